Context: an optimization exercise on an open-source flow, tuned for small area. The choices shown serve that exercise and are no tape-out recipe. RTL that was checked went through simulation tests only; none was proved equivalent to the original. Runs are listed by start time; runs that overlapped did not see each other's results, and the first one shown may already differ from the original design. Not every run is shown, and edits may drop behaviour that the tests do not exercise. For runs 2 to 4, only the layout was checked, not whether the RTL still works. In runs 5 and 7 to 14 the design's own scripts or RTL, not TritonCTS, make the clock network. The clock input has no modelled driver; a real chip could not lean on it and would need a root buffer or a full tree. Power and IR drop assume default switching activity.

`flow/config.mk`:
```
export PLATFORM = sky130hd
export DESIGN_NAME = Morse_IP
export DESIGN_NICKNAME = Morse_IP
export VERILOG_FILES = /design/flow/design.v
export SDC_FILE = /design/flow/constraint.sdc
export NUM_CORES = 4
export LEC_CHECK = 0
export CAP_MARGIN = 20
export CORE_MARGIN = 2
export CORE_UTILIZATION = 40
export SLEW_MARGIN = 20
```
`flow/constraint.sdc`:
```
create_clock -name core_clock -period 10.0 [get_ports {clk}]
set_input_delay 2.0000 -clock core_clock [delete_from_list [all_inputs] [get_ports {clk}]]
set_output_delay 2.0000 -clock core_clock [all_outputs]
set_load 0.01 [all_outputs]
```
`flow/design.v`:
```
module Morse_IP
#( 
    parameter DOT_TIME = 25_000,  
    parameter WAIT_TIME = 50_000 
) (
    input clk,                 
    input reset_n, 
    input write,              
    input read,                 
    input [1:0] address,        
    input [31:0] writedata,     
    output reg [7:0] readdata,    
	 input [7:0] inital,
	 input MODE,
    output reg [7:0] ascii_out,
    output reg dot_t,           
    output reg wait_t           
);
    localparam DW = $clog2(DOT_TIME + 1);
    localparam TW = $clog2(WAIT_TIME + 2);
    reg [4:0] morse_code;        
    reg [2:0] length;
	 reg [1:0] signal;       
    reg [TW-1:0] timer, wait_cnt; 
    reg [DW-1:0] dot_cnt;
    wire clear = !signal[1] || (write && address == 2'd0 && !writedata[1]);
    localparam IDLE = 2'b00, DETECT = 2'b01, RECORD = 2'b10;
    reg [1:0] state, next_state;
    always @(posedge clk or negedge reset_n) begin
        if (!reset_n) begin
            readdata <= 8'b0;
            signal <= 2'b0;
        end else begin
            if (read) begin
                case (address)
                    2'd0: readdata <= {7'b0, MODE};
                    2'd1: readdata <= {3'b0, morse_code};
                    2'd2: readdata <= {5'b0, length};
                    2'd3: readdata <= ascii_out;
                    default: readdata <= 8'b0;
                endcase
            end
            if (write) begin
                case (address)
                    2'd0: signal <= writedata[1:0] ;
                    default: ;
                endcase
            end
        end
    end
    always @(posedge clk or negedge reset_n) begin
        if (!reset_n) begin
            dot_t <= 1'b0;
            wait_t <= 1'b0;
            dot_cnt <= {DW{1'b0}};
            wait_cnt <= {TW{1'b0}};
        end else begin
            if (dot_cnt == DOT_TIME) begin
                dot_t <= ~dot_t;
                dot_cnt <= {DW{1'b0}};
            end else begin
                dot_cnt <= dot_cnt + 1'b1;
            end
            if (wait_cnt == WAIT_TIME) begin
                wait_t <= ~wait_t;
                wait_cnt <= {TW{1'b0}};
            end else begin
                wait_cnt <= wait_cnt + 1'b1;
            end
        end
    end
    always @(posedge clk) begin
        if (!clear && MODE) begin
            case (state)
                IDLE: next_state <= signal[0] ? IDLE : DETECT;
                DETECT: if (signal[0]) next_state <= RECORD;
                RECORD: if (timer > WAIT_TIME) next_state <= IDLE;
                default: ;
            endcase
        end
    end
    always @(posedge clk or negedge reset_n) begin
        if (!reset_n) begin
            state <= IDLE;
            morse_code <= 5'b0;
            length <= 3'b0;
            timer <= {TW{1'b0}};
        end else if (clear) begin
            state <= IDLE;
            morse_code <= 5'b0;
            length <= 3'b0;
            timer <= {TW{1'b0}};
        end else 
		  if(!MODE) begin
		  		morse_code <= inital[4:0] ;
				length <= inital[7:5];
         end else begin
                case (state)
                    IDLE: begin
                        timer <= {TW{1'b0}};
                        if (!signal[0]) begin 
									 length <= length + 1'b1;
                            state <= DETECT;
                        end else
									 state <= IDLE;
                    end
                    DETECT: begin
                        if (!signal[0]) begin
                            if (timer != {TW{1'b1}})
                                timer <= timer + 1'b1;
                            state <= next_state;
                        end else begin
                            if (timer < DOT_TIME) begin
                                morse_code <= {morse_code[3:0], 1'b0};   
                            end else begin
                                morse_code <= {morse_code[3:0], 1'b1};   
                            end
                            state <= RECORD;
                        end
                    end
                    RECORD: begin
                        if (timer > WAIT_TIME) begin
                            state <= IDLE;
                        end else  begin
                            timer <= timer + 1'b1;
                            state <= next_state;
                        end
                    end
                    default: state <= next_state;
                endcase
            end 
    end
	always @(*) begin
		case (length)
			3'd1: begin
				case (morse_code[0])
					1'b0: ascii_out = 8'h45;     
					1'b1: ascii_out = 8'h54;     
				endcase
			end
			3'd2: begin
				case (morse_code[1:0])
					2'b00: ascii_out = 8'h49;    
					2'b01: ascii_out = 8'h41;    
					2'b10: ascii_out = 8'h4E;    
					2'b11: ascii_out = 8'h4D;    
				endcase
			end
			3'd3: begin
				case (morse_code[2:0])
					3'b000: ascii_out = 8'h53;   
					3'b001: ascii_out = 8'h55;   
					3'b010: ascii_out = 8'h52;   
					3'b011: ascii_out = 8'h57;   
					3'b100: ascii_out = 8'h44;   
					3'b101: ascii_out = 8'h4B;   
					3'b110: ascii_out = 8'h47;   
					3'b111: ascii_out = 8'h4F;   
				endcase
			end
			3'd4: begin
				case (morse_code[3:0])
					4'b0000: ascii_out = 8'h48;   
					4'b0001: ascii_out = 8'h56;   
					4'b0010: ascii_out = 8'h46;   
				   4'b0011: ascii_out = 8'h32;   
					4'b0100: ascii_out = 8'h4C;   
					4'b0101: ascii_out = 8'h5E;   
					4'b0110: ascii_out = 8'h50;   
					4'b0111: ascii_out = 8'h4A;   
					4'b1000: ascii_out = 8'h42;   
					4'b1001: ascii_out = 8'h58;   
					4'b1010: ascii_out = 8'h43;   
					4'b1011: ascii_out = 8'h59;   
					4'b1100: ascii_out = 8'h5A;   
					4'b1101: ascii_out = 8'h51;   
					4'b1110: ascii_out = 8'h2B;   
					4'b1111: ascii_out = 8'h2D;   
				endcase
			end
			3'd5: begin
			case (morse_code[4:0])
					5'b00000: ascii_out = 8'h35;   
					5'b00001: ascii_out = 8'h34;   
					5'b00010: ascii_out = 8'h2A;   
					5'b00011: ascii_out = 8'h33;   
					5'b01010: ascii_out = 8'h2E;   
					5'b01011: ascii_out = 8'h22;   
					5'b01110: ascii_out = 8'h3F;   
					5'b01111: ascii_out = 8'h31;   
					5'b10000: ascii_out = 8'h36;   
					5'b10001: ascii_out = 8'h7E;   
					5'b11000: ascii_out = 8'h37;   
					5'b11001: ascii_out = 8'h27;   
					5'b11100: ascii_out = 8'h38;   
					5'b11101: ascii_out = 8'h2F;   
					5'b11110: ascii_out = 8'h39;   
					5'b11111: ascii_out = 8'h3A;   
					default: ascii_out = 8'h5F;    
				endcase
			end
			default: ascii_out = 8'h5F; 
		endcase
	end
endmodule
```
`flow/run.sh`:
```
#!/bin/bash
# synth_recipe.tcl (not shown) runs the flow's synth.tcl, then flattens the netlist and writes it again
# the make line also repeats each setting of config.mk as NAME=value (left out here)
make -C /OpenROAD-flow-scripts/flow DESIGN_CONFIG=/design/flow/config.mk WORK_HOME=/design/flow/orfs CLKGATE_MAP_FILE= SYNTH_SCRIPT=/design/flow/synth_recipe.tcl finish
```
==> impl_metrics.yaml, run 1 <==
setup_path:
  cp_max_fo: 19
  arrival_ps: 3240
  crit_path_max_incr_delay_ps: 720
  cp_num_buf_inv: 2
  crit_required_ps: 8000
  crit_chain: "inv_1 -> ha_1 -> nor2_1 -> a2111oi_0 -> a211oi_1 -> or3b_2 -> clkdlybuf4s50_1"
  crit_family: "flip-flops"
  worst-setup-path-type: "reg -> out"
  slowest_stage: "dfrtp_1"
  worst-r2r-cell-count: 7
  crit_cells: 7
  critPathCaptureType: "output pin"
  startpoint_type: "flop"
global_routing:
  grt_pass1_wl_microns: 17700
  grt_usage_pct: 17.5
  overflow: 0
  antenna_found_initial: 0
  grt_pass1_vias: 3641
  grt_max_degree: 69
timing:
  final-setup-viol-count: 0
  period_minus_slack_ps: 5240
  fin_ws_ps: 4760
  fin_crit_sh_pct: 52.4
  hold_viol: 0
  worst_pin_slew_ps: 858
  totalNegativeSetupSlack_ps: 0
  maxSlewHeadroom_pct: 42.8
  fmax_mhz: 191
  maxSlewViolCount: 0
  fin_worst_skew_ps: 6.82
  grt_setup_unrepaired: "no"
yosys:
  synth.area.top_cells: "dfrtp_1 (37%), ha_1 (6.0%), nor2_1 (3.7%)"
  synth_cells: 520
  avgSynthCellArea_sq_um: 8.77
  synth-edff-count: 2
  synth_flop_cell: "dfrtp_1"
  yosysMostFrequentCell: "dfrtp_1"
  yosysTopAreaCell: "dfrtp_1"
  synth.top_cell.area_share_pct: 37.3
  synth_common_cells: "dfrtp_1 (68), nor2_1 (45), nand2_1 (41)"
  synth-async-reset-ratio_pct: 97.1
  yosysUniqueCellTypes: 68
  yosys_warnings: 1
  netlist_area_sq_um: 4560
  ys_seq_area_share_pct: 38.6
  ys_seq_elements: 70
clock_network:
  cts.path.max_buffers: 2
  cts.htree.levels: 3
  root_buffer: "clkbuf_16"
  cts-resized-gates: 0
  post-cts-setup-buffer-count: 0
  numCtsBuffers: 9
  cts_hold_buf: 0
  tritoncts: "yes"
  cts_sinks: 70
  path_clk_slew_ps: 60
  clock_latency_ps: 340
hold_path:
  min_path_type: "reg -> reg"
  min_path_cells: 1
power:
  p_leak_nw: 2.18
  switchingPower_mw: 0.270
  cellPowerDensity_nw_per_um2: 164
  seqPwrFrac_pct: 38.3
  pwr-share-comb_pct: 23.6
  swShare_pct: 31.6
  internal_power_mw: 0.585
  ir_drop_mv: 0.0881
  pwr-share-clk_pct: 38.0
route:
  wl_per_cell_microns: 15.4
  wl_microns: 10400
  ant_nets: 0
  num_vias: 3871
  drt-pass1-iter-count: 4
  viasPerCell: 5.71
  drcViolationCount: 0
  drtIter0Drc: 381
placed_design:
  place_ws_ps: 5120
  dp_hpwl_microns: 7380
  postPlaceCellArea_sq_um: 4920
  gp_congestion: 0.865
  port_buffers: 32
floorplanning:
  io_pins: 65
  die_area_sq_um: 12300
  die_h_microns: 111
  start_util_pct: 41.5
  core_sq_um: 11000
  die_w_microns: 111
  row_count: 38
final_layout:
  areaGrowthSynthToFinish_pct: 14.6
  utilization_pct: 47.6
  stdcell_area_sq_um: 5220
  layout-drive-gt1-share_pct: 5.95
  n_antenna_cell: 0
  nets: 602
status:
  status: "complete, no violations"
run:
  maxCapViolCount: 0
==> through the flow <==
stage / hold WS (ps) / std cells / power (mW)
finish: 467 / 678 / 0.855
floorplan: 455 / 521 / 0.458
detailed placement: 456 / 662 / 0.535
global placement: 455 / 662 / 0.532
global route: 484 / 678 / 0.900
CTS: 470 / 678 / 0.863
==> per-layer routing <==
metal	global-route usage, %	part of all wire, %
met5	0	0
met4	7.50	2.1
met3	3.44	3.8
met2	27.8	48
met1	23.2	47
==> sequential cells by signal (all words and copies together) (netlist names) <==
name and count:
dot_t 1, signal 2, state 2, readdata 7, timer 16, wait_t 1
next_state 2, morse_code 5, dot_cnt 15, wait_cnt 16, length 3
==> placed cells by master, fill, tap and decap left out, drive strengths merged, types with 12 or more instances in the layout <==
| cell type | n |
|---|---|
| dfrtp | 68 |
| clkdlybuf4s50 | 31 |
| nand2 | 41 |
| nor2 | 46 |
| nand4 | 14 |
| and3 | 16 |
| xnor2 | 18 |
| inv | 26 |
| o21ai | 25 |
| a31oi | 12 |
| nor2b | 14 |
| ha | 22 |
| a21oi | 19 |
| nor3 | 13 |
| nand3 | 27 |
==> cell type report <==
class                   instances  area (sq um)
inverters                      25          93.8
fillers                      1053          5760
clock buffers                  10           229
repair buffers                 34           330
clock inverters                 6          71.3
multi-input cells             393          2560
flip-flops and latches         70          1760
well taps                     140           175
==> worst reg2reg max path, cell delays in order (launching register included) <==
cell and delay, ps:
dfrtp_1 720, inv_1 210, ha_1 390, nor2_1 60, a2111oi_0 380, a211oi_1 120, or3b_2 520, o221a_2 270
==> kinds of logic after synthesis <==
kind of cell / after synthesis / share of synthesized area (%)
other: 1 / 0.0823
adder cells (fa/ha/maj): 22 / 6.04
buffers and inverters: 58 / 5.22
flip-flops: 70 / 38.6
multiplexers: 9 / 2.03
AO/OA/AOI/OAI: 116 / 17.3
AND/OR/NAND/NOR: 215 / 25.1
XOR/XNOR: 29 / 5.57
==> path summary, 6_finish.rpt <==
kind	start	end	slack (ps)
min in group asynchronous	reset_n	dot_cnt[12]$_DFF_PN0_	1850
min reg2reg	wait_t$_DFFE_PN0N_	wait_t$_DFFE_PN0N_	470
max reg2reg	morse_code[1]$_DFFE_PN0P_	readdata[0]$_DFFE_PN0P_	7220
max in group asynchronous	reset_n	morse_code[3]$_DFFE_PN0P_	7580
min	wait_t$_DFFE_PN0N_	wait_t$_DFFE_PN0N_	470
max	morse_code[1]$_DFFE_PN0P_	ascii_out[0]	4760
==> power by group through the flow <==
stage / Combinational [mW] / Clock [mW] / Sequential, mW
2_1_floorplan: 0.143 / 0 / 0.315
3_3_place_gp: 0.200 / 0 / 0.332
3_5_place_dp: 0.203 / 0 / 0.333
4_1_cts: 0.203 / 0.332 / 0.328
5_1_grt: 0.224 / 0.345 / 0.331
6_report: 0.202 / 0.325 / 0.328
==> run 2: changes to the inputs <==
==> flow/design.v (replaced) <==
module Morse_IP
#(
    parameter DOT_TIME = 25_000,
    parameter WAIT_TIME = 50_000
) (
    input clk,
    input reset_n,
    input write,
    input read,
    input [1:0] address,
    input [31:0] writedata,
    output [7:0] readdata,        
    input [7:0] inital,
    input MODE,
    output reg [7:0] ascii_out,
    output reg dot_t,
    output reg wait_t
);
    reg [4:0] morse_code;
    reg [2:0] length;
    reg [1:0] signal;
    reg [6:0] rdata;              
    assign readdata = {1'b0, rdata};
    wire wr0 = write && address == 2'd0;
    wire clear = !signal[1] || (wr0 && !writedata[1]);
    always @(posedge clk or negedge reset_n) begin
        if (!reset_n) begin
            rdata <= 7'b0;
            signal <= 2'b0;
        end else begin
            if (read) begin
                case (address)
                    2'd0: rdata <= {6'b0, MODE};
                    2'd1: rdata <= {2'b0, morse_code};
                    2'd2: rdata <= {4'b0, length};
                    default: rdata <= ascii_out[6:0];
                endcase
            end
            if (wr0)
                signal <= writedata[1:0];
        end
    end
    reg [14:0] dot_cnt;
    wire dot_cnt_end = (dot_cnt & 15'd32631) == 15'd5232;
    wire [14:0] dot_cnt_next = {dot_cnt[13:0], ~(dot_cnt[14] ^ dot_cnt[6])} ^ ({15{dot_cnt_end}} & 15'd16);
    always @(posedge clk or negedge reset_n) begin
        if (!reset_n) begin
            dot_cnt <= 15'd10464;
            dot_t <= 1'b0;
        end else begin
            dot_cnt <= dot_cnt_next;
            dot_t <= dot_t ^ dot_cnt_end;
        end
    end
    reg [15:0] wait_cnt;
    wire wait_cnt_end = (wait_cnt & 16'd65533) == 16'd19353;
    wire [15:0] wait_cnt_next = {wait_cnt[14:0], ~(wait_cnt[15] ^ wait_cnt[8])} ^ ({16{wait_cnt_end}} & 16'd512);
    always @(posedge clk or negedge reset_n) begin
        if (!reset_n) begin
            wait_cnt <= 16'd38194;
            wait_t <= 1'b0;
        end else begin
            wait_cnt <= wait_cnt_next;
            wait_t <= wait_t ^ wait_cnt_end;
        end
    end
    localparam IDLE = 2'b00, DET_S = 2'b01, DET_L = 2'b11, RECORD = 2'b10;
    reg [1:0] state;
    reg [15:0] timer;
    localparam [15:0] T_DOT = DOT_TIME - 1, T_DONE = WAIT_TIME + 1;
    wire t_dot  = &(timer | ~T_DOT);      
    wire t_done = &(timer | ~T_DONE);   
    wire detect = state[0];
    wire t_clr = clear || (MODE && state == IDLE);
    wire t_inc = !clear && MODE && !t_done && (state == RECORD || (detect && !signal[0]));
    always @(posedge clk or negedge reset_n) begin
        if (!reset_n)
            timer <= 16'd0;
        else if (t_clr)
            timer <= 16'd0;
        else if (t_inc)
            timer <= timer + 1'b1;
    end
    always @(posedge clk or negedge reset_n) begin
        if (!reset_n) begin
            state <= IDLE;
            morse_code <= 5'b0;
            length <= 3'b0;
        end else if (clear) begin
            state <= IDLE;
            morse_code <= 5'b0;
            length <= 3'b0;
        end else if (!MODE) begin
            morse_code <= inital[4:0];
            length <= inital[7:5];
        end else begin
            case (state)
                IDLE:
                    if (!signal[0]) begin
                        length <= length + 1'b1;
                        state <= DET_S;
                    end
                DET_S:
                    if (signal[0]) begin
                        morse_code <= {morse_code[3:0], 1'b0};   
                        state <= RECORD;
                    end else if (t_dot)
                        state <= DET_L;
                DET_L:
                    if (signal[0]) begin
                        morse_code <= {morse_code[3:0], 1'b1};   
                        state <= RECORD;
                    end
                default:   
                    if (t_done)
                        state <= IDLE;
            endcase
        end
    end
	always @(*) begin
		case (length)
			3'd1: begin
				case (morse_code[0])
					1'b0: ascii_out = 8'h45;     
					1'b1: ascii_out = 8'h54;     
				endcase
			end
			3'd2: begin
				case (morse_code[1:0])
					2'b00: ascii_out = 8'h49;    
					2'b01: ascii_out = 8'h41;    
					2'b10: ascii_out = 8'h4E;    
					2'b11: ascii_out = 8'h4D;    
				endcase
			end
			3'd3: begin
				case (morse_code[2:0])
					3'b000: ascii_out = 8'h53;   
					3'b001: ascii_out = 8'h55;   
					3'b010: ascii_out = 8'h52;   
					3'b011: ascii_out = 8'h57;   
					3'b100: ascii_out = 8'h44;   
					3'b101: ascii_out = 8'h4B;   
					3'b110: ascii_out = 8'h47;   
					3'b111: ascii_out = 8'h4F;   
				endcase
			end
			3'd4: begin
				case (morse_code[3:0])
					4'b0000: ascii_out = 8'h48;   
					4'b0001: ascii_out = 8'h56;   
					4'b0010: ascii_out = 8'h46;   
				   4'b0011: ascii_out = 8'h32;   
					4'b0100: ascii_out = 8'h4C;   
					4'b0101: ascii_out = 8'h5E;   
					4'b0110: ascii_out = 8'h50;   
					4'b0111: ascii_out = 8'h4A;   
					4'b1000: ascii_out = 8'h42;   
					4'b1001: ascii_out = 8'h58;   
					4'b1010: ascii_out = 8'h43;   
					4'b1011: ascii_out = 8'h59;   
					4'b1100: ascii_out = 8'h5A;   
					4'b1101: ascii_out = 8'h51;   
					4'b1110: ascii_out = 8'h2B;   
					4'b1111: ascii_out = 8'h2D;   
				endcase
			end
			3'd5: begin
			case (morse_code[4:0])
					5'b00000: ascii_out = 8'h35;   
					5'b00001: ascii_out = 8'h34;   
					5'b00010: ascii_out = 8'h2A;   
					5'b00011: ascii_out = 8'h33;   
					5'b01010: ascii_out = 8'h2E;   
					5'b01011: ascii_out = 8'h22;   
					5'b01110: ascii_out = 8'h3F;   
					5'b01111: ascii_out = 8'h31;   
					5'b10000: ascii_out = 8'h36;   
					5'b10001: ascii_out = 8'h7E;   
					5'b11000: ascii_out = 8'h37;   
					5'b11001: ascii_out = 8'h27;   
					5'b11100: ascii_out = 8'h38;   
					5'b11101: ascii_out = 8'h2F;   
					5'b11110: ascii_out = 8'h39;   
					5'b11111: ascii_out = 8'h3A;   
					default: ascii_out = 8'h5F;    
				endcase
			end
			default: ascii_out = 8'h5F; 
		endcase
	end
endmodule
--- a/flow/config.mk
+++ b/flow/config.mk
@@ -8,4 +8,7 @@
 export CAP_MARGIN = 20
 export CORE_MARGIN = 2
 export CORE_UTILIZATION = 40
+export CTS_BUF_LIST = sky130_fd_sc_hd__clkbuf_8
+export CTS_CLUSTER_DIAMETER = 500
+export CTS_CLUSTER_SIZE = 100
 export SLEW_MARGIN = 20
==> run 2 against run 1 <==
Still clean; flip-flop and latch count shrank 2; synthesized cell count shrank 28%; sequential power shrank 3%; clock-buffer cell count grew 1; utilization shrank 0.39 points; largest cell class unchanged; clock skew is essentially flat; total power shrank 13%; critical endpoint is now ascii_out[3]; critical path type unchanged; critical path depth is the same.
==> impl_metrics.yaml, run 2 <==
route:
  drtIter0Drc: 174
  wl_microns: 8120
  ant_nets: 0
  num_vias: 2890
  drcViolationCount: 0
  drt-pass1-iter-count: 4
  wl_per_cell_microns: 15.7
  viasPerCell: 5.59
setup_path:
  crit_path_max_incr_delay_ps: 730
  crit_chain: "inv_1 -> ha_1 -> or3_1 -> a21oi_1 -> a311oi_1 -> or4_1 -> clkdlybuf4s50_1"
  crit_required_ps: 8000
  slowest_stage: "dfrtp_1"
  cp_max_fo: 17
  critPathCaptureType: "output pin"
  worst-setup-path-type: "reg -> out"
  worst-r2r-cell-count: 5
  startpoint_type: "flop"
  arrival_ps: 3070
yosys:
  yosysUniqueCellTypes: 61
  synth_flop_cell: "dfrtp_1"
  netlist_area_sq_um: 3720
  synth-async-reset-ratio_pct: 100
  ys_seq_elements: 68
  synth.top_cell.area_share_pct: 37.7
  yosysMostFrequentCell: "dfrtp_1"
  synth-edff-count: 0
  synth.area.top_cells: "dfrtp_1 (38%), dfstp_2 (8.5%), ha_1 (5.7%)"
  ys_seq_area_share_pct: 46.2
  yosysTopAreaCell: "dfrtp_1"
  synth_common_cells: "dfrtp_1 (56), nor2_1 (28), nand2_1 (22)"
  avgSynthCellArea_sq_um: 9.86
  yosys_warnings: 1
  synth_cells: 377
floorplanning:
  core_sq_um: 9110
  row_count: 35
  start_util_pct: 40.8
  die_h_microns: 100
  io_pins: 65
  die_area_sq_um: 10100
  die_w_microns: 100
status:
  status: "complete, no violations"
timing:
  fin_worst_skew_ps: 6.98
  hold_viol: 0
  period_minus_slack_ps: 5070
  fin_crit_sh_pct: 50.7
  fmax_mhz: 197
  grt_setup_unrepaired: "no"
  final-setup-viol-count: 0
  maxSlewViolCount: 0
  worst_pin_slew_ps: 911
  maxSlewHeadroom_pct: 39.3
  totalNegativeSetupSlack_ps: 0
  fin_ws_ps: 4930
power:
  p_leak_nw: 1.72
  cellPowerDensity_nw_per_um2: 174
  ir_drop_mv: 0.0844
clock_network:
  post-cts-setup-buffer-count: 0
  cts_sinks: 68
  cts.path.max_buffers: 2
  tritoncts: "yes"
  root_buffer: "clkbuf_8"
  cts-resized-gates: 0
  clock_latency_ps: 340
  path_clk_slew_ps: 70
  cts_hold_buf: 0
  cts.htree.levels: 3
  numCtsBuffers: 9
final_layout:
  final-seq-area_sq_um: 1720
  layout-drive-gt1-share_pct: 11.8
  nets: 465
  largestRegisters: "timer: 16 flops, wait_cnt: 16 flops, dot_cnt: 15 flops"
  fillerInstances: 865
  multi_input_area_sq_um: 1830
  n_antenna_cell: 0
  final_cell_mix: "dfrtp_1 (56), clkdlybuf4s50_1 (31), nor2_1 (28)"
  areaGrowthSynthToFinish_pct: 15.6
  layout_commonest_cell: "dfrtp_1"
global_routing:
  overflow: 0
  grt_pass1_vias: 2808
  grt_pass1_wl_microns: 13800
  grt_usage_pct: 17.3
  antenna_found_initial: 0
  grt_max_degree: 69
placed_design:
  dp_hpwl_microns: 5730
  place_ws_ps: 5250
  port_buffers: 32
  gp_congestion: 0.894
run:
  maxCapViolCount: 0
hold_path:
  min_path_type: "reg -> reg"
  min_path_cells: 0
[run 2: layout make-up]
| type | instances | share of cell area [%] |
|---|---|---|
| Inverter | 21 | 1.83 |
| Timing Repair Buffer | 33 | 7.51 |
| Clock buffer | 11 | 3.52 |
| Clock inverter | 5 | 1.37 |
| Multi-Input combinational cell | 268 | 42.6 |
| Tap cell | 111 | 3.23 |
| Sequential cell | 68 | 40.0 |
[run 2: worst paths after layout]
check                                               start                endpoint  slack, ps
worst min-delay path                wait_cnt[4]$_DFF_PN1_   wait_cnt[5]$_DFF_PN1_        360
worst min register to register      wait_cnt[4]$_DFF_PN1_   wait_cnt[5]$_DFF_PN1_        360
min in group asynchronous                         reset_n  wait_cnt[13]$_DFF_PN0_       1840
worst max-delay path            morse_code[0]$_DFFE_PN0P_            ascii_out[3]       4930
worst max register to register  morse_code[2]$_DFFE_PN0P_    rdata[4]$_DFFE_PN0P_       7590
max in group asynchronous                         reset_n    state[1]$_DFFE_PN0P_       7610
[run 2: kinds of logic (layout without fill, tap and decap cells)]
kind of cell             Yosys count  count (layout)  synth area share [%]
flip-flops                        68              68                  46.2
AND/OR/NAND/NOR                  135             135                  20.2
other                              1               2                 0.101
XOR/XNOR                          14              14                  3.30
buffers and inverters             42              70                  4.71
AO/OA/AOI/OAI                     89              89                  16.6
adder cells (fa/ha/maj)           17              17                  5.72
multiplexers                      11              11                  3.20
[run 2: through the flow]
step | utilization (%) | area (sq um) | power, mW | hold WS (ps) | instances
after floorplan | - | 3720 | 0.440 | 347 | 378
after global placement | 44.9 | 4090 | 0.514 | 353 | 501
after detailed placement | 44.9 | 4090 | 0.515 | 355 | 501
after CTS | 47.2 | 4300 | 0.754 | 360 | 517
after global routing | 47.2 | 4300 | 0.791 | 362 | 517
final | 47.2 | 4300 | 0.746 | 362 | 517
[run 2: critical path: cells and delay by family (launching register included)]
kind / cells / cell delay [ps]
adder cells (fa/ha/maj): 1 / 310
AO/OA/AOI/OAI: 2 / 240
AND/OR/NAND/NOR: 2 / 740
flip-flops: 1 / 730
buffers and inverters: 2 / 700
[run 2: where the power goes]
group	internal (mW)	leakage, nW	switching (mW)
Sequential	0.287	0.840	0.0307
Clock	0.129	0.102	0.107
Combinational	0.0910	0.775	0.100
[run 2: metal layers]
layer,wire [microns],GRT usage (%),vias to the layer above
li1,-,-,1411
met1,3900,24.2,1401
met2,3780,26.3,65
met3,311,4.74,13
met4,133,5.27,0
met5,0,0,-
==> run 3: changes to the inputs <==
--- a/flow/config.mk
+++ b/flow/config.mk
@@ -8,7 +8,4 @@
 export CAP_MARGIN = 20
 export CORE_MARGIN = 2
 export CORE_UTILIZATION = 40
-export CTS_BUF_LIST = sky130_fd_sc_hd__clkbuf_8
-export CTS_CLUSTER_DIAMETER = 500
-export CTS_CLUSTER_SIZE = 100
 export SLEW_MARGIN = 20
==> run 3 against run 2 <==
Non-clock buffer count unchanged; synthesized cell count unchanged; flip-flop and latch count unchanged; sequential power hardly changed; global-route usage did not move; routed wire length unchanged; fmax stayed put.
==> impl_metrics.yaml, run 3 <==
setup_path:
  cp-startpoint: "morse_code[0]$_DFFE_PN0P_"
  critPathCaptureType: "output pin"
  crit_family: "simple AND/OR/NAND/NOR gates"
  arrival_ps: 3070
  worst-setup-path-type: "reg -> out"
  ff2ff_setup_slack_ps: 7590
  crit_required_ps: 8000
  crit_path_max_incr_delay_ps: 730
  reg2reg_from: "morse_code[2]$_DFFE_PN0P_"
  crit_end: "ascii_out[3]"
  reg2reg_to: "rdata[4]$_DFFE_PN0P_"
  slowest_stage: "dfrtp_1"
  cp_max_fo: 17
  worst-r2r-cell-count: 5
  cp_num_buf_inv: 2
  crit_cells: 7
  startpoint_type: "flop"
  crit_chain: "inv_1 -> ha_1 -> or3_1 -> a21oi_1 -> a311oi_1 -> or4_1 -> clkdlybuf4s50_1"
global_routing:
  grt_pass1_wl_microns: 13800
  antenna_found_initial: 0
  overflow: 0
  grt_usage_pct: 17.3
  grt_pass1_vias: 2808
  grt_max_degree: 69
timing:
  period_minus_slack_ps: 5070
  fin_worst_skew_ps: 6.98
  totalNegativeSetupSlack_ps: 0
  maxSlewHeadroom_pct: 39.3
  maxSlewViolCount: 0
  hold_viol: 0
  final-setup-viol-count: 0
  fin_crit_sh_pct: 50.7
  fmax_mhz: 197
  grt_setup_unrepaired: "no"
  worst_pin_slew_ps: 911
floorplanning:
  die_area_sq_um: 10100
  row_count: 35
  start_util_pct: 40.8
  core_sq_um: 9110
  io_pins: 65
  die_w_microns: 100
  die_h_microns: 100
yosys:
  yosysMostFrequentCell: "dfrtp_1"
  synth.top_cell.area_share_pct: 37.7
  synth_common_cells: "dfrtp_1 (56), nor2_1 (28), nand2_1 (22)"
  ys_seq_area_share_pct: 46.2
  avgSynthCellArea_sq_um: 9.86
  yosys_warnings: 1
  synth_flop_cell: "dfrtp_1"
  synth_cells: 377
  yosysUniqueCellTypes: 61
  ys_seq_elements: 68
  synth-edff-count: 0
  yosysTopAreaCell: "dfrtp_1"
  synth-async-reset-ratio_pct: 100
  netlist_area_sq_um: 3720
  synth.area.top_cells: "dfrtp_1 (38%), dfstp_2 (8.5%), ha_1 (5.7%)"
clock_network:
  post-cts-setup-buffer-count: 0
  cts.htree.levels: 3
  cts_sinks: 68
  numCtsBuffers: 9
  tritoncts: "yes"
  cts-resized-gates: 0
  path_clk_slew_ps: 70
  cts_hold_buf: 0
  clock_latency_ps: 340
  root_buffer: "clkbuf_8"
  cts.path.max_buffers: 2
status:
  status: "complete, no violations"
power:
  swShare_pct: 31.9
  pwr-share-comb_pct: 25.6
  cellPowerDensity_nw_per_um2: 174
  p_leak_nw: 1.72
  seqPwrFrac_pct: 42.6
  pwr-share-clk_pct: 31.7
  ir_drop_mv: 0.0844
  switchingPower_mw: 0.238
  internal_power_mw: 0.508
final_layout:
  n_antenna_cell: 0
  layout_commonest_cell: "dfrtp_1"
  layout-drive-gt1-share_pct: 11.8
  nets: 465
  stdcell_area_sq_um: 4300
  largestRegisters: "timer: 16 flops, wait_cnt: 16 flops, dot_cnt: 15 flops"
  final_cell_mix: "dfrtp_1 (56), clkdlybuf4s50_1 (31), nor2_1 (28)"
  areaGrowthSynthToFinish_pct: 15.6
placed_design:
  postPlaceCellArea_sq_um: 4090
  dp_hpwl_microns: 5730
  gp_congestion: 0.894
  port_buffers: 32
route:
  viasPerCell: 5.59
  ant_nets: 0
  wl_per_cell_microns: 15.7
  num_vias: 2890
  drcViolationCount: 0
  drt-pass1-iter-count: 4
  drtIter0Drc: 174
  wl_microns: 8120
run:
  maxCapViolCount: 0
hold_path:
  min_path_type: "reg -> reg"
[run 3: cell counts after synthesis]
No cell type changed its count.
[run 3: power by group through the flow]
stage	Combinational, mW	Clock [mW]	Sequential, mW
2_1_floorplan	0.134	0	0.306
3_3_place_gp	0.191	0	0.323
3_5_place_dp	0.192	0	0.323
4_1_cts	0.193	0.243	0.318
5_1_grt	0.215	0.254	0.322
6_report	0.191	0.237	0.318
[run 3: logic make-up after synthesis]
kind of cell | Yosys count | share of synthesized area [%]
and+or+nand+nor | 135 | 20.2
AOI/OAI and AO/OA | 89 | 16.6
DFF | 68 | 46.2
buffers and inverters | 42 | 4.71
adders and majority gates | 17 | 5.72
xor gates and xnor gates | 14 | 3.30
muxes | 11 | 3.20
other | 1 | 0.101
[run 3: through the flow]
stage	hold slack [ps]	total power, mW	utilization (%)	worst slack (ps)	std cells
after floorplan	347	0.440	-	5960	378
after global placement	353	0.514	44.9	5260	501
after detailed placement	355	0.515	44.9	5250	501
after CTS	360	0.754	47.2	4930	517
after global routing	362	0.791	47.2	4770	517
final	362	0.746	47.2	4930	517
[run 3: worst min path at each step]
| stage | from | end | cells after the start | slack [ps] |
|---|---|---|---|---|
| after floorplan | wait_cnt[7]$_DFF_PN0_ | wait_cnt[8]$_DFF_PN1_ | 0 | 350 |
| after global routing | wait_cnt[4]$_DFF_PN1_ | wait_cnt[5]$_DFF_PN1_ | 0 | 360 |
| final | wait_cnt[4]$_DFF_PN1_ | wait_cnt[5]$_DFF_PN1_ | 0 | 360 |
| after global placement | dot_cnt[10]$_DFF_PN0_ | dot_cnt[11]$_DFF_PN1_ | 0 | 350 |
| after detailed placement | wait_cnt[11]$_DFF_PN0_ | wait_cnt[12]$_DFF_PN1_ | 0 | 360 |
| after CTS | wait_cnt[4]$_DFF_PN1_ | wait_cnt[5]$_DFF_PN1_ | 0 | 360 |
[run 3: layout make-up]
type	instances	area (sq um)
Timing Repair Buffer	33	323
Fill cell	865	4810
Tap cell	111	139
Inverter	21	78.8
Sequential cell	68	1720
Clock inverter	5	58.8
Clock buffer	11	151
Multi-Input combinational cell	268	1830
[run 3: per-layer routing]
layer | global-route usage [%] | vias up | routed length [microns]
li1 | - | 1411 | -
met1 | 24.2 | 1401 | 3900
met2 | 26.3 | 65 | 3780
met3 | 4.74 | 13 | 311
met4 | 5.27 | 0 | 133
met5 | 0 | - | 0
==> run 4: changes to the inputs <==
==> flow/flow/run.sh (new file) <==
#!/bin/bash
# Standard layout, with smaller port buffers and a flatter clock tree.
export BUFFER_PORTS_ARGS="-buffer_cell sky130_fd_sc_hd__buf_1"
export CTS_ARGS="-sink_clustering_enable -sink_clustering_size 40 -sink_clustering_max_diameter 300 -buf_list sky130_fd_sc_hd__clkbuf_8 -root_buf sky130_fd_sc_hd__clkbuf_8 -repair_clock_nets"
bash standard.sh > standard.log 2>&1
==> flow/standard.sh (new file) <==
#!/bin/bash
# synth_recipe.tcl (not shown) runs the flow's synth.tcl, then flattens the netlist and writes it again
# the make line also repeats each setting of config.mk as NAME=value (left out here)
make -C /OpenROAD-flow-scripts/flow DESIGN_CONFIG=/design/flow/config.mk WORK_HOME=/design/flow/orfs CLKGATE_MAP_FILE= SYNTH_SCRIPT=/design/flow/synth_recipe.tcl "${@:-finish}"
removed: flow/run.sh
==> run 4 against run 3 <==
Register-to-register slack barely moved; largest power group unchanged; clock-buffer cell count did not move; still clean; via count fell by 0.83%; highest routed layer unchanged; area after synthesis did not move.
==> impl_metrics.yaml, run 4 <==
clock_network:
  cts_hold_buf: 0
  clock_latency_ps: 340
  cts.path.max_buffers: 2
  cts.htree.levels: 3
  tritoncts: "yes"
  post-cts-setup-buffer-count: 0
  root_buffer: "clkbuf_8"
  cts-resized-gates: 0
  path_clk_slew_ps: 70
  cts_sinks: 68
  numCtsBuffers: 9
power:
  seqPwrFrac_pct: 45.8
  pwr-share-comb_pct: 24.6
  switchingPower_mw: 0.236
  internal_power_mw: 0.457
  p_leak_nw: 1.62
  cellPowerDensity_nw_per_um2: 170
  swShare_pct: 34.0
  pwr-share-clk_pct: 29.5
  ir_drop_mv: 0.0621
yosys:
  yosysMostFrequentCell: "dfrtp_1"
  synth_xor_xnor_area_share_pct: 3.30
  synth-edff-count: 0
  yosysTopAreaCell: "dfrtp_1"
  synth_common_cells: "dfrtp_1 (56), nor2_1 (28), nand2_1 (22)"
  synth-simple-area-share_pct: 20.2
  ys_seq_elements: 68
  synth_top_family_by_area: "simple AND/OR/NAND/NOR gates"
  synthMuxAreaShare_pct: 3.20
  ys_seq_area_share_pct: 46.2
  netlist_area_sq_um: 3720
  yosys_warnings: 1
  synth_compound_area_share_pct: 16.6
  synth_flop_cell: "dfrtp_1"
  synth_fa_ha_area_share_pct: 5.72
  synth.top_cell.area_share_pct: 37.7
  synth.area.top_cells: "dfrtp_1 (38%), dfstp_2 (8.5%), ha_1 (5.7%)"
  synth_cells: 377
  yosysUniqueCellTypes: 61
  avgSynthCellArea_sq_um: 9.86
  synth-async-reset-ratio_pct: 100
setup_path:
  arrival_ps: 2750
  worst-r2r-cell-count: 7
  critPathCaptureType: "output pin"
  crit_required_ps: 8000
  reg2reg_from: "morse_code[0]$_DFFE_PN0P_"
  cp_max_fo: 17
  worst-setup-path-type: "reg -> out"
  crit_end: "ascii_out[3]"
  startpoint_type: "flop"
  ff2ff_setup_slack_ps: 7600
  cp-startpoint: "morse_code[0]$_DFFE_PN0P_"
  reg2reg_to: "rdata[3]$_DFFE_PN0P_"
final_layout:
  final_cell_mix: "dfrtp_1 (56), buf_1 (31), nor2_1 (28)"
  multi_input_area_sq_um: 1830
  fillerInstances: 890
  layout-drive-gt1-share_pct: 11.6
  stdcell_count: 516
  final-seq-area_sq_um: 1720
  nets: 465
  areaGrowthSynthToFinish_pct: 9.46
  n_antenna_cell: 0
  largestRegisters: "timer: 16 flops, wait_cnt: 16 flops, dot_cnt: 15 flops"
  layout_commonest_cell: "dfrtp_1"
route:
  num_vias: 2866
  wl_microns: 8230
  drtIter0Drc: 130
  drcViolationCount: 0
  wl_per_cell_microns: 15.9
  drt-pass1-iter-count: 4
  viasPerCell: 5.55
  ant_nets: 0
timing:
  fin_ws_ps: 5250
  maxSlewHeadroom_pct: 40.7
  fin_worst_skew_ps: 11.1
  period_minus_slack_ps: 4750
  fmax_mhz: 211
  maxSlewViolCount: 0
  fin_crit_sh_pct: 47.5
  worst_pin_slew_ps: 889
  hold_viol: 0
  totalNegativeSetupSlack_ps: 0
  final-setup-viol-count: 0
  grt_setup_unrepaired: "no"
hold_path:
  min_path_type: "reg -> reg"
global_routing:
  grt_pass1_vias: 2806
  grt_max_degree: 69
  grt_usage_pct: 17.4
  grt_pass1_wl_microns: 13800
  overflow: 0
  antenna_found_initial: 0
floorplanning:
  die_w_microns: 100
  core_sq_um: 9110
  start_util_pct: 40.8
  io_pins: 65
  die_h_microns: 100
  row_count: 35
  die_area_sq_um: 10100
placed_design:
  dp_hpwl_microns: 5770
  port_buffers: 32
  gp_congestion: 0.855
  place_ws_ps: 5520
  post-place-cells: 501
run:
  maxCapViolCount: 0
status:
  status: "complete, no violations"
[run 4: cell counts after synthesis]
Identical to the previous run, type by type.
[run 4: metal layers]
metal	share of wire [%]	up-vias	GRT usage, %
li1	-	1410	-
met1	48	1383	24.1
met2	46	60	27.2
met3	4.3	13	4.11
met4	1.6	0	5.16
met5	0	-	0
[run 4: critical path: stages (launching register included)]
cell and delay (ps):
dfrtp_1 720, inv_1 200, ha_1 330, or3_1 340, a21oi_1 160, a311oi_1 90, or4_1 430, buf_1 140
[run 4: worst min-delay path by stage]
stage,slack (ps),from,cells after the start,to
global route,360,wait_cnt[4]$_DFF_PN1_,0,wait_cnt[5]$_DFF_PN1_
finish,360,wait_cnt[4]$_DFF_PN1_,0,wait_cnt[5]$_DFF_PN1_
floorplan,350,wait_cnt[7]$_DFF_PN0_,0,wait_cnt[8]$_DFF_PN1_
detailed placement,360,dot_cnt[10]$_DFF_PN0_,0,dot_cnt[11]$_DFF_PN1_
global placement,350,dot_cnt[10]$_DFF_PN0_,0,dot_cnt[11]$_DFF_PN1_
CTS,360,wait_cnt[4]$_DFF_PN1_,0,wait_cnt[5]$_DFF_PN1_
[run 4: cell families after synthesis]
kind of cell | count (synthesis)
adder cells (fa/ha/maj) | 17
flip-flops | 68
other | 1
AND/OR/NAND/NOR | 135
buffers and inverters | 42
multiplexers | 11
XOR/XNOR | 14
AO/OA/AOI/OAI | 89
[run 4: layout make-up]
type                       count  share of cell area (%)
sequential                    68                    42.2
clock buffer                  11                    3.72
tap                          111                    3.41
multi-input combinational    268                    45.0
clock inverter                 4                   0.615
timing repair buffer          33                    3.17
inverter                      21                    1.94
[run 4: per-stage QoR]
step                      utilization [%]  cell area (sq um)  hold slack [ps]  power, mW
after floorplan                         -               3720              347      0.440
after global placement               42.7               3890              352      0.488
after detailed placement             42.7               3890              356      0.493
after CTS                            44.7               4070              361      0.700
after global routing                 44.7               4070              355      0.738
final                                44.7               4070              362      0.693
[run 4: power groups by stage]
stage / clock network, mW / registers [mW] / logic [mW]
3_3_place_gp: 0 / 0.322 / 0.166
5_1_grt: 0.223 / 0.321 / 0.194
2_1_floorplan: 0 / 0.306 / 0.134
6_report: 0.205 / 0.317 / 0.171
4_1_cts: 0.211 / 0.318 / 0.171
3_5_place_dp: 0 / 0.323 / 0.170
==> run 5: changes to the inputs <==
--- a/flow/design.v
+++ b/flow/design.v
@@ -67,19 +67,17 @@
     localparam IDLE = 2'b00, DET_S = 2'b01, DET_L = 2'b11, RECORD = 2'b10;
     reg [1:0] state;
     reg [15:0] timer;
-    localparam [15:0] T_DOT = DOT_TIME - 1, T_DONE = WAIT_TIME + 1;
-    wire t_dot  = &(timer | ~T_DOT);      
-    wire t_done = &(timer | ~T_DONE);   
+    localparam [15:0] T_DOT = 16'd48679, T_DONE = 16'd4641;
+    wire t_dot  = (timer & 16'd65526) == (T_DOT & 16'd65526);
+    wire t_done = (timer & 16'd65535) == (T_DONE & 16'd65535);
     wire detect = state[0];
     wire t_clr = clear || (MODE && state == IDLE);
     wire t_inc = !clear && MODE && !t_done && (state == RECORD || (detect && !signal[0]));
-    always @(posedge clk or negedge reset_n) begin
-        if (!reset_n)
-            timer <= 16'd0;
-        else if (t_clr)
+    always @(posedge clk) begin
+        if (t_clr)
             timer <= 16'd0;
         else if (t_inc)
-            timer <= timer + 1'b1;
+            timer <= {timer[14:0], ~(timer[15] ^ timer[2])};
     end
     always @(posedge clk or negedge reset_n) begin
         if (!reset_n) begin
==> flow/flow/run.sh (replaced) <==
#!/bin/bash
# The standard layout (standard.sh), with two changes:
#  - the port buffers are sky130_fd_sc_hd__buf_1 instead of the resizer's default;
#  - clock_tree_synthesis is replaced (through the PRE_CTS_TCL hook) by a small
#    two-level tree built in flow/manual_cts.tcl: a root buffer driven by the clock
#    port feeds one buffer per group of nearby flip-flops.
set -euo pipefail
export BUFFER_PORTS_ARGS="-buffer_cell sky130_fd_sc_hd__buf_1"
export PRE_CTS_TCL="$PWD/flow/manual_cts.tcl"
export MANUAL_CTS_GROUPS=3
export MANUAL_CTS_LEAF=sky130_fd_sc_hd__clkbuf_16
export MANUAL_CTS_ROOT=sky130_fd_sc_hd__clkbuf_4
bash standard.sh > standard.log 2>&1
==> flow/flow/manual_cts.tcl (new file) <==
# Replaces clock_tree_synthesis with a small two-level clock tree: the clock
# flip-flops are split into MANUAL_CTS_GROUPS groups by position (k-means);
# each group gets a MANUAL_CTS_LEAF buffer at its centre, and one
# MANUAL_CTS_ROOT buffer, driven by the clock port, drives the group buffers.
proc mcts_add_buf { block master name in_net out_net x y } {
  set buf [odb::dbInst_create $block $master $name]
  foreach mt [$master getMTerms] {
    if { [$mt getSigType] ne "SIGNAL" } { continue }
    if { [$mt getIoType] eq "INPUT" } { [$buf findITerm [$mt getName]] connect $in_net }
    if { [$mt getIoType] eq "OUTPUT" } { [$buf findITerm [$mt getName]] connect $out_net }
  }
  $buf setLocation [expr {int($x)}] [expr {int($y)}]
  $buf setPlacementStatus PLACED
  return $buf
}

proc clock_tree_synthesis { args } {
  set k $::env(MANUAL_CTS_GROUPS)
  set db [ord::get_db]
  set block [ord::get_db_block]
  set leaf [$db findMaster $::env(MANUAL_CTS_LEAF)]
  set root [$db findMaster $::env(MANUAL_CTS_ROOT)]
  set clk_net [$block findNet clk]
  set sinks {}
  foreach it [$clk_net getITerms] {
    set bb [[$it getInst] getBBox]
    lappend sinks [list $it [expr {([$bb xMin] + [$bb xMax]) / 2.0}] [expr {([$bb yMin] + [$bb yMax]) / 2.0}]]
  }
  set n [llength $sinks]
  # k-means, seeded with sinks spread through the list sorted by x
  set sorted [lsort -real -index 1 $sinks]
  set cx {}; set cy {}
  for { set g 0 } { $g < $k } { incr g } {
    set s [lindex $sorted [expr {int(($g + 0.5) * $n / $k)}]]
    lappend cx [lindex $s 1]; lappend cy [lindex $s 2]
  }
  for { set iter 0 } { $iter < 50 } { incr iter } {
    set assign {}
    foreach s $sinks {
      set best 0; set bd 1e30
      for { set g 0 } { $g < $k } { incr g } {
        set d [expr {abs([lindex $s 1] - [lindex $cx $g]) + abs([lindex $s 2] - [lindex $cy $g])}]
        if { $d < $bd } { set bd $d; set best $g }
      }
      lappend assign $best
    }
    set nx {}; set ny {}
    for { set g 0 } { $g < $k } { incr g } {
      set sx 0; set sy 0; set c 0
      foreach s $sinks a $assign {
        if { $a == $g } { set sx [expr {$sx + [lindex $s 1]}]; set sy [expr {$sy + [lindex $s 2]}]; incr c }
      }
      if { $c > 0 } { lappend nx [expr {$sx / $c}]; lappend ny [expr {$sy / $c}] } else { lappend nx [lindex $cx $g]; lappend ny [lindex $cy $g] }
    }
    set cx $nx; set cy $ny
  }
  set root_net [odb::dbNet_create $block clknet_root]
  $root_net setSigType CLOCK
  set rx 0; set ry 0
  for { set g 0 } { $g < $k } { incr g } {
    set net [odb::dbNet_create $block clknet_leaf_$g]
    $net setSigType CLOCK
    set c 0
    foreach s $sinks a $assign {
      if { $a == $g } { set it [lindex $s 0]; $it disconnect; $it connect $net; incr c }
    }
    mcts_add_buf $block $leaf clkbuf_leaf_$g $root_net $net [lindex $cx $g] [lindex $cy $g]
    set rx [expr {$rx + [lindex $cx $g]}]; set ry [expr {$ry + [lindex $cy $g]}]
    puts "manual CTS: group $g has $c sinks"
  }
  mcts_add_buf $block $root clkbuf_root $clk_net $root_net [expr {$rx / $k}] [expr {$ry / $k}]
  set_propagated_clock [all_clocks]
}
==> run 5 against run 4 <==
Fmax increased by 0.84%; worst setup slack improved by 40 ps; critical path depth decreased by 1; global-route usage decreased by 3.1 points.
==> impl_metrics.yaml, run 5 <==
status:
  status: "complete, no violations"
yosys:
  yosysMostFrequentCell: "dfrtp_1"
  synth_cells: 331
  ys_seq_elements: 68
  synth.area.top_cells: "dfrtp_1 (28%), dfxtp_1 (9.1%), dfstp_2 (8.9%)"
  synth-async-reset-ratio_pct: 76.5
  ys_seq_area_share_pct: 46.4
  synth_common_cells: "dfrtp_1 (40), nor2_1 (31), mux2i_1 (24)"
  synth_flop_cell: "dfrtp_1"
  yosysUniqueCellTypes: 65
  yosys_warnings: 1
  netlist_area_sq_um: 3520
  avgSynthCellArea_sq_um: 10.6
  synth.top_cell.area_share_pct: 28.4
  synth-edff-count: 0
  yosysTopAreaCell: "dfrtp_1"
global_routing:
  antenna_found_initial: 0
  grt_pass1_vias: 2429
  grt_pass1_wl_microns: 11800
  grt_usage_pct: 14.3
  grt_max_degree: 53
  overflow: 0
route:
  wl_per_cell_microns: 14.9
  drt-pass1-iter-count: 4
  drcViolationCount: 0
  viasPerCell: 5.43
  drtIter0Drc: 121
  ant_nets: 0
  num_vias: 2488
  wl_microns: 6850
clock_network:
  cts_hold_buf: 0
  clock_latency_ps: 370
  path_clk_slew_ps: 80
  cts-resized-gates: 0
  post-cts-setup-buffer-count: 0
final_layout:
  areaGrowthSynthToFinish_pct: 6.29
  n_antenna_cell: 0
  stdcell_count: 458
  utilization_pct: 43.4
  final_cell_mix: "dfrtp_1 (40), nor2_1 (31), buf_1 (31)"
  stdcell_area_sq_um: 3740
  largestRegisters: "timer: 16 flops, wait_cnt: 16 flops, dot_cnt: 15 flops"
  layout_commonest_cell: "dfrtp_1"
  layout-drive-gt1-share_pct: 12.9
  nets: 414
timing:
  maxSlewHeadroom_pct: 40.2
  fin_ws_ps: 5290
  grt_setup_unrepaired: "no"
  hold-worst-slack_ps: 367
  maxSlewViolCount: 0
  fmax_mhz: 212
  fin_crit_sh_pct: 47.1
  period_minus_slack_ps: 4710
  hold_viol: 0
  final-setup-viol-count: 0
  worst_pin_slew_ps: 897
  totalNegativeSetupSlack_ps: 0
  fin_worst_skew_ps: 21.3
setup_path:
  crit_required_ps: 8000
  cp_max_fo: 17
  crit_path_max_incr_delay_ps: 700
  slowest_stage: "dfrtp_1"
  cp-startpoint: "morse_code[1]$_DFFE_PN0P_"
  ff2ff_setup_slack_ps: 7490
  crit_cells: 6
  reg2reg_from: "morse_code[1]$_DFFE_PN0P_"
  crit_chain: "ha_1 -> nor3b_1 -> a31oi_1 -> a2111oi_0 -> o31ai_1 -> buf_1"
  arrival_ps: 2710
  crit_end: "ascii_out[6]"
  startpoint_type: "flop"
  reg2reg_to: "rdata[6]$_DFFE_PN0P_"
  worst-r2r-cell-count: 6
  worst-setup-path-type: "reg -> out"
  cp_num_buf_inv: 1
  crit_family: "compound AO/OA/AOI/OAI gates"
  critPathCaptureType: "output pin"
floorplanning:
  die_area_sq_um: 9580
  start_util_pct: 40.8
  die_h_microns: 97.9
  io_pins: 65
  core_sq_um: 8640
  row_count: 34
  die_w_microns: 97.9
power:
  cellPowerDensity_nw_per_um2: 167
  seqPwrFrac_pct: 49.9
  switchingPower_mw: 0.207
  swShare_pct: 33.1
  p_leak_nw: 1.54
  ir_drop_mv: 0.0793
  internal_power_mw: 0.419
  finalPower_mw: 0.626
  pwr-share-clk_pct: 21.3
  pwr-share-comb_pct: 28.8
hold_path:
  min_path_type: "reg -> reg"
placed_design:
  postPlaceCellArea_sq_um: 3660
  dp_hpwl_microns: 5050
  gp_congestion: 0.874
  post-place-cells: 454
  place_ws_ps: 5720
  port_buffers: 32
run:
  maxCapViolCount: 0
==> run 5: cell families after synthesis <==
| group | Yosys count | share of synthesized area (%) |
|---|---|---|
| buffers and inverters | 33 | 5.33 |
| adders and majority gates | 15 | 5.33 |
| other | 1 | 0.106 |
| DFF | 68 | 46.4 |
| muxes | 28 | 8.10 |
| xor gates and xnor gates | 7 | 1.74 |
| and+or+nand+nor | 112 | 17.8 |
| AOI/OAI and AO/OA | 67 | 15.2 |
==> run 5: worst reg2reg max path: cells and delay by family (launching register included) <==
family,cells,cell delay [ps]
AOI/OAI and AO/OA,4,1130
DFF,1,700
adders and majority gates,1,370
and+or+nand+nor,1,210
==> run 5: final cells by class <==
class                      instances  area [sq um]
fill                             855          4890
timing repair buffer              34           136
inverter                          13          51.3
buffer                             4          82.6
multi-input combinational        231          1700
tap                              108           135
sequential                        68          1640
==> run 5: worst min path at each step <==
stage	depth (start not counted)	end	from
4_1_cts	0	wait_cnt[5]$_DFF_PN1_	wait_cnt[4]$_DFF_PN1_
5_1_grt	0	dot_cnt[6]$_DFF_PN1_	dot_cnt[5]$_DFF_PN1_
3_3_place_gp	0	wait_cnt[4]$_DFF_PN1_	wait_cnt[3]$_DFF_PN0_
6_report	0	wait_cnt[5]$_DFF_PN1_	wait_cnt[4]$_DFF_PN1_
2_1_floorplan	0	wait_cnt[8]$_DFF_PN1_	wait_cnt[7]$_DFF_PN0_
3_5_place_dp	0	wait_cnt[10]$_DFF_PN1_	wait_cnt[9]$_DFF_PN0_
==> run 5: power groups by stage <==
| stage | combinational (mW) | clock, mW | sequential, mW |
|---|---|---|---|
| final | 0.180 | 0.133 | 0.313 |
| after global routing | 0.201 | 0.151 | 0.317 |
| after CTS | 0.182 | 0.141 | 0.313 |
| after detailed placement | 0.181 | 0 | 0.318 |
| after global placement | 0.180 | 0 | 0.319 |
| after floorplan | 0.149 | 0 | 0.304 |
==> run 5: layer usage <==
| layer | GRT usage, % | vias up | wire length (microns) |
|---|---|---|---|
| met5 | 0 | - | 0 |
| met4 | 2.14 | 0 | 80 |
| met3 | 2.00 | 7 | 441 |
| met2 | 23.2 | 64 | 3250 |
| met1 | 20.9 | 1189 | 3070 |
| li1 | - | 1228 | - |
==> run 6: changes to the inputs <==
==> flow/run.sh (new file) <==
#!/bin/bash
# synth_recipe.tcl (not shown) runs the flow's synth.tcl, then flattens the netlist and writes it again
# the make line also repeats each setting of config.mk as NAME=value (left out here)
make -C /OpenROAD-flow-scripts/flow DESIGN_CONFIG=/design/flow/config.mk WORK_HOME=/design/flow/orfs CLKGATE_MAP_FILE= SYNTH_SCRIPT=/design/flow/synth_recipe.tcl finish
removed: flow/flow/run.sh
removed: flow/flow/manual_cts.tcl
removed: flow/standard.sh
==> run 6 against run 5 <==
Combinational power up 14%; routed wire length up 6.3%; still clean; utilization up 3.9 points; sequential power about the same; clock power up 89%; first-iteration DRC count down 24%; cell area up 8.9%; critical path type unchanged; via count up 2.3%; worst hold slack worse by 2.2 ps.
==> impl_metrics.yaml, run 6 <==
global_routing:
  met2_usage_pct: 24.7
  grt_busiest_layer: "met2"
  overflow: 0
  antenna_found_initial: 0
  use_met1_pct: 22.4
  grt_max_degree: 53
  grt_pass1_vias: 2458
  grt_util_met3_pct: 4.44
  grt_pass1_wl_microns: 12500
  grt_usage_pct: 16.1
placed_design:
  dp_hpwl_microns: 5120
  gp_congestion: 0.837
  port_buffers: 32
  post-place-cells: 454
yosys:
  yosysMostFrequentCell: "dfrtp_1"
  ys_seq_area_share_pct: 46.4
  yosysUniqueCellTypes: 65
  yosys_warnings: 1
  synth-simple-area-share_pct: 17.8
  netlist_area_sq_um: 3520
  synth_top_family_by_area: "simple AND/OR/NAND/NOR gates"
  synth-async-reset-ratio_pct: 76.5
  avgSynthCellArea_sq_um: 10.6
  synth.area.top_cells: "dfrtp_1 (28%), dfxtp_1 (9.1%), dfstp_2 (8.9%)"
  ys_seq_elements: 68
  synth_fa_ha_area_share_pct: 5.33
  synth_flop_cell: "dfrtp_1"
  synth_cells: 331
  synth.top_cell.area_share_pct: 28.4
  synth_common_cells: "dfrtp_1 (40), nor2_1 (31), mux2i_1 (24)"
  synth_xor_xnor_area_share_pct: 1.74
  synth_compound_area_share_pct: 15.2
  synth-edff-count: 0
  yosysTopAreaCell: "dfrtp_1"
  synthMuxAreaShare_pct: 8.10
final_layout:
  layout-drive-gt1-share_pct: 15.7
  n_antenna_cell: 0
  final_cell_mix: "dfrtp_1 (40), nor2_1 (31), clkdlybuf4s50_1 (31)"
  largestRegisters: "timer: 16 flops, wait_cnt: 16 flops, dot_cnt: 15 flops"
  fillerInstances: 844
  utilization_pct: 47.2
  stdcell_count: 470
  areaGrowthSynthToFinish_pct: 15.8
  nets: 419
  layout_commonest_cell: "dfrtp_1"
  final-seq-area_sq_um: 1640
  multi_input_area_sq_um: 1700
clock_network:
  cts.htree.levels: 3
  root_buffer: "clkbuf_8"
  cts_hold_buf: 0
  cts.path.max_buffers: 2
  clock_latency_ps: 340
  cts_sinks: 68
  tritoncts: "yes"
  post-cts-setup-buffer-count: 0
  numCtsBuffers: 9
  cts-resized-gates: 0
  path_clk_slew_ps: 80
setup_path:
  startpoint_type: "flop"
  crit_required_ps: 8000
  worst-setup-path-type: "reg -> out"
  cp_max_fo: 17
  ff2ff_setup_slack_ps: 7550
  critPathCaptureType: "output pin"
  arrival_ps: 3000
  worst-r2r-cell-count: 6
floorplanning:
  die_w_microns: 97.9
  die_h_microns: 97.9
  die_area_sq_um: 9580
  core_sq_um: 8640
  start_util_pct: 40.8
  io_pins: 65
  row_count: 34
run:
  maxCapViolCount: 0
timing:
  fmax_mhz: 200
  totalNegativeSetupSlack_ps: 0
  hold-worst-slack_ps: 365
  grt_setup_unrepaired: "no"
  maxSlewHeadroom_pct: 39.5
  final-setup-viol-count: 0
  fin_crit_sh_pct: 50.0
  worst_pin_slew_ps: 908
  maxSlewViolCount: 0
  fin_worst_skew_ps: 14.9
  period_minus_slack_ps: 5000
  hold_viol: 0
power:
  swShare_pct: 31.7
  internal_power_mw: 0.527
  pwr-share-comb_pct: 26.7
  cellPowerDensity_nw_per_um2: 189
  ir_drop_mv: 0.0989
  p_leak_nw: 1.69
  switchingPower_mw: 0.244
  seqPwrFrac_pct: 40.7
  pwr-share-clk_pct: 32.5
route:
  wl_microns: 7280
  drt-pass1-iter-count: 4
  drtIter0Drc: 92
  viasPerCell: 5.41
  drcViolationCount: 0
  wl_per_cell_microns: 15.5
  ant_nets: 0
  num_vias: 2544
status:
  status: "complete, no violations"
hold_path:
  min_path_type: "reg -> reg"
  min_path_cells: 0
[run 6: power by group through the flow]
stage | clock network [mW] | logic, mW | registers (mW)
5_1_grt | 0.272 | 0.228 | 0.317
6_report | 0.251 | 0.206 | 0.314
2_1_floorplan | 0 | 0.149 | 0.304
3_5_place_dp | 0 | 0.205 | 0.319
3_3_place_gp | 0 | 0.204 | 0.319
4_1_cts | 0.255 | 0.206 | 0.314
[run 6: metal layers]
layer | vias up | part of all wire [%]
li1 | 1248 | -
met1 | 1232 | 48
met2 | 55 | 47
met3 | 9 | 4.5
met4 | 0 | 1.0
met5 | - | 0
[run 6: final timing paths]
check / startpoint / end
min in group asynchronous: reset_n / wait_cnt[11]$_DFF_PN0_
max: morse_code[1]$_DFFE_PN0P_ / ascii_out[0]
max reg2reg: morse_code[1]$_DFFE_PN0P_ / rdata[6]$_DFFE_PN0P_
min: wait_cnt[0]$_DFF_PN0_ / wait_cnt[1]$_DFF_PN1_
max in group asynchronous: reset_n / length[1]$_DFFE_PN0P_
min reg2reg: wait_cnt[0]$_DFF_PN0_ / wait_cnt[1]$_DFF_PN1_
[run 6: worst max-delay path, cell delays in order (launching register included)]
cell and delay (ps):
dfrtp_1 710, inv_1 190, ha_1 350, mux2_2 270
a221oi_1 380, or3_4 220, clkdlybuf4s50_1 530
[run 6: cells by family (layout without fill, tap and decap cells)]
| kind of cell | Yosys count | after routing |
|---|---|---|
| buffers and inverters | 33 | 63 |
| AND/OR/NAND/NOR | 112 | 112 |
| other | 1 | 2 |
| flip-flops | 68 | 68 |
| adder cells (fa/ha/maj) | 15 | 15 |
| XOR/XNOR | 7 | 7 |
| multiplexers | 28 | 28 |
| AO/OA/AOI/OAI | 67 | 67 |
[run 6: stage by stage]
stage	total power, mW	setup WS (ps)	area, sq um
after floorplan	0.453	6330	3530
after global placement	0.523	5340	3860
after detailed placement	0.524	5400	3860
after CTS	0.775	5020	4080
after global routing	0.817	4840	4080
final	0.771	5000	4080
[run 6: area by class of cell]
cell class / count / area share [%]
multi-input combinational: 231 / 41.7
sequential: 68 / 40.1
timing repair buffer: 34 / 8.10
tap: 108 / 3.31
clock buffer: 9 / 3.04
clock inverter: 7 / 2.42
inverter: 13 / 1.26
==> run 7: changes to the inputs <==
==> flow/flow/run.sh (new file) <==
#!/bin/bash
# The standard layout (standard.sh), with two changes:
#  - the port buffers are sky130_fd_sc_hd__buf_1 instead of the resizer's default;
#  - clock_tree_synthesis is replaced (through the PRE_CTS_TCL hook) by a small
#    two-level tree built in flow/manual_cts.tcl: a root buffer driven by the clock
#    port feeds one buffer per group of nearby flip-flops;
#  - synthesis leaves adders to abc (ADDER_MAP_FILE empty): Yosys's extract_fa
#    otherwise turns two-input AND/XOR pairs of the decode logic into half-adder cells.
set -euo pipefail
export BUFFER_PORTS_ARGS="-buffer_cell sky130_fd_sc_hd__buf_1"
export PRE_CTS_TCL="$PWD/flow/manual_cts.tcl"
export MANUAL_CTS_GROUPS=3
export MANUAL_CTS_LEAF=sky130_fd_sc_hd__clkbuf_16
export MANUAL_CTS_ROOT=sky130_fd_sc_hd__clkbuf_4
bash standard.sh ADDER_MAP_FILE= finish > standard.log 2>&1
==> flow/flow/manual_cts.tcl: back to that of run 5 <==
==> flow/standard.sh (new file) <==
#!/bin/bash
# synth_recipe.tcl (not shown) runs the flow's synth.tcl, then flattens the netlist and writes it again
# the make line also repeats each setting of config.mk as NAME=value (left out here)
make -C /OpenROAD-flow-scripts/flow DESIGN_CONFIG=/design/flow/config.mk WORK_HOME=/design/flow/orfs CLKGATE_MAP_FILE= SYNTH_SCRIPT=/design/flow/synth_recipe.tcl "${@:-finish}"
removed: flow/run.sh
==> run 7 against run 6 <==
Still clean; fmax up 11%; cell area down 14%; die area down 6.7%; final cell count down 6.4%; utilization down 3.9 points; critical path depth down 1; first-iteration DRC count down 39%; critical endpoint is now ascii_out[2].
==> impl_metrics.yaml, run 7 <==
yosys:
  synth-async-reset-ratio_pct: 76.5
  yosysTopAreaCell: "dfrtp_1"
  synth.area.top_cells: "dfrtp_1 (31%), dfxtp_1 (9.8%), dfstp_2 (9.6%)"
  yosys_warnings: 1
  synth.top_cell.area_share_pct: 30.5
  netlist_area_sq_um: 3280
  ys_seq_area_share_pct: 49.9
  yosysUniqueCellTypes: 64
  synth_flop_cell: "dfrtp_1"
  ys_seq_elements: 68
  synth_cells: 322
  avgSynthCellArea_sq_um: 10.2
  synth_common_cells: "nor2_1 (44), dfrtp_1 (40), mux2i_1 (24)"
  synth-edff-count: 0
  yosysMostFrequentCell: "nor2_1"
global_routing:
  antenna_found_initial: 0
  overflow: 0
  grt_pass1_wl_microns: 11400
  grt_usage_pct: 15.2
  grt_pass1_vias: 2383
  grt_max_degree: 53
route:
  drcViolationCount: 0
  drt-pass1-iter-count: 4
  viasPerCell: 5.44
  ant_nets: 0
  wl_microns: 6600
  wl_per_cell_microns: 15.0
  num_vias: 2394
  drtIter0Drc: 56
floorplanning:
  die_h_microns: 94.5
  row_count: 33
  core_sq_um: 8090
  io_pins: 65
  die_w_microns: 94.5
  start_util_pct: 40.5
  die_area_sq_um: 8940
final_layout:
  nets: 384
  multi_input_area_sq_um: 1500
  final-seq-area_sq_um: 1640
  layout_commonest_cell: "nor2_1"
  areaGrowthSynthToFinish_pct: 6.98
  largestRegisters: "timer: 16 flops, wait_cnt: 16 flops, dot_cnt: 15 flops"
  final_cell_mix: "nor2_1 (44), dfrtp_1 (40), buf_1 (31)"
  fillerInstances: 809
  layout-drive-gt1-share_pct: 7.46
  stdcell_count: 440
  n_antenna_cell: 0
clock_network:
  post-cts-setup-buffer-count: 0
  cts-resized-gates: 0
  clock_latency_ps: 390
  cts_hold_buf: 0
  path_clk_slew_ps: 110
status:
  status: "complete, no violations"
power:
  finalPower_mw: 0.592
  cellPowerDensity_nw_per_um2: 169
  p_leak_nw: 1.32
  ir_drop_mv: 0.0900
timing:
  final-setup-viol-count: 0
  totalNegativeSetupSlack_ps: 0
  fin_worst_skew_ps: 40.3
  maxSlewHeadroom_pct: 41.7
  period_minus_slack_ps: 4490
  fmax_mhz: 223
  hold_viol: 0
  fin_crit_sh_pct: 44.9
  grt_setup_unrepaired: "no"
  worst_pin_slew_ps: 875
  maxSlewViolCount: 0
setup_path:
  cp_max_fo: 27
  slowest_stage: "dfrtp_1"
  startpoint_type: "flop"
  crit_required_ps: 8000
  worst-setup-path-type: "reg -> out"
  crit_path_max_incr_delay_ps: 890
  critPathCaptureType: "output pin"
  arrival_ps: 2490
  crit_chain: "inv_1 -> a221oi_1 -> o41ai_1 -> a22oi_1 -> buf_1"
run:
  maxCapViolCount: 0
placed_design:
  dp_hpwl_microns: 4460
  post-place-cells: 436
  gp_congestion: 0.850
  port_buffers: 32
hold_path:
  min_path_type: "reg -> reg"
run 7: changes by cell type in the layout (fill, tap and decap cells not counted), moves of 4 or more:
cell	delta
buf_1	+31
clkdlybuf4s50_1	-31
ha_1	-15
nor2_1	+13
nor2_2	-10
clkbuf_8	-9
nand2_1	-8
inv_1	-6
o31ai_2	-5
a21oi_1	+4
run 7: per-layer routing:
metal	share of wire (%)	vias to the layer above	GRT usage [%]
met5	0	-	0
met4	1.6	0	2.05
met2	47	41	25.8
met3	4.8	10	1.44
li1	-	1175	-
met1	47	1168	21.8
run 7: cell families after synthesis:
logic type,Yosys count,synth area share [%]
AND/OR/NAND/NOR,111,18.1
multiplexers,26,8.01
buffers and inverters,32,4.62
XOR/XNOR,11,2.94
AO/OA/AOI/OAI,73,16.3
other,1,0.114
flip-flops,68,49.9
run 7: worst max-delay path, delay by kind of cell (launching register included):
family	cells	cell delay, ps
buf+inv	2	460
flops	1	890
compound gates	3	770
run 7: power breakdown:
group	switching (mW)	total (mW)	internal, mW
registers	0.0353	0.321	0.286
logic	0.0749	0.132	0.0573
clock network	0.0800	0.138	0.0585
total	0.190	0.592	0.401
run 7: layout make-up:
cell class                      instances  area share (%)
Sequential cell                        68            46.6
Multi-Input combinational cell        223            42.7
Timing Repair Buffer                   34            3.89
Tap cell                              105            3.74
Buffer                                  4            2.35
Inverter                                6           0.642
run 7: path summary, 6_finish.rpt:
path	cells past startpoint	end	slack [ps]	startpoint
max reg2reg	5	rdata[2]$_DFFE_PN0P_	7730	length[0]$_DFFE_PN0P_
min	0	dot_cnt[11]$_DFF_PN1_	360	dot_cnt[10]$_DFF_PN0_
min in group asynchronous	2	rdata[4]$_DFFE_PN0P_	1700	reset_n
max in group asynchronous	2	morse_code[3]$_DFFE_PN0P_	7830	reset_n
max	5	ascii_out[2]	5510	length[0]$_DFFE_PN0P_
min reg2reg	0	dot_cnt[11]$_DFF_PN1_	360	dot_cnt[10]$_DFF_PN0_
run 7: stage by stage:
stage | setup WS, ps | area [sq um] | utilization (%) | hold WS [ps]
2_1_floorplan | 6410 | 3280 | - | 347
3_3_place_gp | 5940 | 3420 | 42.3 | 352
3_5_place_dp | 5960 | 3420 | 42.3 | 358
4_1_cts | 5540 | 3500 | 43.3 | 357
5_1_grt | 5280 | 3510 | 43.4 | 380
6_report | 5510 | 3510 | 43.4 | 356
==> run 8: changes to the inputs <==
--- a/flow/design.v
+++ b/flow/design.v
@@ -26,7 +26,7 @@
     always @(posedge clk or negedge reset_n) begin
         if (!reset_n) begin
             rdata <= 7'b0;
-            signal <= 2'b0;
+            signal[1] <= 1'b0;
         end else begin
             if (read) begin
                 case (address)
@@ -37,9 +37,12 @@
                 endcase
             end
             if (wr0)
-                signal <= writedata[1:0];
-        end
-    end
+                signal[1] <= writedata[1];
+        end
+    end
+    always @(posedge clk)
+        if (wr0)
+            signal[0] <= writedata[0];
     reg [14:0] dot_cnt;
     wire dot_cnt_end = (dot_cnt & 15'd32631) == 15'd5232;
     wire [14:0] dot_cnt_next = {dot_cnt[13:0], ~(dot_cnt[14] ^ dot_cnt[6])} ^ ({15{dot_cnt_end}} & 15'd16);
@@ -81,11 +84,9 @@
     end
     always @(posedge clk or negedge reset_n) begin
         if (!reset_n) begin
-            state <= IDLE;
             morse_code <= 5'b0;
             length <= 3'b0;
         end else if (clear) begin
-            state <= IDLE;
             morse_code <= 5'b0;
             length <= 3'b0;
         end else if (!MODE) begin
@@ -94,21 +95,34 @@
         end else begin
             case (state)
                 IDLE:
-                    if (!signal[0]) begin
+                    if (!signal[0])
                         length <= length + 1'b1;
+                DET_S:
+                    if (signal[0])
+                        morse_code <= {morse_code[3:0], 1'b0};   
+                DET_L:
+                    if (signal[0])
+                        morse_code <= {morse_code[3:0], 1'b1};   
+                default: ;
+            endcase
+        end
+    end
+    always @(posedge clk) begin
+        if (clear)
+            state <= IDLE;
+        else if (MODE) begin
+            case (state)
+                IDLE:
+                    if (!signal[0])
                         state <= DET_S;
-                    end
                 DET_S:
-                    if (signal[0]) begin
-                        morse_code <= {morse_code[3:0], 1'b0};   
+                    if (signal[0])
                         state <= RECORD;
-                    end else if (t_dot)
+                    else if (t_dot)
                         state <= DET_L;
                 DET_L:
-                    if (signal[0]) begin
-                        morse_code <= {morse_code[3:0], 1'b1};   
+                    if (signal[0])
                         state <= RECORD;
-                    end
                 default:   
                     if (t_done)
                         state <= IDLE;
==> run 8 against run 7 <==
Final cell count decreased by 1.8%; total power shrank 6.0%; flip-flop and latch count did not move; synthesized cell count decreased by 2.8%; worst hold slack gained 17 ps; area after synthesis decreased by 3.2%; worst setup slack better by 44 ps; sequential power down 4%; register-to-register slack better by 60 ps; utilization grew 0.69 points; first-iteration DRC count rose to 2.6 times the previous value.
==> impl_metrics.yaml, run 8 <==
clock_network:
  cts_hold_buf: 0
  post-cts-setup-buffer-count: 0
  path_clk_slew_ps: 100
  clock_latency_ps: 370
  cts-resized-gates: 0
final_layout:
  largestRegisters: "timer: 16 flops, wait_cnt: 16 flops, dot_cnt: 15 flops"
  nets: 379
  final_cell_mix: "nor2_1 (37), dfrtp_1 (37), buf_1 (31)"
  stdcell_area_sq_um: 3400
  areaGrowthSynthToFinish_pct: 7.17
  n_antenna_cell: 0
  layout-drive-gt1-share_pct: 8.48
power:
  swShare_pct: 30.2
  p_leak_nw: 1.40
  pwr-share-clk_pct: 24.5
  ir_drop_mv: 0.119
  switchingPower_mw: 0.168
  seqPwrFrac_pct: 55.5
  pwr-share-comb_pct: 19.9
  internal_power_mw: 0.388
  cellPowerDensity_nw_per_um2: 163
floorplanning:
  start_util_pct: 41.1
  io_pins: 65
  die_h_microns: 93.1
  core_sq_um: 7730
  row_count: 32
  die_area_sq_um: 8670
  die_w_microns: 93.1
hold_path:
  min_path_type: "reg -> reg"
  min_path_cells: 0
timing:
  final-setup-viol-count: 0
  period_minus_slack_ps: 4440
  maxSlewViolCount: 0
  fin_crit_sh_pct: 44.4
  fmax_mhz: 225
  fin_worst_skew_ps: 23.6
  hold_viol: 0
  worst_pin_slew_ps: 845
  hold-worst-slack_ps: 373
  maxSlewHeadroom_pct: 43.7
  totalNegativeSetupSlack_ps: 0
  fin_ws_ps: 5560
  grt_setup_unrepaired: "no"
setup_path:
  crit_path_max_incr_delay_ps: 850
  startpoint_type: "flop"
  arrival_ps: 2440
  worst-r2r-cell-count: 5
  worst-setup-path-type: "reg -> out"
  cp_num_buf_inv: 1
  crit_cells: 5
  cp_max_fo: 26
  crit_required_ps: 8000
  crit_chain: "nor2b_1 -> a2111oi_0 -> o311ai_0 -> and2_1 -> buf_1"
  critPathCaptureType: "output pin"
  slowest_stage: "dfrtp_1"
  crit_family: "flip-flops"
yosys:
  ys_seq_elements: 68
  synth.area.top_cells: "dfrtp_1 (29%), dfxtp_1 (11%), dfstp_2 (9.9%)"
  yosysTopAreaCell: "dfrtp_1"
  ys_seq_area_share_pct: 51.4
  synth_common_cells: "dfrtp_1 (37), nor2_1 (37), mux2i_1 (21)"
  synth-edff-count: 1
  yosys_warnings: 1
  synth_cells: 313
  avgSynthCellArea_sq_um: 10.1
  yosysUniqueCellTypes: 56
  synth_flop_cell: "dfrtp_1"
  synth-async-reset-ratio_pct: 72.1
  synth.top_cell.area_share_pct: 29.2
  netlist_area_sq_um: 3180
global_routing:
  grt_pass1_vias: 2158
  grt_usage_pct: 14.1
  antenna_found_initial: 0
  overflow: 0
  grt_max_degree: 50
  grt_pass1_wl_microns: 10400
placed_design:
  dp_hpwl_microns: 4380
  gp_congestion: 0.840
  place_ws_ps: 5830
  port_buffers: 32
  postPlaceCellArea_sq_um: 3320
route:
  drtIter0Drc: 145
  drcViolationCount: 0
  num_vias: 2326
  ant_nets: 0
  wl_per_cell_microns: 14.5
  drt-pass1-iter-count: 4
  viasPerCell: 5.38
  wl_microns: 6250
status:
  status: "complete, no violations"
run:
  maxCapViolCount: 0
==> run 8: cell types whose count changed in the layout (fill, tap and decap cells not counted), sizes merged, moves of 4 or more <==
cell,delta
nand2b,-4
inv,+5
a221oi,-4
nand2,+7
o311ai,+4
nor2,-7
==> run 8: power groups by stage <==
stage	Combinational, mW	Sequential (mW)	Clock (mW)
after floorplan	0.0959	0.299	0
after global placement	0.111	0.314	0
after detailed placement	0.111	0.314	0
after CTS	0.112	0.308	0.142
after global routing	0.125	0.312	0.154
final	0.111	0.309	0.136
==> run 8: final cells by class <==
class,instances,area [sq um]
fillers,736,4320
multi-input cells,213,1380
repair buffers,34,136
plain buffers,4,82.6
inverters,11,41.3
well taps,102,128
flip-flops and latches,68,1630
==> run 8: worst register-to-register path, delay by kind of cell, from the launching register on <==
family | cells | cell delay, ps
compound gates | 4 | 830
flops | 1 | 850
simple gates | 1 | 400
==> run 8: kinds of logic (layout without fill, tap and decap cells) <==
kind of cell              Yosys count  after routing  share of synthesized area [%]
AOI/OAI and AO/OA                  67             67                           14.3
muxes                              23             23                           7.33
DFF                                68             68                           51.4
and+or+nand+nor                   111            111                           19.0
buffers and inverters              33             49                           5.16
other                               1              2                          0.118
xor gates and xnor gates           10             10                           2.76
==> run 8: through the flow <==
stage	cells	util, %	total power [mW]
floorplan	314	-	0.394
global placement	428	43.0	0.425
detailed placement	428	43.0	0.425
CTS	432	44.0	0.561
global route	432	44.0	0.590
finish	432	44.0	0.556
==> run 8: metal layers <==
layer  routed length, microns  up-vias  global-route usage, %
met3                      212        4                   1.21
li1                         -     1148                      -
met2                     3080       39                   24.0
met5                        0        -                      0
met1                     2910     1135                   20.6
met4                       45        0                   1.35
==> run 8: path summary, 6_finish.rpt <==
path,startpoint,to,slack [ps]
min,wait_cnt[4]$_DFF_PN1_,wait_cnt[5]$_DFF_PN1_,370
max reg2reg,morse_code[0]$_DFFE_PN0P_,rdata[3]$_DFFE_PN0P_,7790
max in group asynchronous,reset_n,rdata[0]$_DFFE_PN0P_,7870
min reg2reg,wait_cnt[4]$_DFF_PN1_,wait_cnt[5]$_DFF_PN1_,370
min in group asynchronous,reset_n,wait_cnt[0]$_DFF_PN0_,1710
max,morse_code[0]$_DFFE_PN0P_,ascii_out[3],5560
==> run 9: changes to the inputs <==
--- a/flow/flow/run.sh
+++ b/flow/flow/run.sh
@@ -1,5 +1,5 @@
 #!/bin/bash
-# The standard layout (standard.sh), with two changes:
+# The standard layout (standard.sh), with these changes:
 #  - the port buffers are sky130_fd_sc_hd__buf_1 instead of the resizer's default;
 #  - clock_tree_synthesis is replaced (through the PRE_CTS_TCL hook) by a small
 #    two-level tree built in flow/manual_cts.tcl: a root buffer driven by the clock
@@ -9,7 +9,8 @@
 set -euo pipefail
 export BUFFER_PORTS_ARGS="-buffer_cell sky130_fd_sc_hd__buf_1"
 export PRE_CTS_TCL="$PWD/flow/manual_cts.tcl"
-export MANUAL_CTS_GROUPS=3
+export MANUAL_CTS_GROUPS=2
+export MANUAL_CTS_MAX_SLEW=0.105
 export MANUAL_CTS_LEAF=sky130_fd_sc_hd__clkbuf_16
 export MANUAL_CTS_ROOT=sky130_fd_sc_hd__clkbuf_4
 bash standard.sh ADDER_MAP_FILE= finish > standard.log 2>&1
--- a/flow/flow/manual_cts.tcl
+++ b/flow/flow/manual_cts.tcl
@@ -1,5 +1,7 @@
 # Replaces clock_tree_synthesis with a small two-level clock tree: the clock
-# flip-flops are split into MANUAL_CTS_GROUPS groups by position (k-means);
+# flip-flops are split into k groups by position (k-means), k starting at
+# MANUAL_CTS_GROUPS and raised until the estimated clock-pin slew is at most
+# MANUAL_CTS_MAX_SLEW ns;
 # each group gets a MANUAL_CTS_LEAF buffer at its centre, and one
 # MANUAL_CTS_ROOT buffer, driven by the clock port, drives the group buffers.
 proc mcts_add_buf { block master name in_net out_net x y } {
@@ -14,8 +16,7 @@
   return $buf
 }
 
-proc clock_tree_synthesis { args } {
-  set k $::env(MANUAL_CTS_GROUPS)
+proc mcts_build { k } {
   set db [ord::get_db]
   set block [ord::get_db_block]
   set leaf [$db findMaster $::env(MANUAL_CTS_LEAF)]
@@ -69,5 +70,45 @@
     puts "manual CTS: group $g has $c sinks"
   }
   mcts_add_buf $block $root clkbuf_root $clk_net $root_net [expr {$rx / $k}] [expr {$ry / $k}]
+  return $k
+}
+
+proc mcts_undo { k } {
+  set block [ord::get_db_block]
+  set clk_net [$block findNet clk]
+  for { set g 0 } { $g < $k } { incr g } {
+    set net [$block findNet clknet_leaf_$g]
+    foreach it [$net getITerms] {
+      if { [[$it getInst] getName] eq "clkbuf_leaf_$g" } { continue }
+      $it disconnect
+      $it connect $clk_net
+    }
+    odb::dbInst_destroy [$block findInst clkbuf_leaf_$g]
+    odb::dbNet_destroy $net
+  }
+  odb::dbInst_destroy [$block findInst clkbuf_root]
+  odb::dbNet_destroy [$block findNet clknet_root]
+}
+
+proc mcts_worst_slew { } {
+  estimate_parasitics -placement
+  set worst 0
+  foreach p [get_pins -hierarchical */CLK] {
+    set s [get_property $p slew_max]
+    if { $s > $worst } { set worst $s }
+  }
+  return $worst
+}
+
+proc clock_tree_synthesis { args } {
   set_propagated_clock [all_clocks]
+  set k $::env(MANUAL_CTS_GROUPS)
+  while { 1 } {
+    mcts_build $k
+    set w [mcts_worst_slew]
+    puts "manual CTS: $k groups, worst clock-pin slew $w ns"
+    if { $w <= $::env(MANUAL_CTS_MAX_SLEW) || $k >= 12 } { break }
+    mcts_undo $k
+    incr k
+  }
 }
--- a/flow/config.mk
+++ b/flow/config.mk
@@ -7,5 +7,5 @@
 export LEC_CHECK = 0
 export CAP_MARGIN = 20
 export CORE_MARGIN = 2
-export CORE_UTILIZATION = 40
+export CORE_UTILIZATION = 60
 export SLEW_MARGIN = 20
==> run 9 against run 8 <==
Utilization rose by 22 points; synthesized cell count did not move; register-to-register slack improved by 20 ps; global-route usage rose by 7.0 points; worst setup slack got worse by 54 ps; first-iteration DRC count rose by 70%; cell area fell by 1.2%; die area fell by 32%; clock power barely moved; critical path type unchanged; sequential power barely moved; final cell count fell by 7.4%.
==> impl_metrics.yaml, run 9 <==
yosys:
  synth_common_cells: "dfrtp_1 (37), nor2_1 (37), mux2i_1 (21)"
  avgSynthCellArea_sq_um: 10.1
  synth_fa_ha_area_share_pct: 0
  yosysUniqueCellTypes: 56
  synth.top_cell.area_share_pct: 29.2
  synth-async-reset-ratio_pct: 72.1
  synth_top_family_by_area: "simple AND/OR/NAND/NOR gates"
  synth_compound_area_share_pct: 14.3
  synth.area.top_cells: "dfrtp_1 (29%), dfxtp_1 (11%), dfstp_2 (9.9%)"
  yosys_warnings: 1
  ys_seq_elements: 68
  synth-simple-area-share_pct: 19.0
  synth-edff-count: 1
  ys_seq_area_share_pct: 51.4
  synthMuxAreaShare_pct: 7.33
  synth_cells: 313
  yosysTopAreaCell: "dfrtp_1"
  synth_flop_cell: "dfrtp_1"
  synth_xor_xnor_area_share_pct: 2.76
  netlist_area_sq_um: 3180
final_layout:
  final_cell_mix: "nor2_1 (37), dfrtp_1 (37), buf_1 (31)"
  layout-drive-gt1-share_pct: 8.48
  fillerInstances: 417
  final-seq-area_sq_um: 1630
  nets: 379
  largestRegisters: "timer: 16 flops, wait_cnt: 16 flops, dot_cnt: 15 flops"
  multi_input_area_sq_um: 1380
  n_antenna_cell: 0
  areaGrowthSynthToFinish_pct: 5.91
global_routing:
  grt_pass1_wl_microns: 10500
  met2_usage_pct: 34.1
  use_met1_pct: 32.2
  grt_pass1_vias: 2233
  antenna_found_initial: 0
  grt_busiest_layer: "met2"
  grt_util_met3_pct: 1.29
  grt_usage_pct: 21.1
  overflow: 0
  grt_max_degree: 50
route:
  drcViolationCount: 0
  drtIter0Drc: 246
  wl_per_cell_microns: 14.9
  viasPerCell: 5.75
  num_vias: 2301
  ant_nets: 0
  wl_microns: 5950
  drt-pass1-iter-count: 4
clock_network:
  post-cts-setup-buffer-count: 0
  cts_hold_buf: 0
  cts-resized-gates: 0
  clock_latency_ps: 380
  path_clk_slew_ps: 80
setup_path:
  worst-setup-path-type: "reg -> out"
  crit_path_max_incr_delay_ps: 820
  slowest_stage: "dfrtp_1"
  cp_max_fo: 26
  critPathCaptureType: "output pin"
  arrival_ps: 2500
  crit_chain: "nor2b_1 -> a2111oi_0 -> o311ai_0 -> and2_1 -> buf_1"
  crit_required_ps: 8000
  startpoint_type: "flop"
placed_design:
  gp_congestion: 0.909
  dp_hpwl_microns: 4120
  place_ws_ps: 5740
  port_buffers: 32
timing:
  fin_ws_ps: 5500
  maxSlewViolCount: 0
  fin_worst_skew_ps: 30.3
  hold_viol: 0
  fin_crit_sh_pct: 45.0
  period_minus_slack_ps: 4500
  fmax_mhz: 222
  totalNegativeSetupSlack_ps: 0
  final-setup-viol-count: 0
  grt_setup_unrepaired: "no"
  maxSlewHeadroom_pct: 44.4
  worst_pin_slew_ps: 833
floorplanning:
  die_w_microns: 76.8
  row_count: 26
  core_sq_um: 5110
  start_util_pct: 62.2
  die_h_microns: 76.8
  die_area_sq_um: 5890
  io_pins: 65
run:
  maxCapViolCount: 0
hold_path:
  min_path_type: "reg -> reg"
status:
  status: "complete, no violations"
power:
  cellPowerDensity_nw_per_um2: 164
  ir_drop_mv: 0.147
  p_leak_nw: 1.40
## run 9: per-stage QoR
stage | instance area (sq um) | hold WS, ps | instances | util, % | power, mW
after floorplan | 3180 | 347 | 314 | - | 0.394
after global placement | 3280 | 350 | 396 | 64.2 | 0.424
after detailed placement | 3280 | 354 | 396 | 64.2 | 0.425
after CTS | 3360 | 372 | 400 | 65.9 | 0.559
after global routing | 3360 | 379 | 400 | 65.9 | 0.586
final | 3360 | 372 | 400 | 65.9 | 0.553
## run 9: worst max-delay path, delay by kind of cell (launching register included)
family	cells	cell delay [ps]
simple gates	2	560
compound gates	2	600
buf+inv	1	170
flops	1	820
## run 9: cell type report
class	instances	area share, %
multi-input combinational	213	41.1
sequential	68	48.5
timing repair buffer	34	4.06
inverter	11	1.23
buffer	4	2.46
tap	70	2.60
## run 9: path summary, 6_finish.rpt
path	start	to	slack, ps	cells after the start
setup / recovery	morse_code[0]$_DFFE_PN0P_	ascii_out[3]	5500	5
min in group asynchronous	reset_n	rdata[1]$_DFFE_PN0P_	1700	2
max in group asynchronous	reset_n	wait_cnt[13]$_DFF_PN0_	7890	2
hold reg to reg	wait_cnt[4]$_DFF_PN1_	wait_cnt[5]$_DFF_PN1_	370	0
setup reg to reg	morse_code[0]$_DFFE_PN0P_	rdata[6]$_DFFE_PN0P_	7810	5
hold / removal	wait_cnt[4]$_DFF_PN1_	wait_cnt[5]$_DFF_PN1_	370	0
## run 9: logic make-up (layout without fill, tap and decap cells)
group | after synthesis | after routing
buffers and inverters | 33 | 49
XOR/XNOR | 10 | 10
other | 1 | 2
AO/OA/AOI/OAI | 67 | 67
flip-flops | 68 | 68
multiplexers | 23 | 23
AND/OR/NAND/NOR | 111 | 111
## run 9: report_power, final
part | switching [mW] | leakage [nW] | internal, mW
registers | 0.0242 | 0.733 | 0.285
clock network | 0.0749 | 0.0416 | 0.0583
logic | 0.0660 | 0.621 | 0.0452
## run 9: layer usage
metal / wire (microns) / up-vias / share of wire [%]
met5: 0 / - / 0
met4: 106 / 0 / 1.8
li1: - / 1148 / -
met2: 2740 / 61 / 46
met1: 2880 / 1084 / 48
met3: 219 / 8 / 3.7
==> run 10: changes to the inputs <==
--- a/flow/flow/run.sh
+++ b/flow/flow/run.sh
@@ -5,7 +5,10 @@
 #    two-level tree built in flow/manual_cts.tcl: a root buffer driven by the clock
 #    port feeds one buffer per group of nearby flip-flops;
 #  - synthesis leaves adders to abc (ADDER_MAP_FILE empty): Yosys's extract_fa
-#    otherwise turns two-input AND/XOR pairs of the decode logic into half-adder cells.
+#    otherwise turns two-input AND/XOR pairs of the decode logic into half-adder cells;
+#  - abc maps the logic with an area script (flow/area.abc, through flow/my_synth.tcl,
+#    which wraps synth_recipe.tcl) instead of ORFS's delay script; the registers and
+#    every other synthesis step are the standard flow's.
 set -euo pipefail
 export BUFFER_PORTS_ARGS="-buffer_cell sky130_fd_sc_hd__buf_1"
 export PRE_CTS_TCL="$PWD/flow/manual_cts.tcl"
@@ -13,4 +16,6 @@
 export MANUAL_CTS_MAX_SLEW=0.105
 export MANUAL_CTS_LEAF=sky130_fd_sc_hd__clkbuf_16
 export MANUAL_CTS_ROOT=sky130_fd_sc_hd__clkbuf_4
-bash standard.sh ADDER_MAP_FILE= finish > standard.log 2>&1
+export FLOW_SYNTH_TCL="$PWD/synth_recipe.tcl"
+export MY_ABC_SCRIPT="$PWD/flow/area.abc"
+bash standard.sh ADDER_MAP_FILE= SYNTH_SCRIPT="$PWD/flow/my_synth.tcl" finish > standard.log 2>&1
==> flow/flow/area.abc (new file) <==
strash
&get -n
&deepsyn -T 60 -I 4
&put
dch -f
map -a
strash
dch -f
map -a
==> flow/flow/my_synth.tcl (new file) <==
# The standard flow's synthesis script (synth_recipe.tcl: ORFS synth.tcl without Yosys's fsm and share
# passes, then flatten and rename), with abc run on MY_ABC_SCRIPT instead of ORFS's script.
proc abc {args} {
  set i [lsearch -exact $args -script]
  if { $i >= 0 } { set args [lreplace $args [expr {$i + 1}] [expr {$i + 1}] $::env(MY_ABC_SCRIPT)] }
  yosys abc {*}$args
}
source $::env(FLOW_SYNTH_TCL)
--- a/flow/config.mk
+++ b/flow/config.mk
@@ -7,5 +7,5 @@
 export LEC_CHECK = 0
 export CAP_MARGIN = 20
 export CORE_MARGIN = 2
-export CORE_UTILIZATION = 60
+export CORE_UTILIZATION = 40
 export SLEW_MARGIN = 20
==> run 10 against run 9 <==
Total power decreased by 1.1%; routed wire length increased by 0.42%; register-to-register slack got worse by 220 ps; area after synthesis decreased by 12%; global-route usage decreased by 4.9 points; worst hold slack got worse by 6.4 ps; final cell count increased by 4.5%; highest routed layer unchanged; fmax decreased by 4.8%; die area increased by 30%.
==> impl_metrics.yaml, run 10 <==
status:
  status: "complete, no violations"
timing:
  maxSlewHeadroom_pct: 55.6
  period_minus_slack_ps: 4720
  grt_setup_unrepaired: "no"
  fmax_mhz: 212
  fin_worst_skew_ps: 19.1
  final-setup-viol-count: 0
  totalNegativeSetupSlack_ps: 0
  maxSlewViolCount: 0
  fin_crit_sh_pct: 47.2
  hold_viol: 0
  worst_pin_slew_ps: 663
  fin_ws_ps: 5280
power:
  seqPwrFrac_pct: 54.5
  switchingPower_mw: 0.158
  pwr-share-clk_pct: 28.9
  pwr-share-comb_pct: 16.7
  internal_power_mw: 0.389
  finalPower_mw: 0.547
  cellPowerDensity_nw_per_um2: 175
  ir_drop_mv: 0.100
  swShare_pct: 28.9
  p_leak_nw: 1.16
yosys:
  synth.top_cell.area_share_pct: 33.2
  netlist_area_sq_um: 2790
  yosysMostFrequentCell: "clkinv_1"
  synth_common_cells: "clkinv_1 (52), dfrtp_1 (37), nor2_1 (36)"
  synth.area.top_cells: "dfrtp_1 (33%), dfxtp_1 (13%), dfstp_2 (11%)"
  avgSynthCellArea_sq_um: 9.29
  ys_seq_area_share_pct: 58.5
  yosysTopAreaCell: "dfrtp_1"
  synth_flop_cell: "dfrtp_1"
  synth-edff-count: 1
  yosysUniqueCellTypes: 31
  yosys_warnings: 1
  ys_seq_elements: 68
  synth-async-reset-ratio_pct: 72.1
  synth_cells: 300
final_layout:
  utilization_pct: 46.2
  nets: 387
  n_antenna_cell: 0
  layout-drive-gt1-share_pct: 6.21
  areaGrowthSynthToFinish_pct: 11.9
  final_cell_mix: "clkinv_1 (52), dfrtp_1 (37), nor2_1 (36)"
  layout_commonest_cell: "clkinv_1"
  largestRegisters: "timer: 16 flops, wait_cnt: 16 flops, dot_cnt: 15 flops"
setup_path:
  critPathCaptureType: "output pin"
  cp_max_fo: 12
  arrival_ps: 2720
  crit_required_ps: 8000
  startpoint_type: "flop"
  worst-setup-path-type: "reg -> out"
route:
  viasPerCell: 5.42
  wl_microns: 5970
  num_vias: 2267
  drcViolationCount: 0
  drt-pass1-iter-count: 5
  ant_nets: 0
  drtIter0Drc: 149
  wl_per_cell_microns: 14.3
global_routing:
  overflow: 0
  grt_pass1_wl_microns: 10200
  grt_usage_pct: 16.3
  antenna_found_initial: 0
  grt_max_degree: 34
  grt_pass1_vias: 2107
run:
  maxCapViolCount: 0
floorplanning:
  die_w_microns: 87.5
  start_util_pct: 41.3
  die_h_microns: 87.5
  row_count: 30
  io_pins: 65
  core_sq_um: 6760
  die_area_sq_um: 7650
placed_design:
  place_ws_ps: 5460
  dp_hpwl_microns: 4370
  port_buffers: 32
  gp_congestion: 0.934
clock_network:
  post-cts-setup-buffer-count: 0
  clock_latency_ps: 410
  cts_hold_buf: 0
  path_clk_slew_ps: 80
  cts-resized-gates: 0
hold_path:
  min_path_type: "reg -> reg"
==> run 10: logic make-up after synthesis <==
family / count (synthesis) / synth area share (%)
simple gates: 96 / 15.1
compound gates: 76 / 17.1
flops: 68 / 58.5
buf+inv: 54 / 7.54
xor+xnor: 5 / 1.57
other cells: 1 / 0.135
==> run 10: per-layer routing <==
metal	up-vias	wire, microns	global-route usage (%)
met3	11	365	1.42
met5	-	0	0
li1	1117	-	-
met2	86	2540	24.4
met4	0	136	3.78
met1	1053	2930	25.3
==> run 10: per-stage QoR <==
step	cells	hold WS (ps)	instance area, sq um
final	418	366	3120
after global routing	418	372	3120
after CTS	418	365	3120
after detailed placement	413	357	3010
after global placement	413	356	3010
after floorplan	301	345	2790
==> run 10: path summary, 6_finish.rpt <==
path,cells after the start,endpoint,from,slack [ps]
max in group asynchronous,2,wait_cnt[15]$_DFF_PN1_,reset_n,7690
setup / recovery,10,ascii_out[1],morse_code[0]$_DFFE_PN0P_,5280
setup reg to reg,9,rdata[0]$_DFFE_PN0P_,morse_code[2]$_DFFE_PN0P_,7590
min in group asynchronous,1,dot_t$_DFF_PN0_,reset_n,1520
hold / removal,0,wait_cnt[5]$_DFF_PN1_,wait_cnt[4]$_DFF_PN1_,370
hold reg to reg,0,wait_cnt[5]$_DFF_PN1_,wait_cnt[4]$_DFF_PN1_,370
==> run 10: layout make-up <==
cell class                 instances  area, sq um
buffer                             5          108
fill                             649         3640
inverter                          52          195
multi-input combinational        179          950
sequential                        68         1630
tap                               80          100
timing repair buffer              34          136
==> run 10: critical path: stages (launching register included) <==
cell	delay, ps
dfrtp_1	600
clkinv_1	290
nor2_1	210
clkinv_1	100
o21ai_0	140
nand2_1	80
a31oi_1	240
clkinv_1	150
a32oi_1	280
clkinv_1	90
buf_1	130
==> run 10: power by group through the flow <==
stage | clock (mW) | combinational (mW) | sequential (mW)
2_1_floorplan | 0 | 0.0596 | 0.301
3_3_place_gp | 0 | 0.0906 | 0.303
3_5_place_dp | 0 | 0.0902 | 0.303
4_1_cts | 0.163 | 0.0906 | 0.297
5_1_grt | 0.173 | 0.104 | 0.300
6_report | 0.158 | 0.0911 | 0.298
==> run 11: changes to the inputs <==
==> flow/flow/run.sh (replaced) <==
#!/bin/bash
# The standard layout (standard.sh), with these changes:
#  - the port buffers are sky130_fd_sc_hd__buf_1 instead of the resizer's default;
#  - synthesis leaves adders to abc (ADDER_MAP_FILE empty): Yosys's extract_fa
#    otherwise turns two-input AND/XOR pairs of the decode logic into half-adder cells;
#  - abc maps the logic with an area script (flow/area.abc, through flow/my_synth.tcl,
#    which wraps synth_recipe.tcl) instead of ORFS's delay script; the registers and
#    every other synthesis step are the standard flow's.
# The make output is in standard.log; each ORFS step's log is under orfs/logs/.
set -euo pipefail
export BUFFER_PORTS_ARGS="-buffer_cell sky130_fd_sc_hd__buf_1"
export PRE_CTS_TCL="$PWD/flow/manual_cts.tcl"
B=sky130_fd_sc_hd__clkbuf
export MANUAL_CTS_CONFIGS="${B}_16:2 ${B}_8:4 ${B}_4:7 ${B}_4:8 ${B}_16:3 ${B}_8:5 ${B}_16:4 ${B}_16:5 ${B}_16:6"
export MANUAL_CTS_MAX_SLEW=0.12
export MANUAL_CTS_ROOT=${B}_4
export FLOW_SYNTH_TCL="$PWD/synth_recipe.tcl"
export MY_ABC_SCRIPT="$PWD/flow/area.abc"
bash standard.sh ADDER_MAP_FILE= SYNTH_SCRIPT="$PWD/flow/my_synth.tcl" finish > standard.log 2>&1
==> flow/flow/area.abc (replaced) <==
strash
&get -n
&deepsyn -T 60 -I 4
&put
dch -f
amap
strash
dch -f
amap
--- a/flow/flow/manual_cts.tcl
+++ b/flow/flow/manual_cts.tcl
@@ -1,9 +1,3 @@
-# Replaces clock_tree_synthesis with a small two-level clock tree: the clock
-# flip-flops are split into k groups by position (k-means), k starting at
-# MANUAL_CTS_GROUPS and raised until the estimated clock-pin slew is at most
-# MANUAL_CTS_MAX_SLEW ns;
-# each group gets a MANUAL_CTS_LEAF buffer at its centre, and one
-# MANUAL_CTS_ROOT buffer, driven by the clock port, drives the group buffers.
 proc mcts_add_buf { block master name in_net out_net x y } {
   set buf [odb::dbInst_create $block $master $name]
   foreach mt [$master getMTerms] {
@@ -16,10 +10,10 @@
   return $buf
 }
 
-proc mcts_build { k } {
+proc mcts_build { k leaf_name } {
   set db [ord::get_db]
   set block [ord::get_db_block]
-  set leaf [$db findMaster $::env(MANUAL_CTS_LEAF)]
+  set leaf [$db findMaster $leaf_name]
   set root [$db findMaster $::env(MANUAL_CTS_ROOT)]
   set clk_net [$block findNet clk]
   set sinks {}
@@ -55,8 +49,12 @@
     }
     set cx $nx; set cy $ny
   }
-  set root_net [odb::dbNet_create $block clknet_root]
-  $root_net setSigType CLOCK
+  if { $k > 4 } {
+    set root_net [odb::dbNet_create $block clknet_root]
+    $root_net setSigType CLOCK
+  } else {
+    set root_net $clk_net
+  }
   set rx 0; set ry 0
   for { set g 0 } { $g < $k } { incr g } {
     set net [odb::dbNet_create $block clknet_leaf_$g]
@@ -69,7 +67,9 @@
     set rx [expr {$rx + [lindex $cx $g]}]; set ry [expr {$ry + [lindex $cy $g]}]
     puts "manual CTS: group $g has $c sinks"
   }
-  mcts_add_buf $block $root clkbuf_root $clk_net $root_net [expr {$rx / $k}] [expr {$ry / $k}]
+  if { $k > 4 } {
+    mcts_add_buf $block $root clkbuf_root $clk_net $root_net [expr {$rx / $k}] [expr {$ry / $k}]
+  }
   return $k
 }
 
@@ -86,8 +86,10 @@
     odb::dbInst_destroy [$block findInst clkbuf_leaf_$g]
     odb::dbNet_destroy $net
   }
-  odb::dbInst_destroy [$block findInst clkbuf_root]
-  odb::dbNet_destroy [$block findNet clknet_root]
+  if { $k > 4 } {
+    odb::dbInst_destroy [$block findInst clkbuf_root]
+    odb::dbNet_destroy [$block findNet clknet_root]
+  }
 }
 
 proc mcts_worst_slew { } {
@@ -102,13 +104,16 @@
 
 proc clock_tree_synthesis { args } {
   set_propagated_clock [all_clocks]
-  set k $::env(MANUAL_CTS_GROUPS)
-  while { 1 } {
-    mcts_build $k
+  set configs $::env(MANUAL_CTS_CONFIGS)
+  set last [expr {[llength $configs] - 1}]
+  set i 0
+  foreach cfg $configs {
+    lassign [split $cfg :] leaf k
+    mcts_build $k $leaf
     set w [mcts_worst_slew]
-    puts "manual CTS: $k groups, worst clock-pin slew $w ns"
-    if { $w <= $::env(MANUAL_CTS_MAX_SLEW) || $k >= 12 } { break }
+    puts "manual CTS: $k x $leaf, worst clock-pin slew $w ns"
+    if { $w <= $::env(MANUAL_CTS_MAX_SLEW) || $i == $last } { break }
     mcts_undo $k
-    incr k
+    incr i
   }
 }
==> run 11 against run 10 <==
Clock power decreased by 24%; cell area decreased by 2.4%; utilization decreased by 0.84 points.
==> impl_metrics.yaml, run 11 <==
placed_design:
  port_buffers: 32
  postPlaceCellArea_sq_um: 2970
  gp_congestion: 0.911
  dp_hpwl_microns: 4310
global_routing:
  use_met1_pct: 23.9
  grt_busiest_layer: "met2"
  grt_pass1_vias: 2113
  antenna_found_initial: 0
  overflow: 0
  grt_max_degree: 50
  grt_usage_pct: 16.0
  met2_usage_pct: 25.8
  grt_pass1_wl_microns: 9920
  grt_util_met3_pct: 1.33
floorplanning:
  core_sq_um: 6720
  start_util_pct: 40.8
  die_w_microns: 86.7
  die_h_microns: 86.7
  row_count: 30
  io_pins: 65
  die_area_sq_um: 7520
setup_path:
  worst-r2r-cell-count: 9
  reg2reg_from: "morse_code[0]$_DFFE_PN0P_"
  ff2ff_setup_slack_ps: 7230
  startpoint_type: "flop"
  critPathCaptureType: "output pin"
  cp_max_fo: 11
  reg2reg_to: "rdata[0]$_DFFE_PN0P_"
  worst-setup-path-type: "reg -> out"
  arrival_ps: 2510
  crit_required_ps: 8000
clock_network:
  cts_hold_buf: 0
  post-cts-setup-buffer-count: 0
  cts-resized-gates: 0
  path_clk_slew_ps: 110
  clock_latency_ps: 170
yosys:
  yosysUniqueCellTypes: 31
  ys_seq_area_share_pct: 59.6
  synth_common_cells: "clkinv_1 (40), nor2_1 (38), dfrtp_1 (37)"
  synth_flop_cell: "dfrtp_1"
  synth.area.top_cells: "dfrtp_1 (34%), dfxtp_1 (13%), dfstp_2 (12%)"
  synth.top_cell.area_share_pct: 33.8
  yosysMostFrequentCell: "clkinv_1"
  synth-async-reset-ratio_pct: 72.1
  netlist_area_sq_um: 2740
  ys_seq_elements: 68
  yosys_warnings: 1
  synth-edff-count: 1
  synth_cells: 284
  avgSynthCellArea_sq_um: 9.64
  yosysTopAreaCell: "dfrtp_1"
route:
  drt-pass1-iter-count: 4
  wl_microns: 5970
  wl_per_cell_microns: 14.9
  drcViolationCount: 0
  ant_nets: 0
  viasPerCell: 5.53
  num_vias: 2219
  drtIter0Drc: 262
final_layout:
  layout_commonest_cell: "clkinv_1"
  fillerInstances: 656
  layout-drive-gt1-share_pct: 5.92
  nets: 370
  largestRegisters: "timer: 16 flops, wait_cnt: 16 flops, dot_cnt: 15 flops"
  areaGrowthSynthToFinish_pct: 11.2
  final_cell_mix: "clkinv_1 (40), nor2_1 (38), dfrtp_1 (37)"
  n_antenna_cell: 0
  utilization_pct: 45.3
  stdcell_area_sq_um: 3050
timing:
  hold_viol: 0
  worst_pin_slew_ps: 691
  maxSlewHeadroom_pct: 53.6
  final-setup-viol-count: 0
  grt_setup_unrepaired: "no"
  period_minus_slack_ps: 4510
  totalNegativeSetupSlack_ps: 0
  fin_crit_sh_pct: 45.1
  fin_worst_skew_ps: 51.4
  maxSlewViolCount: 0
  fmax_mhz: 222
  hold-worst-slack_ps: 374
power:
  ir_drop_mv: 0.130
  seqPwrFrac_pct: 58.5
  swShare_pct: 27.5
  pwr-share-clk_pct: 23.6
  internal_power_mw: 0.369
  pwr-share-comb_pct: 17.9
  finalPower_mw: 0.509
  cellPowerDensity_nw_per_um2: 167
  p_leak_nw: 1.12
  switchingPower_mw: 0.140
run:
  maxCapViolCount: 0
hold_path:
  min_path_type: "reg -> reg"
  worstHoldStart: "wait_cnt[13]$_DFF_PN0_"
  min_path_cells: 0
  whs_endpoint: "wait_cnt[14]$_DFF_PN0_"
status:
  status: "complete, no violations"
## run 11: changes by cell type in the layout (fill, tap and decap cells not counted), moves of 3 or more
| cell | change |
|---|---|
| nand3_1 | -7 |
| clkinv_1 | -12 |
| a22o_1 | +3 |
| a222oi_1 | +3 |
| nand2_1 | -9 |
| a21oi_1 | +4 |
| xnor2_1 | -4 |
## run 11: how the worst max path moves through the flow
stage	cells past startpoint	from	to
5_1_grt	7	morse_code[1]$_DFFE_PN0P_	ascii_out[3]
2_1_floorplan	9	address[0]	timer[0]$_SDFFE_PP0P_
3_5_place_dp	11	address[0]	timer[5]$_SDFFE_PP0P_
4_1_cts	7	morse_code[1]$_DFFE_PN0P_	ascii_out[3]
3_3_place_gp	11	address[1]	timer[1]$_SDFFE_PP0P_
6_report	7	morse_code[0]$_DFFE_PN0P_	ascii_out[0]
## run 11: layout make-up
type / instances / area [sq um] / area share, %
flip-flops and latches: 68 / 1630 / 53.6
repair buffers: 35 / 144 / 4.72
plain buffers: 3 / 75.1 / 2.46
well taps: 80 / 100 / 3.29
multi-input cells: 175 / 946 / 31.0
inverters: 40 / 150 / 4.93
## run 11: stage by stage
stage,worst slack (ps),std cells
global placement,5520,398
detailed placement,5470,398
CTS,5600,401
global route,5240,401
finish,5490,401
floorplan,5900,285
## run 11: kinds of logic after synthesis
| family | Yosys count | synth area share, % |
|---|---|---|
| and+or+nand+nor | 86 | 14.1 |
| buffers and inverters | 42 | 6.03 |
| other | 1 | 0.137 |
| DFF | 68 | 59.6 |
| xor gates and xnor gates | 1 | 0.320 |
| AOI/OAI and AO/OA | 86 | 19.8 |
## run 11: per-layer routing
metal  routed length (microns)  vias up
met1                      2900     1050
met4                       112        0
met5                         0        -
met2                      2600       67
li1                          -     1090
met3                       361       12
## run 11: power groups by stage
stage	registers [mW]	clock network [mW]	logic, mW
after CTS	0.297	0.125	0.0906
after detailed placement	0.302	0	0.0903
after global placement	0.302	0	0.0900
after global routing	0.299	0.134	0.103
final	0.298	0.120	0.0911
after floorplan	0.300	0	0.0577
## run 11: worst max-delay path, stage by stage (launching register included)
cell	delay, ps
dfrtp_1	590
clkinv_1	260
nor2_1	410
a21oi_1	210
clkinv_1	70
o311ai_0	150
a222oi_1	450
buf_1	210
==> run 12: changes to the inputs <==
--- a/flow/flow/manual_cts.tcl
+++ b/flow/flow/manual_cts.tcl
@@ -8,6 +8,20 @@
   $buf setLocation [expr {int($x)}] [expr {int($y)}]
   $buf setPlacementStatus PLACED
   return $buf
+}
+
+proc mcts_bisect { sinks k } {
+  if { $k <= 1 } { return [list $sinks] }
+  set xs [lmap s $sinks { lindex $s 1 }]
+  set ys [lmap s $sinks { lindex $s 2 }]
+  set xs [lsort -real $xs]; set ys [lsort -real $ys]
+  set dx [expr {[lindex $xs end] - [lindex $xs 0]}]
+  set dy [expr {[lindex $ys end] - [lindex $ys 0]}]
+  set sorted [lsort -real -index [expr {$dx >= $dy ? 1 : 2}] $sinks]
+  set k1 [expr {$k / 2}]
+  set n1 [expr {int(round(double([llength $sinks]) * $k1 / $k))}]
+  return [concat [mcts_bisect [lrange $sorted 0 [expr {$n1 - 1}]] $k1] \
+                 [mcts_bisect [lrange $sorted $n1 end] [expr {$k - $k1}]]]
 }
 
 proc mcts_build { k leaf_name } {
@@ -22,33 +36,20 @@
     lappend sinks [list $it [expr {([$bb xMin] + [$bb xMax]) / 2.0}] [expr {([$bb yMin] + [$bb yMax]) / 2.0}]]
   }
   set n [llength $sinks]
-  # k-means, seeded with sinks spread through the list sorted by x
-  set sorted [lsort -real -index 1 $sinks]
+  # Recursive bisection: split the sinks at the median of their wider
+  # dimension, in proportion to the groups each side gets, until k groups.
+  set groups [mcts_bisect $sinks $k]
+  set assign {}
   set cx {}; set cy {}
-  for { set g 0 } { $g < $k } { incr g } {
-    set s [lindex $sorted [expr {int(($g + 0.5) * $n / $k)}]]
-    lappend cx [lindex $s 1]; lappend cy [lindex $s 2]
+  set idx 0
+  set gid [dict create]
+  foreach grp $groups {
+    set sx 0; set sy 0
+    foreach s $grp { set sx [expr {$sx + [lindex $s 1]}]; set sy [expr {$sy + [lindex $s 2]}]; dict set gid [lindex $s 0] $idx }
+    lappend cx [expr {$sx / [llength $grp]}]; lappend cy [expr {$sy / [llength $grp]}]
+    incr idx
   }
-  for { set iter 0 } { $iter < 50 } { incr iter } {
-    set assign {}
-    foreach s $sinks {
-      set best 0; set bd 1e30
-      for { set g 0 } { $g < $k } { incr g } {
-        set d [expr {abs([lindex $s 1] - [lindex $cx $g]) + abs([lindex $s 2] - [lindex $cy $g])}]
-        if { $d < $bd } { set bd $d; set best $g }
-      }
-      lappend assign $best
-    }
-    set nx {}; set ny {}
-    for { set g 0 } { $g < $k } { incr g } {
-      set sx 0; set sy 0; set c 0
-      foreach s $sinks a $assign {
-        if { $a == $g } { set sx [expr {$sx + [lindex $s 1]}]; set sy [expr {$sy + [lindex $s 2]}]; incr c }
-      }
-      if { $c > 0 } { lappend nx [expr {$sx / $c}]; lappend ny [expr {$sy / $c}] } else { lappend nx [lindex $cx $g]; lappend ny [lindex $cy $g] }
-    }
-    set cx $nx; set cy $ny
-  }
+  foreach s $sinks { lappend assign [dict get $gid [lindex $s 0]] }
   if { $k > 4 } {
     set root_net [odb::dbNet_create $block clknet_root]
     $root_net setSigType CLOCK
==> run 12 against run 11 <==
Flip-flop and latch count unchanged; fmax about the same; via count up 1.8%; synthesized cell count unchanged; first-iteration DRC count shrank 6.1%; total power decreased by 3.7%.
==> impl_metrics.yaml, run 12 <==
hold_path:
  min_path_cells: 0
  min_path_type: "reg -> reg"
timing:
  maxSlewViolCount: 0
  maxSlewHeadroom_pct: 53.0
  period_minus_slack_ps: 4510
  final-setup-viol-count: 0
  grt_setup_unrepaired: "no"
  hold_viol: 0
  totalNegativeSetupSlack_ps: 0
  fin_crit_sh_pct: 45.1
  fin_ws_ps: 5490
  worst_pin_slew_ps: 700
  fin_worst_skew_ps: 7.31
  fmax_mhz: 222
placed_design:
  postPlaceCellArea_sq_um: 2970
  place_ws_ps: 5470
  dp_hpwl_microns: 4310
  port_buffers: 32
  gp_congestion: 0.911
final_layout:
  layout_commonest_cell: "clkinv_1"
  areaGrowthSynthToFinish_pct: 10.5
  final-seq-area_sq_um: 1630
  stdcell_area_sq_um: 3030
  fillerInstances: 657
  utilization_pct: 45.0
  final_cell_mix: "clkinv_1 (40), nor2_1 (38), dfrtp_1 (37)"
  largestRegisters: "timer: 16 flops, wait_cnt: 16 flops, dot_cnt: 15 flops"
  n_antenna_cell: 0
  nets: 371
  layout-drive-gt1-share_pct: 6.21
  multi_input_area_sq_um: 946
global_routing:
  grt_pass1_wl_microns: 9950
  grt_pass1_vias: 2120
  antenna_found_initial: 0
  overflow: 0
  grt_max_degree: 50
  grt_usage_pct: 16.0
setup_path:
  critPathCaptureType: "output pin"
  worst-r2r-cell-count: 9
  crit_required_ps: 8000
  ff2ff_setup_slack_ps: 7290
  cp_max_fo: 11
  worst-setup-path-type: "reg -> out"
  startpoint_type: "flop"
  arrival_ps: 2510
clock_network:
  cts_hold_buf: 0
  post-cts-setup-buffer-count: 0
  cts-resized-gates: 0
  path_clk_slew_ps: 100
  clock_latency_ps: 160
yosys:
  yosysMostFrequentCell: "clkinv_1"
  synth_flop_cell: "dfrtp_1"
  synth-async-reset-ratio_pct: 72.1
  avgSynthCellArea_sq_um: 9.64
  synth.area.top_cells: "dfrtp_1 (34%), dfxtp_1 (13%), dfstp_2 (12%)"
  ys_seq_elements: 68
  ys_seq_area_share_pct: 59.6
  synth_common_cells: "clkinv_1 (40), nor2_1 (38), dfrtp_1 (37)"
  yosysUniqueCellTypes: 31
  yosysTopAreaCell: "dfrtp_1"
  synth.top_cell.area_share_pct: 33.8
  synth-edff-count: 1
  netlist_area_sq_um: 2740
  yosys_warnings: 1
  synth_cells: 284
floorplanning:
  io_pins: 65
  die_w_microns: 86.7
  core_sq_um: 6720
  die_area_sq_um: 7520
  die_h_microns: 86.7
  row_count: 30
  start_util_pct: 40.8
power:
  cellPowerDensity_nw_per_um2: 162
  finalPower_mw: 0.490
  p_leak_nw: 1.11
  ir_drop_mv: 0.0791
status:
  status: "complete, no violations"
run:
  maxCapViolCount: 0
route:
  drtIter0Drc: 246
  ant_nets: 0
  drt-pass1-iter-count: 6
  wl_per_cell_microns: 15.0
  viasPerCell: 5.62
  num_vias: 2260
  wl_microns: 6020
  drcViolationCount: 0
==> run 12: changes by cell type in the layout (fill, tap and decap cells not counted), sizes merged <==
cell,change
clkbuf,+1
==> run 12: report_power, final <==
part / switching, mW / total [mW] / internal, mW
registers: 0.0130 / 0.297 / 0.284
clock network: 0.0644 / 0.102 / 0.0371
logic: 0.0618 / 0.0914 / 0.0296
total: 0.139 / 0.490 / 0.351
==> run 12: per-layer routing <==
metal  global-route usage, %  vias up  routed length (microns)
met3                    1.43       16                      344
met4                    3.55        0                      160
li1                        -     1089                        -
met1                    23.8     1075                     2940
met5                       0        -                        0
met2                    25.6       80                     2580
==> run 12: cell type report <==
cell class	instances	area share, %
tap	80	3.31
multi-input combinational	175	31.3
sequential	68	53.9
timing repair buffer	35	4.75
buffer	4	1.82
inverter	40	4.96
==> run 12: final timing paths <==
check | from | to
worst max-delay path | morse_code[1]$_DFFE_PN0P_ | ascii_out[3]
worst min-delay path | wait_cnt[4]$_DFF_PN1_ | wait_cnt[5]$_DFF_PN1_
worst max register to register | morse_code[0]$_DFFE_PN0P_ | rdata[0]$_DFFE_PN0P_
worst min register to register | wait_cnt[4]$_DFF_PN1_ | wait_cnt[5]$_DFF_PN1_
max in group asynchronous | reset_n | wait_cnt[11]$_DFF_PN0_
min in group asynchronous | reset_n | rdata[5]$_DFFE_PN0P_
==> run 12: worst max-delay path, cell delays in order, from the launching register on <==
cell and delay, ps:
dfrtp_1 610, clkinv_1 400, nor2_1 260, nor2_1 50
o21ai_0 350, nor2_1 70, nor4_1 410, buf_1 200
==> run 12: cells by family (layout without fill, tap and decap cells) <==
group / count (synthesis) / after routing / share of synthesized area, %
AOI/OAI and AO/OA: 86 / 86 / 19.8
xor gates and xnor gates: 1 / 1 / 0.320
buffers and inverters: 42 / 79 / 6.03
DFF: 68 / 68 / 59.6
other: 1 / 2 / 0.137
and+or+nand+nor: 86 / 86 / 14.1
==> run 12: stage by stage <==
step / hold slack, ps / std cells
4_1_cts: 374 / 402
3_3_place_gp: 357 / 398
3_5_place_dp: 357 / 398
2_1_floorplan: 345 / 285
5_1_grt: 368 / 402
6_report: 367 / 402
==> run 13: changes to the inputs <==
--- a/flow/config.mk
+++ b/flow/config.mk
@@ -5,7 +5,7 @@
 export SDC_FILE = /design/flow/constraint.sdc
 export NUM_CORES = 4
 export LEC_CHECK = 0
-export CAP_MARGIN = 20
+export CAP_MARGIN = 0
 export CORE_MARGIN = 2
 export CORE_UTILIZATION = 40
-export SLEW_MARGIN = 20
+export SLEW_MARGIN = 0
==> run 13 against run 12 <==
Still clean on timing, DRC and antenna; clock power about the same; worst hold slack unchanged; flip-flop and latch count unchanged; combinational power about the same; register-to-register slack is essentially flat; sequential share of layout area unchanged; critical path depth stayed put; area after synthesis is the same; die area unchanged; via count stayed put; global-route usage stayed put; largest cell class unchanged; largest power group unchanged.
==> impl_metrics.yaml, run 13 <==
global_routing:
  grt_max_degree: 50
  grt_usage_pct: 16.0
  grt_pass1_vias: 2120
  grt_pass1_wl_microns: 9950
  overflow: 0
  antenna_found_initial: 0
setup_path:
  crit_path_frequent_cell: "nor2_1"
  crit_path_max_incr_delay_ps: 610
  startpoint_type: "flop"
  ff2ff_setup_slack_ps: 7290
  reg2reg_to: "rdata[0]$_DFFE_PN0P_"
  worst-r2r-cell-count: 9
  critPathCaptureType: "output pin"
  crit_family: "simple AND/OR/NAND/NOR gates"
  cp_max_fo: 11
  arrival_ps: 2510
  cp-startpoint: "morse_code[1]$_DFFE_PN0P_"
  reg2reg_from: "morse_code[0]$_DFFE_PN0P_"
  crit_chain: "clkinv_1 -> nor2_1 -> nor2_1 -> o21ai_0 -> nor2_1 -> nor4_1 -> buf_1"
  slowest_stage: "dfrtp_1"
  worst-setup-path-type: "reg -> out"
  cp_num_buf_inv: 2
  crit_end: "ascii_out[3]"
  crit_required_ps: 8000
  crit_cells: 7
yosys:
  synth.area.top_cells: "dfrtp_1 (34%), dfxtp_1 (13%), dfstp_2 (12%)"
  avgSynthCellArea_sq_um: 9.64
  synth_compound_area_share_pct: 19.8
  yosys_warnings: 1
  synth-edff-count: 1
  yosysMostFrequentCell: "clkinv_1"
  synth_common_cells: "clkinv_1 (40), nor2_1 (38), dfrtp_1 (37)"
  yosysTopAreaCell: "dfrtp_1"
  netlist_area_sq_um: 2740
  yosysUniqueCellTypes: 31
  synth_top_family_by_area: "compound AO/OA/AOI/OAI gates"
  synth_fa_ha_area_share_pct: 0
  synth_cells: 284
  synth-async-reset-ratio_pct: 72.1
  synth.top_cell.area_share_pct: 33.8
  synth_flop_cell: "dfrtp_1"
  synth-simple-area-share_pct: 14.1
  synthMuxAreaShare_pct: 0
  ys_seq_area_share_pct: 59.6
  ys_seq_elements: 68
  synth_xor_xnor_area_share_pct: 0.320
power:
  seqPwrFrac_pct: 60.7
  cellPowerDensity_nw_per_um2: 162
  swShare_pct: 28.4
  pwr-share-comb_pct: 18.6
  p_leak_nw: 1.11
  internal_power_mw: 0.351
  switchingPower_mw: 0.139
  pwr-share-clk_pct: 20.7
  ir_drop_mv: 0.0791
route:
  drcViolationCount: 0
  num_vias: 2260
  ant_nets: 0
  wl_microns: 6020
  wl_per_cell_microns: 15.0
  drtIter0Drc: 246
  drt-pass1-iter-count: 6
  viasPerCell: 5.62
clock_network:
  cts-resized-gates: 0
  clock_latency_ps: 160
  post-cts-setup-buffer-count: 0
  path_clk_slew_ps: 100
  cts_hold_buf: 0
placed_design:
  dp_hpwl_microns: 4310
  gp_congestion: 0.911
  port_buffers: 32
final_layout:
  largestRegisters: "timer: 16 flops, wait_cnt: 16 flops, dot_cnt: 15 flops"
  layout-drive-gt1-share_pct: 6.21
  nets: 371
  fillerInstances: 657
  layout_commonest_cell: "clkinv_1"
  n_antenna_cell: 0
  areaGrowthSynthToFinish_pct: 10.5
  final_cell_mix: "clkinv_1 (40), nor2_1 (38), dfrtp_1 (37)"
  utilization_pct: 45.0
timing:
  maxSlewViolCount: 0
  fin_worst_skew_ps: 7.31
  worst_pin_slew_ps: 700
  fin_crit_sh_pct: 45.1
  final-setup-viol-count: 0
  hold_viol: 0
  period_minus_slack_ps: 4510
  fmax_mhz: 222
  totalNegativeSetupSlack_ps: 0
  maxSlewHeadroom_pct: 53.0
  grt_setup_unrepaired: "no"
run:
  maxCapViolCount: 0
floorplanning:
  die_h_microns: 86.7
  row_count: 30
  die_w_microns: 86.7
  die_area_sq_um: 7520
  core_sq_um: 6720
  start_util_pct: 40.8
  io_pins: 65
hold_path:
  min_path_type: "reg -> reg"
status:
  status: "complete, no violations"
[run 13: cell families after synthesis]
group	Yosys count
xor+xnor	1
other cells	1
compound gates	86
flops	68
simple gates	86
buf+inv	42
[run 13: per-stage QoR]
step / worst slack [ps] / power [mW] / hold slack (ps) / instance area, sq um / instances
after global placement: 5520 / 0.392 / 357 / 2970 / 398
after CTS: 5530 / 0.494 / 374 / 3030 / 402
after floorplan: 5900 / 0.358 / 345 / 2740 / 285
after detailed placement: 5470 / 0.393 / 357 / 2970 / 398
final: 5490 / 0.490 / 367 / 3030 / 402
after global routing: 5150 / 0.518 / 368 / 3030 / 402
[run 13: per-layer routing]
metal / part of all wire [%] / global-route usage [%] / vias up
met5: 0 / 0 / -
met4: 2.7 / 3.55 / 0
met3: 5.7 / 1.43 / 16
met2: 43 / 25.6 / 80
met1: 49 / 23.8 / 1075
li1: - / - / 1089
[run 13: power by group through the flow]
| stage | Clock, mW | Sequential, mW | Combinational, mW |
|---|---|---|---|
| after global routing | 0.116 | 0.299 | 0.103 |
| after CTS | 0.106 | 0.297 | 0.0906 |
| after detailed placement | 0 | 0.302 | 0.0903 |
| final | 0.102 | 0.297 | 0.0914 |
| after floorplan | 0 | 0.300 | 0.0577 |
| after global placement | 0 | 0.302 | 0.0900 |
[run 13: worst min path at each step]
stage / startpoint / cells after the start / to / slack (ps)
floorplan: wait_cnt[13]$_DFF_PN0_ / 0 / wait_cnt[14]$_DFF_PN0_ / 350
CTS: wait_cnt[4]$_DFF_PN1_ / 0 / wait_cnt[5]$_DFF_PN1_ / 370
global route: wait_cnt[4]$_DFF_PN1_ / 0 / wait_cnt[5]$_DFF_PN1_ / 370
detailed placement: dot_cnt[5]$_DFF_PN1_ / 0 / dot_cnt[6]$_DFF_PN1_ / 360
global placement: wait_cnt[13]$_DFF_PN0_ / 0 / wait_cnt[14]$_DFF_PN0_ / 360
finish: wait_cnt[4]$_DFF_PN1_ / 0 / wait_cnt[5]$_DFF_PN1_ / 370
[run 13: layout make-up]
| type | count | area (sq um) | share of cell area [%] |
|---|---|---|---|
| flip-flops and latches | 68 | 1630 | 53.9 |
| multi-input cells | 175 | 946 | 31.3 |
| inverters | 40 | 150 | 4.96 |
| repair buffers | 35 | 144 | 4.75 |
| well taps | 80 | 100 | 3.31 |
| plain buffers | 4 | 55.1 | 1.82 |
==> run 14: changes to the inputs <==
--- a/flow/config.mk
+++ b/flow/config.mk
@@ -5,7 +5,8 @@
 export SDC_FILE = /design/flow/constraint.sdc
 export NUM_CORES = 4
 export LEC_CHECK = 0
-export CAP_MARGIN = 0
+export CAP_MARGIN = 20
 export CORE_MARGIN = 2
 export CORE_UTILIZATION = 40
-export SLEW_MARGIN = 0
+export GPL_TIMING_DRIVEN = 0
+export SLEW_MARGIN = 20
==> run 14 against run 13 <==
Still clean on timing, DRC and antenna; total power grew 3.1%; area after synthesis is the same; routed wire length shrank 2.3%; synthesized cell count is the same; clock skew grew 7.1 ps; final cell count grew 1.2%; combinational power grew 0.7%; critical path type unchanged; largest cell class unchanged.
==> impl_metrics.yaml, run 14 <==
status:
  status: "complete, no violations"
power:
  switchingPower_mw: 0.153
  cellPowerDensity_nw_per_um2: 165
  ir_drop_mv: 0.0683
  pwr-share-comb_pct: 18.2
  seqPwrFrac_pct: 58.8
  swShare_pct: 30.3
  internal_power_mw: 0.352
  pwr-share-clk_pct: 23.0
  p_leak_nw: 1.13
timing:
  grt_setup_unrepaired: "no"
  final-setup-viol-count: 0
  hold-worst-slack_ps: 372
  worst_pin_slew_ps: 913
  totalNegativeSetupSlack_ps: 0
  period_minus_slack_ps: 4740
  fin_worst_skew_ps: 14.4
  fin_crit_sh_pct: 47.4
  maxSlewViolCount: 0
  fmax_mhz: 211
  fin_ws_ps: 5260
  hold_viol: 0
  maxSlewHeadroom_pct: 37.6
setup_path:
  cp_max_fo: 8
  cp_num_buf_inv: 2
  cp-startpoint: "morse_code[2]$_DFFE_PN0P_"
  crit_required_ps: 8000
  critPathCaptureType: "output pin"
  worst-setup-path-type: "reg -> out"
  crit_family: "compound AO/OA/AOI/OAI gates"
  startpoint_type: "flop"
  reg2reg_to: "rdata[0]$_DFFE_PN0P_"
  crit_cells: 6
  crit_path_max_incr_delay_ps: 830
  arrival_ps: 2740
  crit_chain: "clkinv_1 -> nand2_1 -> nor2_1 -> a2111oi_0 -> o31ai_1 -> buf_1"
  slowest_stage: "a2111oi_0"
  crit_end: "ascii_out[6]"
  worst-r2r-cell-count: 9
  reg2reg_from: "morse_code[0]$_DFFE_PN0P_"
  ff2ff_setup_slack_ps: 7330
yosys:
  synth_cells: 284
  netlist_area_sq_um: 2740
  avgSynthCellArea_sq_um: 9.64
  ys_seq_elements: 68
  ys_seq_area_share_pct: 59.6
  yosys_warnings: 1
  yosysMostFrequentCell: "clkinv_1"
  synth.area.top_cells: "dfrtp_1 (34%), dfxtp_1 (13%), dfstp_2 (12%)"
  synth_flop_cell: "dfrtp_1"
  yosysUniqueCellTypes: 31
  synth_common_cells: "clkinv_1 (40), nor2_1 (38), dfrtp_1 (37)"
  synth-async-reset-ratio_pct: 72.1
  synth-edff-count: 1
  synth.top_cell.area_share_pct: 33.8
  yosysTopAreaCell: "dfrtp_1"
floorplanning:
  core_sq_um: 6720
  io_pins: 65
  die_h_microns: 86.7
  die_area_sq_um: 7520
  start_util_pct: 40.8
  row_count: 30
  die_w_microns: 86.7
placed_design:
  port_buffers: 32
  place_ws_ps: 5370
  gp_congestion: 0.903
  dp_hpwl_microns: 4320
final_layout:
  n_antenna_cell: 0
  areaGrowthSynthToFinish_pct: 11.7
  layout_commonest_cell: "clkinv_1"
  fillerInstances: 626
  largestRegisters: "timer: 16 flops, wait_cnt: 16 flops, dot_cnt: 15 flops"
  layout-drive-gt1-share_pct: 7.65
  final_cell_mix: "clkinv_1 (40), nor2_1 (38), dfrtp_1 (37)"
  nets: 376
route:
  wl_microns: 5880
  viasPerCell: 5.46
  drcViolationCount: 0
  ant_nets: 0
  num_vias: 2221
  drtIter0Drc: 298
  wl_per_cell_microns: 14.4
  drt-pass1-iter-count: 5
global_routing:
  grt_pass1_vias: 2194
  grt_max_degree: 28
  grt_usage_pct: 16.5
  antenna_found_initial: 0
  overflow: 0
  grt_pass1_wl_microns: 10300
hold_path:
  worstHoldStart: "wait_cnt[14]$_DFF_PN0_"
  min_path_type: "reg -> reg"
clock_network:
  post-cts-setup-buffer-count: 0
  path_clk_slew_ps: 110
  cts-resized-gates: 0
  clock_latency_ps: 410
  cts_hold_buf: 0
run:
  maxCapViolCount: 0
## run 14: logic make-up (layout without fill, tap and decap cells)
kind of cell    after synthesis  count (layout)  share of synthesized area, %
xor+xnor                      1               1                         0.320
flops                        68              68                          59.6
buf+inv                      42              84                          6.03
compound gates               86              86                          19.8
other cells                   1               2                         0.137
simple gates                 86              86                          14.1
## run 14: per-stage QoR
step | utilization, % | power [mW] | area, sq um | instances
2_1_floorplan | - | 0.358 | 2740 | 285
3_3_place_gp | 44.1 | 0.391 | 2960 | 397
3_5_place_dp | 44.6 | 0.394 | 3000 | 399
4_1_cts | 45.5 | 0.515 | 3060 | 407
5_1_grt | 45.5 | 0.542 | 3060 | 407
6_report | 45.5 | 0.506 | 3060 | 407
## run 14: final cells by class
cell class	instances	area [sq um]	share of cell area, %
tap	80	100	3.27
timing repair buffer	34	156	5.11
inverter	40	150	4.91
sequential	68	1630	53.3
buffer	10	75.1	2.45
multi-input combinational	175	946	30.9
## run 14: power by group through the flow
stage	Sequential, mW	Clock (mW)	Combinational [mW]
2_1_floorplan	0.300	0	0.0577
3_3_place_gp	0.302	0	0.0883
3_5_place_dp	0.302	0	0.0914
4_1_cts	0.297	0.126	0.0918
5_1_grt	0.299	0.137	0.105
6_report	0.297	0.116	0.0920
## run 14: worst min path at each step
stage,end,cells past startpoint
after floorplan,wait_cnt[14]$_DFF_PN0_,0
after global placement,wait_cnt[14]$_DFF_PN0_,0
after detailed placement,dot_cnt[6]$_DFF_PN1_,0
after CTS,wait_cnt[15]$_DFF_PN1_,0
after global routing,wait_cnt[15]$_DFF_PN1_,0
final,wait_cnt[15]$_DFF_PN1_,0
## run 14: per-layer routing
metal,up-vias,routed length (microns),GRT usage (%)
met2,86,2610,26.6
met5,-,0,0
met4,0,92,2.41
met3,13,500,3.24
met1,1019,2680,23.8
li1,1103,-,-

-- separate check: timing with driven ports --
The results above use ideal ports. As a check the final layouts listed here were re-extracted and re-timed, cells and wires unchanged.
Step 1, drivers: a clkbuf_16 drives clk and a buf_2 each remaining input, both assumed.
Step 2 times the ports against the registers' clock, not the clock port: input delays grow and output delays shrink by t, the midpoint of the rising clock arrivals with the driver on.
a / b / c = ideal / step 1 / step 2; a / b = the first two.
| run | t (ns) | slack for setup (ns) | worst hold slack (ns) | clock arrival spread, ns | worst slew at a driven data input, ns |
|---|---|---|---|---|---|
| run 1 | 0.377 | 4.758 / 4.721 / 5.098 | 0.467 / 0.467 / 0.467 | 0.008 / 0.008 | 0.06 |
| run 2 | 0.365 | 4.934 / 4.903 / 5.236 | 0.362 / 0.362 / 0.362 | 0.008 / 0.007 | 0.04 |
| run 3 | 0.365 | 4.934 / 4.903 / 5.236 | 0.362 / 0.362 / 0.362 | 0.008 / 0.007 | 0.04 |
| run 4 | 0.360 | 5.252 / 5.222 / 5.502 | 0.362 / 0.362 / 0.362 | 0.012 / 0.012 | 0.04 |
| run 5 | 0.386 | 5.292 / 5.266 / 5.652 | 0.367 / 0.367 / 0.367 | 0.021 / 0.021 | 0.05 |
| run 6 | 0.366 | 5.004 / 4.975 / 5.341 | 0.365 / 0.365 / 0.365 | 0.017 / 0.017 | 0.05 |
| run 7 | 0.397 | 5.511 / 5.485 / 5.882 | 0.356 / 0.356 / 0.356 | 0.040 / 0.041 | 0.04 |
| run 8 | 0.382 | 5.556 / 5.528 / 5.828 | 0.373 / 0.373 / 0.373 | 0.028 / 0.027 | 0.04 |
| run 9 | 0.394 | 5.502 / 5.477 / 5.762 | 0.372 / 0.372 / 0.372 | 0.030 / 0.030 | 0.04 |
| run 10 | 0.427 | 5.277 / 5.249 / 5.433 | 0.366 / 0.366 / 0.366 | 0.019 / 0.020 | 0.05 |
| run 11 | 0.206 | 5.491 / 5.428 / 5.480 | 0.374 / 0.374 / 0.374 | 0.051 / 0.051 | 0.03 |
| run 12 | 0.213 | 5.491 / 5.432 / 5.454 | 0.367 / 0.367 / 0.367 | 0.009 / 0.008 | 0.03 |
| run 13 | 0.213 | 5.491 / 5.432 / 5.454 | 0.367 / 0.367 / 0.367 | 0.009 / 0.008 | 0.03 |
| run 14 | 0.424 | 5.256 / 5.230 / 5.348 | 0.372 / 0.372 / 0.372 | 0.015 / 0.015 | 0.03 |
After both steps setup and hold are still met in every run listed.
